This is an optimization exercise on Yosys and OpenROAD, whose aim is small area, not a production implementation. Where RTL was checked, it was by simulation tests only, not by an equivalence proof against the original. Runs are listed by start time; runs that overlapped did not see each other's results, and the first one shown may already differ from the original design. Some runs may be left out. An edit can pass the tests and still lose a function that they never use. For run 1, only the layout was checked, not whether the RTL still works. Power figures rest on the tool's default switching activity, not on a simulated workload.

### design/flow/config.mk
export PLATFORM = sky130hd
export DESIGN_NAME = reservation_station
export DESIGN_NICKNAME = reservation_station
export VERILOG_FILES = /design/flow/design.v
export SDC_FILE = /design/flow/constraint.sdc
export NUM_CORES = 4
export LEC_CHECK = 0
export CAP_MARGIN = 20
export CORE_MARGIN = 4
export CORE_UTILIZATION = 35
export PLACE_DENSITY = 0.55
export SLEW_MARGIN = 20
### design/flow/constraint.sdc
create_clock -name core_clock -period 10.0 [get_ports {clk_i}]
set_input_delay 2.0000 -clock core_clock [delete_from_list [all_inputs] [get_ports {clk_i}]]
set_output_delay 2.0000 -clock core_clock [all_outputs]
set_load 0.01 [all_outputs]
### design/flow/design.v
`timescale 1ns / 1ns
    localparam int PREGS   = 128;
    localparam int PREG_W  = $clog2(PREGS);    
    localparam int ROB_DEPTH = 16;
    localparam int ROB_PTR_W = $clog2(ROB_DEPTH);
    typedef enum logic [3:0] {
        NA,
        ADD,
        SUB,
        ANDD,
        ORR,
        RSHIFT,
        SLTIU,
        LUI
    } ALUCTRL;
    typedef enum logic [3:0] {
        NOFUNC,
        ALU,
        MEM,
        BRANCH
    } FUNCU;
    typedef enum logic {
        BHW,
        WORD
    } MEMDATATYPE;
    typedef enum logic {
        STORE,
        LOAD
    } LOADSTORE;
    typedef struct packed {
        logic [31:0] instr;
        logic [31:0] pc;
    } fetch_t;
    typedef struct packed {
        logic [31:0] instr;
        logic [31:0] pc;         
        logic [6:0]  opcode;
        logic [4:0]  rs1;        
        logic        rs1Used;
        logic [4:0]  rs2;
        logic        rs2Used;
        logic [4:0]  rd;
        logic        rdUsed;
        logic [31:0] imm;
        logic        immUsed;
        logic        spec;
        logic        lsType;     
        logic        loadStore;  
        logic        branch;
        logic        jump;
        logic        speculative;
        logic [3:0]  aluop;
        logic [3:0]  funcU;
    } decode_t;
    typedef struct packed {
        logic [PREG_W-1:0] rs1;
        logic [PREG_W-1:0] rs2;
        logic [PREG_W-1:0] rd;
        logic [PREG_W-1:0] old_rd;
        logic [4:0] arch_rd;
        logic [31:0] pc;
        logic [6:0]  opcode;
        logic [31:0] imm;
        logic        imm_used;
        logic        rd_used;
        logic [3:0]  aluop;
        logic [3:0]  funcU;
        logic [1:0]  load_store_type;    
        logic        speculative;
        logic        jump;
        logic        branch;
    } rename_t;
    typedef struct packed {
        logic        valid;
        logic        ready;
        logic [PREG_W-1:0] rs1;
        logic [PREG_W-1:0] rs2;
        logic [PREG_W-1:0] rd;
        logic [PREG_W-1:0] old_rd;
        logic [ROB_PTR_W-1:0] ROB_tag;
        logic [ROB_PTR_W-1:0] ROB_tag_clone;  
        logic [31:0] pc;
        logic [6:0]  opcode;
        logic [31:0] imm;
        logic        imm_used;
        logic        rd_used;
        logic [3:0]  aluop;
        logic [3:0]  funcU;
        logic [1:0]  load_store_type;
        logic        speculative;
        logic        jump;
        logic        branch;
        logic [31:0] rs1_val;
        logic [31:0] rs2_val;
        logic        rs1_rdy;
        logic        rs2_rdy;
        logic [6:0]  rs1_tag;    
        logic [6:0]  rs2_tag;
    } rs_entry_t;
    typedef rs_entry_t dispatch_t;
    typedef struct packed {
        logic        valid;
        logic        completed;
        logic        has_dest;
        logic [4:0]        arch_rd;
        logic [PREG_W-1:0] dest_preg;
        logic [PREG_W-1:0] old_preg;
        logic        is_branch;
        logic [31:0] pc;
    } rob_entry_t;
    typedef struct packed {
        logic [PREG_W-1:0] rd_addr;
        logic [31:0] rs1_val;
        logic rs1_used;
        logic [31:0] rs2_val;
        logic rs2_used;
        logic [31:0] imm_val;
        logic imm_used;
        logic [3:0] aluop;
        logic [ROB_PTR_W-1:0] ROB_tag;
    } alu_entry_t;
    typedef struct packed {
        logic [PREG_W-1:0] rd_addr;
        logic [31:0] rd_val;
        logic completed;
        logic [ROB_PTR_W-1:0] ROB_tag;
    } alu_out_t;
    typedef struct packed {
        logic [PREG_W-1:0] rd_addr;
        logic [31:0] rs1_val;
        logic rs1_used;
        logic [31:0] rs2_val;
        logic rs2_used;
        logic [31:0] imm_val;
        logic imm_used;
        logic jump;
        logic branch;
        logic [31:0] pc;
        logic took_branch;
        logic [ROB_PTR_W-1:0] ROB_tag;
    } branch_entry_t;
    typedef struct packed {
        logic [PREG_W-1:0] rd_addr;
        logic [31:0] rd_val;
        logic [31:0] dest_addr;
        logic branch_taken;  
        logic completed;
        logic mispredict;
        logic [ROB_PTR_W-1:0] ROB_tag;
    } branch_out_t;
    typedef struct packed {
        logic [PREG_W-1:0] rd_addr;
        logic [31:0] rs1_val;
        logic rs1_used;
        logic [31:0] rs2_val;
        logic rs2_used;
        logic [31:0] imm_val;
        logic imm_used;
        logic lsType;  
        logic loadStore;  
        logic [31:0] pc;
        logic [ROB_PTR_W-1:0] ROB_tag;
    } lsu_entry_t;
    typedef struct packed {
        logic [PREG_W-1:0] rd_addr; 
        logic [31:0] rd_val;
        logic completed;
        logic [ROB_PTR_W-1:0] ROB_tag;
    } lsu_out_t;
    typedef struct packed {
        logic [PREG_W-1:0] rd_addr;      
        logic [31:0]       rd_val;       
        logic              completed;    
        logic              mispredict;   
        logic [ROB_PTR_W-1:0] ROB_tag;  
        logic              branch_taken;  
        logic [31:0]       dest_addr;     
        logic [1:0]        src_fu;        
    } wb_packet_t;
    localparam int RS_ENTRY_W     = 204;    
    localparam int FETCH_T_W      = 64;
    localparam int DECODE_T_W     = 136;
    localparam int RENAME_T_W     = 119;
    localparam int ALU_OUT_T_W    = 44;
    localparam int BRANCH_OUT_T_W = 78;
    localparam int LSU_OUT_T_W    = 44;
`timescale 1ns / 1ns
module prioritydecoder 
#(
    parameter WIDTH = 4
)(
    input logic [WIDTH-1:0] in,
    output logic [$clog2(WIDTH)-1:0] out,
    output logic valid
);
    always_comb begin
        valid = 1'b0;
        out   = '0;
        for (int i = WIDTH-1; i >= 0; i--) begin
            if (in[i] && !valid) begin
                valid = 1'b1;
                out   = i[$clog2(WIDTH)-1:0];  
            end
        end
    end
endmodule
`timescale 1ns / 1ns
 `timescale 1ns / 1ns
module reservation_station #(
    parameter int  RS_DEPTH   = 8
)(
    input  logic      clk_i,
    input  logic      rst_i,
    input  logic      recover_i,
    input  logic      disp_valid_i,
    output logic      disp_ready_o,
    input  logic [RS_ENTRY_W-1:0] disp_entry_i,    
    output logic      issue_valid_o,
    input  logic      issue_ready_i,
    output logic [RS_ENTRY_W-1:0] issue_entry_o,   
    input  logic       cdb_valid_i,
    input  logic [6:0] cdb_tag_i
);
    logic [RS_ENTRY_W-1:0] entries [RS_DEPTH];      
    rs_entry_t rd_tmp;                  
    rs_entry_t nx_tmp;                  
    logic [RS_ENTRY_W-1:0] entries_n [RS_DEPTH];
    logic [RS_DEPTH-1:0] valid_vec;
    logic [RS_DEPTH-1:0] ready_vec;
    always_comb begin
        for (int i = 0; i < RS_DEPTH; i++) begin
            rd_tmp       = entries[i];
            valid_vec[i] = rd_tmp.valid;
            ready_vec[i] = rd_tmp.rs1_rdy & rd_tmp.rs2_rdy;  
        end
    end
    logic [RS_DEPTH-1:0] free_mask; 
    assign free_mask = ~valid_vec;
    logic [$clog2(RS_DEPTH)-1:0] free_idx;
    logic have_free;
    prioritydecoder #(.WIDTH(RS_DEPTH)) u_dec_free (
        .in   (free_mask),
        .out  (free_idx),
        .valid(have_free)
    );
    assign disp_ready_o = have_free && !recover_i;
    wire do_insert = disp_valid_i && disp_ready_o;
    logic [RS_DEPTH-1:0] issue_mask;
    assign issue_mask = valid_vec & ready_vec;
    logic [$clog2(RS_DEPTH)-1:0] issue_idx;
    logic have_issue;
    prioritydecoder #(.WIDTH(RS_DEPTH)) u_dec_issue (
        .in   (issue_mask),
        .out  (issue_idx),
        .valid(have_issue)
    );
    logic                          hold_valid;      
    rs_entry_t                      hold_entry;      
    logic [$clog2(RS_DEPTH)-1:0]    hold_idx;        
    wire cand_valid = have_issue && !recover_i;      
    wire do_issue   = issue_valid_o && issue_ready_i;  
    always_ff @(posedge clk_i or posedge rst_i) begin
        if (rst_i) begin
            hold_valid <= 1'b0;                     
            hold_entry <= '0;                       
            hold_idx   <= '0;                       
        end else if (recover_i) begin
            hold_valid <= 1'b0;
            hold_entry <= '0;
            hold_idx   <= '0;
        end else begin
            if (!hold_valid && cand_valid) begin    
                hold_valid <= 1'b1;                 
                hold_entry <= entries[issue_idx];   
                hold_idx   <= issue_idx;            
            end
            if (hold_valid && issue_ready_i) begin  
                hold_valid <= 1'b0;                 
            end
        end
    end
    assign issue_valid_o = hold_valid && !recover_i;       
    assign issue_entry_o = hold_valid ? hold_entry : '0;   
    always_comb begin
        for (int i = 0; i < RS_DEPTH; i++) begin
            nx_tmp = entries[i];
            if (cdb_valid_i && nx_tmp.valid) begin
                if (!nx_tmp.rs1_rdy && (nx_tmp.rs1_tag == cdb_tag_i))
                    nx_tmp.rs1_rdy = 1'b1;
                if (!nx_tmp.rs2_rdy && (nx_tmp.rs2_tag == cdb_tag_i))
                    nx_tmp.rs2_rdy = 1'b1;
            end
            if (do_insert && (free_idx == i)) begin
                nx_tmp       = disp_entry_i;
                nx_tmp.valid = 1'b1;
            end
            if (do_issue && !(do_insert && (hold_idx == free_idx)) && (hold_idx == i)) begin
                nx_tmp.valid   = 1'b0;
                nx_tmp.rs1_rdy = 1'b0;
                nx_tmp.rs2_rdy = 1'b0;
            end
            entries_n[i] = nx_tmp;
        end
    end
    always_ff @(posedge clk_i or posedge rst_i) begin
        if (rst_i) begin
            for (int i = 0; i < RS_DEPTH; i++) begin
                entries[i] <= '0;
            end
        end else if (recover_i) begin
            for (int i = 0; i < RS_DEPTH; i++) begin
                entries[i] <= '0;
            end
        end else begin
            for (int i = 0; i < RS_DEPTH; i++) begin
                entries[i] <= entries_n[i];
            end
        end
    end
endmodule
### design/flow/run.sh
#!/bin/bash
# synth_recipe.tcl (not shown) runs the flow's synth.tcl, then flattens the netlist and writes it again
# the make line also repeats each setting of config.mk as NAME=value (left out here)
make -C /OpenROAD-flow-scripts/flow DESIGN_CONFIG=/design/flow/config.mk WORK_HOME=/design/flow/orfs CLKGATE_MAP_FILE= SYNTH_SCRIPT=/design/flow/synth_recipe.tcl finish
==> flow_summary.yaml, run 1 <==
status:
  outcome: "complete, no violations"
setup_path:
  r2r_start: "entries[7][203]"
  cp_num_buf_inv: 2
  worst_setup_path_start_kind: "flip-flop"
  critical_path.endpoint: "issue_entry_o[108]"
  worst_setup_path_end_kind: "primary output"
  worst-setup-path-type: "reg -> out"
  worst_ep_required_time_ns: 8.00
  rrSetupSlack_ns: 5.26
  regToRegEndpoint: "hold_entry[141]"
  worst-r2r-cell-count: 7
  critPathMaxStageDelay_ns: 0.98
  crit_path_start: "hold_valid"
  worstPathMaxFanout: 76
  arrival_time_of_the_worst_setup_path_ns: 3.83
  timing.critical_path.max_delay_family: "buffers and inverters"
  crit_chain: "buf_4 -> and2_1 -> clkdlybuf4s50_1"
  critPathSlowestCell: "dfrtp_4"
  crit_path_cell_count: 3
detailed_routing:
  route.detailed.vias_per_inst: 5.82
  drt-wirelength-per-cell_um: 26.1
  post-route-drc-count: 0
  postRouteWirelength_mm: 338
  routed-via-count: 75300
  initialDrtViolationCount: 8023
  antenna_violating_nets_post_route: 0
  dr.pass1.iters: 6
synthesis:
  cell_taking_the_most_area_after_synthesis: "dfrtp_1"
  synth_cells: 9901
  synth_edf_count: 0
  synth_cell_type_count: 46
  yosysTopAreaCellShare_pct: 54.0
  share_of_the_yosys_chip_area_belonging_to_registers_pct: 54.0
  synth_flop_cell: "dfrtp_1"
  synth-async-reset-ratio_pct: 100
  post_synthesis_net_count: 10100
  post_synth.cell_area_avg_um2: 8.62
  synth_cell_area_um2: 85300
  ys_ff_latch: 1840
  yosysWarningCount: 4
  synth_area_leaders: "dfrtp_1 54%, nand2_1 15%, a21oi_1 11%"
final_layout:
  layout_commonest_cell: "nand2_1"
  layout_common_cells: "3432 x nand2_1, 1839 x dfrtp_1, 1810 x a21oi_1"
  num-nets-final: 9771
  layout-area-overhead-vs-synth_pct: 14.6
  drive_above_1_share_pct: 5.13
sta:
  setup_viol_count_final: 0
  period_needed_ns: 5.83
  timing.setup.tns_ns: 0
  clock-skew-final_ns: 0.0636
  timing_worst_slew_pin_value_ns: 1.20
  hold_viol: 0
  unrepaired_setup_endpoints_after_global_routing: "false"
  finalMaxSlewViolations: 0
  achievable-frequency_mhz: 171
  slew_headroom_pct: 20.1
  post-route-period-util_pct: 58.3
power_and_ir_drop:
  max-vdd-ir-drop_uv: 127
  leakagePower_nw: 41.2
  totalPowerFinal_w: 0.0162
  power_density_nw_per_um2: 166
clock_tree:
  cts_resized: 0
  clkSinkCount: 1840
  cts_tree: "done"
  insertion_delay_ns: 0.88
  cts_htree_levels: 4
  cts_root_buf: "clkbuf_16"
  postCtsHoldBufs: 0
  clkSlewWorstSetupHoldPaths_ns: 0.06
  ctsLongestPathBuffers: 3
  cts_setup_buffers: 0
  cts_made_buffers: 204
job:
  drv.max_cap_violation_count: 0
placement:
  gpl.final_weighted_congestion: 0.791
  place_hpwl_mm: 167
  port_buffers: 421
floorplanning:
  die_extent_in_x_um: 502
  initial_core_util_pct: 35.3
  design.die.area_um2: 252000
  coreArea_um2: 242000
  fp-row-count: 180
  dieHeight_um: 502
  pin_count: 423
grt:
  gr-total-overflow: 0
  grt_pass1_wl_mm: 501
  grt_max_degree: 215
  grt_pass1_vias: 75000
  grtUsageTotal_pct: 26.1
  initial_antenna_violation_count: 61
worst_hold_path:
  holdCritPathClass: "reg -> reg"
[synth_stat cells (all sizes together) (2+ instances only)]
cell type     n
a211oi       11
a21o        201
a21oi      1811
a221o       201
a31oi       211
a41o          2
and2        207
and3          7
buf         314
clkbuf      788
dfrtp      1840
mux2i         2
nand2      3434
nand2b        8
nand3        19
nand3b        4
nand4         8
nor2         34
nor3         19
nor3b         3
nor4         34
o21ai       206
o221ai      402
o22ai         4
or2           2
or3b          2
xnor2        34
xor2         80
[cells by family after synthesis]
kind of cell           Yosys count  synth area share [%]
AO/OA/AOI/OAI                 3052                  21.8
XOR/XNOR                       114                  1.17
multiplexers                     2                0.0235
AND/OR/NAND/NOR               3789                  17.6
flip-flops                    1840                  54.0
buffers and inverters         1104                  5.41
[stage by stage]
stage                     setup WS (ns)  area, um^2  hold WS [ns]  instances  util [%]
after detailed placement           3.88       90500         0.486      12500      37.5
after floorplan                  -17.53       85300         0.458       9901         -
after global placement             3.94       90500         0.477      12500      37.4
after CTS                          3.96       97700         0.500      12900      40.4
after global routing               3.91       97700         0.530      12900      40.4
final                              4.17       97800         0.494      12900      40.5
[final cells by class]
class,instances,area (um^2)
inverter,2,18.8
fill,23800,144000
clock buffer,315,6200
timing repair buffer,549,5640
multi-input combinational,6957,34900
clock inverter,65,937
sequential,1840,46000
tap,3185,3990
antenna,33,82.6
[metal layers]
layer | GRT usage (%) | up-vias | wire length (um)
met5 | 0 | - | 229
met4 | 9.54 | 40 | 11600
met1 | 34.4 | 37900 | 136000
li1 | - | 33000 | -
met2 | 42.4 | 3634 | 160000
met3 | 5.62 | 713 | 30100
[flip-flops by register name, summed over array words and instances (netlist names)]
name	flops
hold_valid	1
hold_entry	204
entries	1632
hold_idx	3
[power breakdown]
part | internal [W] | switching, W | total [W]
registers | 0.00751 | 0.0000385 | 0.00755
logic | 0.000179 | 0.000584 | 0.000763
clock network | 0.00462 | 0.00330 | 0.00792
[how the worst min path moves through the flow]
stage	start	end	slack (ns)	cells after the start
final	hold_entry[14]	hold_entry[14]	0.49	2
after global placement	hold_entry[14]	hold_entry[14]	0.48	2
after floorplan	hold_entry[14]	hold_entry[14]	0.46	2
after CTS	hold_entry[15]	hold_entry[15]	0.50	2
after global routing	entries[7][170]	entries[7][170]	0.53	2
after detailed placement	hold_entry[15]	hold_entry[15]	0.49	2
[worst reg2reg max path, cell delays in order, from the launching register on]
cell and delay, ns:
dfrtp_1 0.70, nand3_4 0.74, nand4_1 0.52, buf_12 0.74
buf_4 0.83, buf_4 0.75, a21o_1 0.20, a31oi_1 0.09
==> inputs of run 2 (changes only) <==
--- a/design/flow/design.v
+++ b/design/flow/design.v
@@ -222,99 +222,78 @@
     input  logic [6:0] cdb_tag_i
 );
-    logic [RS_ENTRY_W-1:0] entries [RS_DEPTH];      
-    rs_entry_t rd_tmp;                  
-    rs_entry_t nx_tmp;                  
-    logic [RS_ENTRY_W-1:0] entries_n [RS_DEPTH];
-    logic [RS_DEPTH-1:0] valid_vec;
-    logic [RS_DEPTH-1:0] ready_vec;
+    localparam int PW = RS_ENTRY_W - 3;             
+    localparam int IW = $clog2(RS_DEPTH);
+    logic [PW-1:0]       pay [RS_DEPTH];            
+    logic [RS_DEPTH-1:0] val, rdy1, rdy2;
+    logic                hold_valid;
+    logic [IW-1:0]       hold_idx;
+    wire [PW-1:0] din = {disp_entry_i[RS_ENTRY_W-2:16], disp_entry_i[13:0]};
+    logic [RS_DEPTH-1:0] free_oh;
+    logic                have_free;
     always_comb begin
-        for (int i = 0; i < RS_DEPTH; i++) begin
-            rd_tmp       = entries[i];
-            valid_vec[i] = rd_tmp.valid;
-            ready_vec[i] = rd_tmp.rs1_rdy & rd_tmp.rs2_rdy;  
+        have_free = 1'b0;
+        free_oh   = '0;
+        for (int i = RS_DEPTH-1; i >= 0; i--) begin
+            if (!val[i] && !have_free) begin
+                have_free  = 1'b1;
+                free_oh[i] = 1'b1;
+            end
         end
     end
-    logic [RS_DEPTH-1:0] free_mask; 
-    assign free_mask = ~valid_vec;
-    logic [$clog2(RS_DEPTH)-1:0] free_idx;
-    logic have_free;
-    prioritydecoder #(.WIDTH(RS_DEPTH)) u_dec_free (
-        .in   (free_mask),
-        .out  (free_idx),
-        .valid(have_free)
-    );
     assign disp_ready_o = have_free && !recover_i;
     wire do_insert = disp_valid_i && disp_ready_o;
-    logic [RS_DEPTH-1:0] issue_mask;
-    assign issue_mask = valid_vec & ready_vec;
-    logic [$clog2(RS_DEPTH)-1:0] issue_idx;
-    logic have_issue;
+    wire [RS_DEPTH-1:0] ins = do_insert ? free_oh : '0;
+    wire [RS_DEPTH-1:0] ready_vec = val & rdy1 & rdy2;
+    logic [IW-1:0] issue_idx;
+    logic          have_issue;
     prioritydecoder #(.WIDTH(RS_DEPTH)) u_dec_issue (
-        .in   (issue_mask),
+        .in   (ready_vec),
         .out  (issue_idx),
         .valid(have_issue)
     );
-    logic                          hold_valid;      
-    rs_entry_t                      hold_entry;      
-    logic [$clog2(RS_DEPTH)-1:0]    hold_idx;        
-    wire cand_valid = have_issue && !recover_i;      
-    wire do_issue   = issue_valid_o && issue_ready_i;  
+    assign issue_valid_o = hold_valid && !recover_i;
+    wire do_issue = issue_valid_o && issue_ready_i;
+    logic [RS_DEPTH-1:0] hold_sel;
+    always_comb begin
+        for (int i = 0; i < RS_DEPTH; i++)
+            hold_sel[i] = hold_valid && (hold_idx == IW'(i));
+    end
+    logic [PW-1:0] out_pay;
+    always_comb begin
+        out_pay = '0;
+        for (int i = 0; i < RS_DEPTH; i++)
+            out_pay = out_pay | (pay[i] & {PW{hold_sel[i]}});
+    end
+    assign issue_entry_o = {hold_valid, out_pay[PW-1:14], hold_valid, hold_valid, out_pay[13:0]};
     always_ff @(posedge clk_i or posedge rst_i) begin
         if (rst_i) begin
-            hold_valid <= 1'b0;                     
-            hold_entry <= '0;                       
-            hold_idx   <= '0;                       
+            val        <= '0;
+            hold_valid <= 1'b0;
         end else if (recover_i) begin
+            val        <= '0;
             hold_valid <= 1'b0;
-            hold_entry <= '0;
-            hold_idx   <= '0;
         end else begin
-            if (!hold_valid && cand_valid) begin    
-                hold_valid <= 1'b1;                 
-                hold_entry <= entries[issue_idx];   
-                hold_idx   <= issue_idx;            
-            end
-            if (hold_valid && issue_ready_i) begin  
-                hold_valid <= 1'b0;                 
-            end
+            val <= (val & ~(do_issue ? hold_sel : '0)) | ins;
+            if (hold_valid) hold_valid <= !issue_ready_i;
+            else            hold_valid <= have_issue;
         end
     end
-    assign issue_valid_o = hold_valid && !recover_i;       
-    assign issue_entry_o = hold_valid ? hold_entry : '0;   
-    always_comb begin
+    always_ff @(posedge clk_i) begin
+        if (!hold_valid) hold_idx <= issue_idx;
+    end
+    always_ff @(posedge clk_i) begin
         for (int i = 0; i < RS_DEPTH; i++) begin
-            nx_tmp = entries[i];
-            if (cdb_valid_i && nx_tmp.valid) begin
-                if (!nx_tmp.rs1_rdy && (nx_tmp.rs1_tag == cdb_tag_i))
-                    nx_tmp.rs1_rdy = 1'b1;
-                if (!nx_tmp.rs2_rdy && (nx_tmp.rs2_tag == cdb_tag_i))
-                    nx_tmp.rs2_rdy = 1'b1;
-            end
-            if (do_insert && (free_idx == i)) begin
-                nx_tmp       = disp_entry_i;
-                nx_tmp.valid = 1'b1;
-            end
-            if (do_issue && !(do_insert && (hold_idx == free_idx)) && (hold_idx == i)) begin
-                nx_tmp.valid   = 1'b0;
-                nx_tmp.rs1_rdy = 1'b0;
-                nx_tmp.rs2_rdy = 1'b0;
+            if (ins[i]) begin
+                rdy1[i] <= disp_entry_i[15];
+                rdy2[i] <= disp_entry_i[14];
+            end else if (cdb_valid_i) begin
+                if (pay[i][13:7] == cdb_tag_i) rdy1[i] <= 1'b1;
+                if (pay[i][6:0]  == cdb_tag_i) rdy2[i] <= 1'b1;
             end
-            entries_n[i] = nx_tmp;
         end
     end
-    always_ff @(posedge clk_i or posedge rst_i) begin
-        if (rst_i) begin
-            for (int i = 0; i < RS_DEPTH; i++) begin
-                entries[i] <= '0;
-            end
-        end else if (recover_i) begin
-            for (int i = 0; i < RS_DEPTH; i++) begin
-                entries[i] <= '0;
-            end
-        end else begin
-            for (int i = 0; i < RS_DEPTH; i++) begin
-                entries[i] <= entries_n[i];
-            end
-        end
+    always_ff @(posedge clk_i) begin
+        for (int i = 0; i < RS_DEPTH; i++)
+            if (ins[i]) pay[i] <= din;
     end
 endmodule
==> flow_summary.yaml, run 2 <==
synthesis:
  post_synth.cell_area_avg_um2: 18.7
  synth_cell_area_um2: 60700
  netlist_top_cells_count: "1627 x edfxtp_1, 326 x a22o_1, 242 x a22oi_1"
  yosysWarningCount: 3
  synth-async-reset-ratio_pct: 0.550
  cell_taking_the_most_area_after_synthesis: "edfxtp_1"
  synth_area_leaders: "edfxtp_1 81%, a22o_1 4.7%, a222oi_1 3.1%"
  ys_ff_latch: 1636
  share_of_the_yosys_chip_area_belonging_to_registers_pct: 80.9
  synth_flop_cell: "edfxtp_1"
  yosysTopAreaCellShare_pct: 80.6
  synth_cell_type_count: 50
  synth_most_common_cell: "edfxtp_1"
  synth_edf_count: 1627
  synth_cells: 3244
  post_synthesis_net_count: 3461
sta:
  period_needed_ns: 6.78
  finalMaxSlewViolations: 0
  timing_worst_slew_pin_value_ns: 1.23
  setup_viol_count_final: 0
  hold_viol: 0
  achievable-frequency_mhz: 148
  slew_headroom_pct: 18.3
  post-route-period-util_pct: 67.8
  unrepaired_setup_endpoints_after_global_routing: "false"
  whs_ns: 0.573
  clock-skew-final_ns: 0.0352
  timing.setup.tns_ns: 0
setup_path:
  worst_setup_path_start_kind: "flip-flop"
  worst_setup_path_end_kind: "primary output"
  rrSetupSlack_ns: 6.49
  worst_ep_required_time_ns: 8.00
  worstPathMaxFanout: 54
  worst-setup-path-type: "reg -> out"
  arrival_time_of_the_worst_setup_path_ns: 4.78
clock_tree:
  ctsLongestPathBuffers: 3
  cts_root_buf: "clkbuf_16"
  cts_made_buffers: 171
  clkSinkCount: 1636
  clkSlewWorstSetupHoldPaths_ns: 0.06
  cts_resized: 0
  cts_setup_buffers: 0
  cts_tree: "done"
  postCtsHoldBufs: 0
  cts_htree_levels: 4
  insertion_delay_ns: 0.79
detailed_routing:
  route.detailed.vias_per_inst: 5.44
  dr.pass1.iters: 7
  post-route-drc-count: 0
  routed-via-count: 33300
  postRouteWirelength_mm: 173
  antenna_violating_nets_post_route: 0
  initialDrtViolationCount: 3680
  drt-wirelength-per-cell_um: 28.3
floorplanning:
  fp-row-count: 152
  design.die.area_um2: 180000
  dieHeight_um: 424
  initial_core_util_pct: 35.3
  die_extent_in_x_um: 424
  coreArea_um2: 172000
  pin_count: 423
final_layout:
  layout-area-overhead-vs-synth_pct: 20.0
  largest_reg_flops: 1608
  layout_commonest_cell: "edfxtp_1"
  top_register: "pay"
  layout_common_cells: "1627 x edfxtp_1, 420 x clkdlybuf4s50_1, 326 x a22o_1"
  drive_above_1_share_pct: 9.43
  final_core_util_pct: 42.3
  layout.cell_area.non_filler_um2: 72800
  num-nets-final: 3881
placement:
  placed_area_um2: 67300
  gpl.final_weighted_congestion: 0.752
  port_buffers: 421
  place_hpwl_mm: 87.4
power_and_ir_drop:
  internal-power_w: 0.0114
  power_density_nw_per_um2: 198
  leakagePower_nw: 22.8
  sw_frac_of_total_pct: 21.1
  comb_power_share_pct: 4.6
  max-vdd-ir-drop_uv: 178
  share_clk_of_total_power_pct: 42.5
  power_share_of_the_sequential_group_pct: 52.9
  switchingPower_w: 0.00303
grt:
  grtUsageTotal_pct: 18.7
  grt_max_degree: 143
  gr-total-overflow: 0
  grt_pass1_vias: 33900
  grt_pass1_wl_mm: 245
  initial_antenna_violation_count: 40
worst_hold_path:
  holdCritPathClass: "reg -> reg"
job:
  drv.max_cap_violation_count: 0
status:
  outcome: "complete, no violations"
==> run 2: layout make-up <==
cell class	count	area [um^2]
fill	15400	99200
sequential	1636	49100
multi-input combinational	1372	10600
timing repair buffer	472	4680
clock buffer	209	4500
tap	2310	2890
clock inverter	96	886
inverter	11	103
antenna	17	42.5
==> run 2: metal layers <==
layer	up-vias	GRT usage [%]	share of wire [%]
li1	14500	-	-
met1	17400	23.6	41
met2	1089	32.2	50
met3	289	4.10	6.4
met4	12	5.88	2.9
met5	-	0	0.054
==> run 2: logic make-up after synthesis <==
| kind of cell | synth area share (%) |
|---|---|
| compound gates | 12.1 |
| xor+xnor | 1.62 |
| buf+inv | 1.80 |
| flops | 80.9 |
| mux | 0.937 |
| simple gates | 2.67 |
==> run 2: final timing paths <==
kind / startpoint / depth (start not counted) / endpoint
worst max-delay path: hold_idx[2] / 6 / issue_entry_o[2]
worst min-delay path: val[0] / 2 / val[0]
worst max register to register: val[7] / 5 / pay[2][124]
worst min register to register: val[0] / 2 / val[0]
max in group asynchronous: rst_i / 2 / val[4]
min in group asynchronous: rst_i / 2 / val[0]
==> run 2: power by group through the flow <==
stage / Clock, W / Sequential, W / Combinational (W)
6_report: 0.00613 / 0.00763 / 0.000656
5_1_grt: 0.00659 / 0.00763 / 0.000704
4_1_cts: 0.00630 / 0.00763 / 0.000668
3_5_place_dp: 0 / 0.00777 / 0.000665
3_3_place_gp: 0 / 0.00777 / 0.000659
2_1_floorplan: 0 / 0.00778 / 0.000278
==> run 2: metrics by stage <==
step | power [W] | setup slack, ns | instances
after floorplan | 0.00806 | 2.60 | 3244
after global placement | 0.00843 | 3.97 | 5801
after detailed placement | 0.00844 | 3.95 | 5801
after CTS | 0.0146 | 3.04 | 6106
after global routing | 0.0149 | 2.99 | 6114
final | 0.0144 | 3.22 | 6123
==> run 2: worst max-delay path, stage by stage (launching register included) <==
cell	delay, ns
edfxtp_1	0.64
buf_4	0.33
and4b_4	0.93
buf_4	0.84
a222oi_1	0.26
nand3_1	0.15
clkdlybuf4s50_1	0.74
==> inputs of run 3 (changes only) <==
==> design/flow/flow/run.sh (new file) <==
#!/bin/bash
# Standard layout, with two changes:
#  - port buffers are sky130_fd_sc_hd__buf_1 instead of the default choice;
#  - CTS uses small clock buffers, small sink clusters and no dummy loads.
# The make output goes to standard_flow.log; ORFS's per-step logs stay under orfs/logs.
set -euo pipefail
export BUFFER_PORTS_ARGS="-buffer_cell sky130_fd_sc_hd__buf_1"
export CTS_ARGS="-sink_clustering_enable -repair_clock_nets -dont_use_dummy_load -buf_list sky130_fd_sc_hd__clkbuf_4 -sink_clustering_size 8 -sink_clustering_max_diameter 50"
bash standard.sh > standard_flow.log 2>&1
==> design/flow/standard.sh (new file) <==
#!/bin/bash
# synth_recipe.tcl (not shown) runs the flow's synth.tcl, then flattens the netlist and writes it again
# the make line also repeats each setting of config.mk as NAME=value (left out here)
make -C /OpenROAD-flow-scripts/flow DESIGN_CONFIG=/design/flow/config.mk WORK_HOME=/design/flow/orfs CLKGATE_MAP_FILE= SYNTH_SCRIPT=/design/flow/synth_recipe.tcl "${@:-finish}"
removed: design/flow/run.sh
==> flow_summary.yaml, run 3 <==
placement:
  port_buffers: 421
  post-place-cells: 5808
  gpl.final_weighted_congestion: 0.750
  place_hpwl_mm: 86.3
setup_path:
  worst_ep_required_time_ns: 8.00
  arrival_time_of_the_worst_setup_path_ns: 5.00
  worst-setup-path-type: "reg -> out"
  worstPathMaxFanout: 48
  worst-r2r-cell-count: 5
  worst_setup_path_start_kind: "flip-flop"
  worst_setup_path_end_kind: "primary output"
worst_hold_path:
  holdCritPathClass: "reg -> reg"
  count_of_cells_along_the_worst_hold_path: 2
synthesis:
  synth_edf_count: 1627
  share_of_the_yosys_chip_area_belonging_to_registers_pct: 80.9
  synth_cell_type_count: 50
  post_synth.cell_area_avg_um2: 18.7
  synth_flop_cell: "edfxtp_1"
  synth_most_common_cell: "edfxtp_1"
  yosysWarningCount: 3
  cell_taking_the_most_area_after_synthesis: "edfxtp_1"
  netlist_top_cells_count: "1627 x edfxtp_1, 326 x a22o_1, 242 x a22oi_1"
  synth_cell_area_um2: 60700
  synth_area_leaders: "edfxtp_1 81%, a22o_1 4.7%, a222oi_1 3.1%"
  synth-async-reset-ratio_pct: 0.550
  synth_cells: 3244
  ys_ff_latch: 1636
  yosysTopAreaCellShare_pct: 80.6
  post_synthesis_net_count: 3461
final_layout:
  top_register: "pay"
  final.fill_count: 15900
  layout-area-overhead-vs-synth_pct: 9.73
  layout_commonest_cell: "edfxtp_1"
  finalNonFillerCells: 6066
  largest_reg_flops: 1608
  layout_common_cells: "1627 x edfxtp_1, 421 x buf_1, 326 x a22o_1"
  seqCellArea_um2: 49100
  multi_input_comb_area_um2: 10600
  drive_above_1_share_pct: 9.81
  num-nets-final: 3950
clock_tree:
  postCtsHoldBufs: 0
  insertion_delay_ns: 1.22
  ctsLongestPathBuffers: 3
  clkSlewWorstSetupHoldPaths_ns: 0.08
  cts_tree: "done"
  clkSinkCount: 1636
  cts_setup_buffers: 0
  cts_made_buffers: 233
  cts_resized: 0
  cts_root_buf: "clkbuf_4"
  cts_htree_levels: 4
detailed_routing:
  dr.pass1.iters: 7
  routed-via-count: 33300
  post-route-drc-count: 0
  route.detailed.vias_per_inst: 5.49
  drt-wirelength-per-cell_um: 28.3
  antenna_violating_nets_post_route: 0
  postRouteWirelength_mm: 171
  initialDrtViolationCount: 3669
sta:
  unrepaired_setup_endpoints_after_global_routing: "false"
  post-route-period-util_pct: 70.0
  hold_viol: 0
  timing.setup.tns_ns: 0
  setup_viol_count_final: 0
  finalMaxSlewViolations: 0
  period_needed_ns: 7.00
  slew_headroom_pct: 25.2
  timing_worst_slew_pin_value_ns: 1.12
  achievable-frequency_mhz: 143
  clock-skew-final_ns: 0.103
floorplanning:
  dieHeight_um: 424
  pin_count: 423
  initial_core_util_pct: 35.3
  die_extent_in_x_um: 424
  fp-row-count: 152
  design.die.area_um2: 180000
  coreArea_um2: 172000
grt:
  initial_antenna_violation_count: 47
  grt_pass1_vias: 34200
  grt_max_degree: 145
  gr-total-overflow: 0
  grt_pass1_wl_mm: 243
  grtUsageTotal_pct: 18.6
power_and_ir_drop:
  leakagePower_nw: 20.2
  max-vdd-ir-drop_uv: 128
  power_density_nw_per_um2: 170
status:
  outcome: "complete, no violations"
job:
  drv.max_cap_violation_count: 0
run 3: kinds of logic (layout without fill, tap and decap cells):
kind of cell              count (synthesis)  after routing  share of synthesized area (%)
xor gates and xnor gates                112            112                           1.62
muxes                                    52             52                          0.937
other                                     0             25                              0
DFF                                    1636           1636                           80.9
buffers and inverters                   236            723                           1.80
AOI/OAI and AO/OA                       889            889                           12.1
and+or+nand+nor                         319            319                           2.67
run 3: worst paths after layout:
check | from | endpoint | slack [ns]
max | hold_idx[2] | issue_entry_o[6] | 3.00
min | val[0] | val[0] | 0.58
max reg2reg | val[7] | pay[1][25] | 6.28
min reg2reg | val[0] | val[0] | 0.58
max in group asynchronous | rst_i | val[0] | 8.98
min in group asynchronous | rst_i | val[2] | 0.72
run 3: critical path, cell delays in order (launching register included):
cell and delay, ns:
edfxtp_1 0.34, buf_4 0.58, and2b_4 0.33, and2_4 0.53
buf_4 0.71, a222oi_1 0.24, o21ai_0 0.75, buf_1 0.22
run 3: through the flow:
| stage | hold slack, ns | worst slack, ns | instance area [um^2] | util [%] | power, W |
|---|---|---|---|---|---|
| 6_report | 0.585 | 3.00 | 66600 | 38.7 | 0.0113 |
| 5_1_grt | 0.625 | 2.68 | 66500 | 38.7 | 0.0118 |
| 4_1_cts | 0.544 | 2.68 | 66500 | 38.7 | 0.0115 |
| 3_5_place_dp | 0.571 | 4.06 | 64700 | 37.7 | 0.00834 |
| 3_3_place_gp | 0.565 | 4.07 | 64700 | 37.7 | 0.00833 |
| 2_1_floorplan | 0.530 | 2.60 | 60700 | - | 0.00806 |
run 3: cell type report:
cell class / instances / area share [%]
clock buffers: 233 / 2.63
multi-input cells: 1372 / 15.9
repair buffers: 479 / 3.14
diodes: 25 / 0.0940
flip-flops and latches: 1636 / 73.7
well taps: 2310 / 4.34
inverters: 11 / 0.154
run 3: per-layer routing:
metal  routed length (um)  track usage (%)  up-vias  share of wire [%]
met2                85200             31.6     1158                 50
met1                68900             23.3    17200                 40
met3                11700             4.36      337                6.8
li1                     -                -    14600                  -
met5                  181                0        -               0.11
met4                 5430             6.67       24                3.2
run 3: where the power goes:
part / switching [W] / internal [W]
clock: 0.00211 / 0.00106
combinational: 0.000402 / 0.000158
sequential: 0.0000159 / 0.00760
==> inputs of run 4 (changes only) <==
==> design/flow/flow/run.sh (replaced) <==
#!/bin/bash
# Standard layout (standard.sh, all steps), with three changes:
#  - synthesis is the standard one (same passes, same flip-flop mapping, same
#    flatten and renaming) except that abc maps the logic with an area-oriented
#    script (flow/area.abc) instead of the speed script; see flow/synth_area.tcl;
#  - port buffers are sky130_fd_sc_hd__buf_1 instead of the default choice;
#  - CTS uses small clock buffers, small sink clusters and no dummy loads.
# The make output goes to flow.log; ORFS's per-step logs stay under orfs/logs.
set -euo pipefail
W=$PWD
export AREA_ABC_SCRIPT=$W/flow/area.abc
export BUFFER_PORTS_ARGS="-buffer_cell sky130_fd_sc_hd__buf_1"
export CTS_ARGS="-sink_clustering_enable -repair_clock_nets -dont_use_dummy_load -buf_list sky130_fd_sc_hd__clkbuf_4 -sink_clustering_size 8 -sink_clustering_max_diameter 50"
sed "s#SYNTH_SCRIPT=[^ ]*#SYNTH_SCRIPT=$W/flow/synth_area.tcl#" standard.sh > own_standard.sh
grep -q "SYNTH_SCRIPT=$W/flow/synth_area.tcl" own_standard.sh
bash own_standard.sh > flow.log 2>&1
==> design/flow/flow/area.abc (new file) <==
strash
&get -n
&fraig -x
&put
scorr
dc2
strash
&get -n
&dch -f
&nf -R 1000
&put
topo
stime -c
==> design/flow/flow/synth_area.tcl (new file) <==
proc synth {args} { yosys synth -nofsm -noshare {*}$args }
# Same as the standard synthesis, but abc maps with an area-oriented script.
proc abc {args} {
  set i [lsearch -exact $args -script]
  if {$i >= 0} { set args [lreplace $args [expr {$i+1}] [expr {$i+1}] $::env(AREA_ABC_SCRIPT)] }
  yosys abc {*}$args
}
source $::env(SCRIPTS_DIR)/synth.tcl
# left out here: clear keep_hierarchy, flatten, clean up, hide names made inside functions, write 1_2_yosys.v
==> flow_summary.yaml, run 4 <==
final_layout:
  top_register: "pay"
  layout_common_cells: "1627 x edfxtp_1, 421 x buf_1, 315 x a222oi_1"
  drive_above_1_share_pct: 8.35
  num-nets-final: 3740
  layout_commonest_cell: "edfxtp_1"
  largest_reg_flops: 1608
  layout-area-overhead-vs-synth_pct: 11.7
synthesis:
  synth_cell_area_um2: 57700
  synth_edf_count: 1627
  share_of_the_yosys_chip_area_belonging_to_registers_pct: 85.0
  synth_area_leaders: "edfxtp_1 85%, a222oi_1 5.5%, a22oi_1 2.7%"
  netlist_top_cells_count: "1627 x edfxtp_1, 315 x a222oi_1, 206 x a22oi_1"
  cell_taking_the_most_area_after_synthesis: "edfxtp_1"
  synth_flop_cell: "edfxtp_1"
  synth-async-reset-ratio_pct: 0.550
  yosysTopAreaCellShare_pct: 84.6
  yosysWarningCount: 3
  synth_cells: 2825
  synth_most_common_cell: "edfxtp_1"
  post_synth.cell_area_avg_um2: 20.4
  post_synthesis_net_count: 3042
  ys_ff_latch: 1636
  synth_cell_type_count: 39
worst_hold_path:
  min_to: "hold_valid"
  count_of_cells_along_the_worst_hold_path: 1
  holdCritStartpoint: "hold_valid"
  holdCritPathClass: "reg -> reg"
setup_path:
  regToRegEndpoint: "pay[6][80]"
  r2r_start: "val[6]"
  crit_chain: "nand2b_1 -> nor3_4 -> buf_4 -> buf_4 -> a222oi_1 -> nand3_1 -> buf_1"
  worst_setup_path_start_kind: "flip-flop"
  worst_ep_required_time_ns: 8.00
  worst-r2r-cell-count: 8
  critPathSlowestCell: "buf_4"
  worst_setup_path_end_kind: "primary output"
  arrival_time_of_the_worst_setup_path_ns: 4.57
  rrSetupSlack_ns: 5.87
  worst_path_most_repeated_cell: "buf_4"
  worst-setup-path-type: "reg -> out"
  critPathMaxStageDelay_ns: 0.88
  worstPathMaxFanout: 61
detailed_routing:
  wl_met2_mm: 77.5
  top_signal_layer_used: "met5"
  dr.pass1.iters: 8
  antenna_violating_nets_post_route: 0
  wl_met3_mm: 11.6
  postRouteWirelength_mm: 161
  drt-wirelength-per-cell_um: 28.1
  post-route-drc-count: 0
  routed-via-count: 32500
  initialDrtViolationCount: 3739
  route.detailed.vias_per_inst: 5.68
  wire_length_the_detailed_router_placed_on_met1_mm: 66.9
clock_tree:
  insertion_delay_ns: 1.31
  cts_htree_levels: 4
  cts_root_buf: "clkbuf_4"
  cts_setup_buffers: 0
  clkSlewWorstSetupHoldPaths_ns: 0.08
  cts_made_buffers: 231
  postCtsHoldBufs: 0
  clkSinkCount: 1636
  cts_tree: "done"
  cts_resized: 0
  ctsLongestPathBuffers: 3
grt:
  grt_pass1_vias: 32400
  grt_pass1_wl_mm: 231
  grt_max_degree: 112
  gr-total-overflow: 0
  grtUsageTotal_pct: 18.2
  initial_antenna_violation_count: 30
placement:
  place_hpwl_mm: 79.8
  port_buffers: 421
  gpl.final_weighted_congestion: 0.797
sta:
  setup_viol_count_final: 0
  period_needed_ns: 6.57
  hold_viol: 0
  unrepaired_setup_endpoints_after_global_routing: "false"
  post-route-period-util_pct: 65.7
  slew_headroom_pct: 27.9
  finalMaxSlewViolations: 0
  timing_worst_slew_pin_value_ns: 1.08
  timing.setup.tns_ns: 0
  clock-skew-final_ns: 0.131
  achievable-frequency_mhz: 152
floorplanning:
  dieHeight_um: 414
  initial_core_util_pct: 35.3
  pin_count: 423
  fp-row-count: 148
  design.die.area_um2: 171000
  coreArea_um2: 163000
  die_extent_in_x_um: 414
power_and_ir_drop:
  power_density_nw_per_um2: 172
  max-vdd-ir-drop_uv: 114
  leakagePower_nw: 19.3
  totalPowerFinal_w: 0.0111
status:
  outcome: "complete, no violations"
job:
  drv.max_cap_violation_count: 0
run 4: cell count changes in the layout (fill, tap and decap cells not counted), sizes merged, moves of 60 or more:
| cell | delta |
|---|---|
| a221oi | +60 |
| a222oi | +128 |
| a22o | -277 |
| nand2 | +86 |
| nor2 | -73 |
| o21ai | -78 |
| xnor2 | -102 |
run 4: through the flow:
step	setup slack, ns	area, um^2	cells	hold slack (ns)	utilization [%]
2_1_floorplan	0.143	57700	2825	0.504	-
3_3_place_gp	4.57	62700	5465	0.557	38.4
3_5_place_dp	4.61	62700	5465	0.568	38.4
4_1_cts	3.15	64400	5696	0.507	39.4
5_1_grt	3.00	64400	5713	0.551	39.5
6_report	3.43	64400	5717	0.575	39.5
run 4: layout make-up:
cell class                      instances  area, um^2
Fill cell                           14900       98900
Sequential cell                      1636       49100
Multi-Input combinational cell       1146        8540
Tap cell                             2175        2720
Timing Repair Buffer                  468        2110
Clock buffer                          231        1730
Inverter                               40         203
Antenna cell                           21        52.6
run 4: cell families after synthesis:
logic type             synth area share (%)
AND/OR/NAND/NOR                        3.38
AO/OA/AOI/OAI                          10.9
buffers and inverters                 0.299
flip-flops                             85.0
XOR/XNOR                              0.395
run 4: per-layer routing:
| metal | global-route usage [%] | up-vias |
|---|---|---|
| li1 | - | 14100 |
| met1 | 24.3 | 16800 |
| met2 | 29.4 | 1335 |
| met3 | 3.96 | 280 |
| met4 | 6.44 | 10 |
| met5 | 0 | - |
run 4: critical path, delay by kind of cell, from the launching register on:
kind,cells,cell delay [ns]
buffers and inverters,3,1.69
AO/OA/AOI/OAI,1,0.30
AND/OR/NAND/NOR,3,0.85
flip-flops,1,0.39
run 4: worst max path at each step:
stage / slack [ns] / startpoint / to / depth (start not counted)
after detailed placement: 4.61 / hold_valid / issue_entry_o[148] / 7
after global routing: 3.00 / hold_valid / issue_entry_o[149] / 7
after floorplan: 0.14 / hold_idx[0] / issue_entry_o[0] / 4
after global placement: 4.57 / hold_idx[2] / issue_entry_o[148] / 7
after CTS: 3.15 / hold_idx[2] / issue_entry_o[148] / 7
final: 3.43 / hold_idx[2] / issue_entry_o[149] / 7
run 4: power by group:
part | switching [W] | total, W | internal [W] | leakage [nW]
clock | 0.00206 | 0.00311 | 0.00105 | 1.06
sequential | 0.0000176 | 0.00761 | 0.00759 | 14.8
combinational | 0.000263 | 0.000346 | 0.0000838 | 3.35
total | 0.00234 | 0.0111 | 0.00872 | 19.3
==> inputs of run 5 (changes only) <==
--- a/design/flow/design.v
+++ b/design/flow/design.v
@@ -205,4 +205,16 @@
     end
 endmodule
+module rs_slot_next
+#(
+    parameter W = 1
+)(
+    input  logic [W-1:0] wdata,
+    input  logic         we,
+    input  logic         we_n,
+    input  logic [W-1:0] q,
+    output logic [W-1:0] d
+);
+    assign d = (wdata & {W{we}}) | (q & {W{we_n}});
+endmodule
 `timescale 1ns / 1ns
  `timescale 1ns / 1ns
@@ -293,7 +305,17 @@
         end
     end
+    logic [PW-1:0] pay_d [RS_DEPTH];
+    for (genvar g = 0; g < RS_DEPTH; g++) begin : g_slot
+        rs_slot_next #(.W(PW)) u_next (
+            .wdata(din),
+            .we   (ins[g]),
+            .we_n (~ins[g]),
+            .q    (pay[g]),
+            .d    (pay_d[g])
+        );
+    end
     always_ff @(posedge clk_i) begin
         for (int i = 0; i < RS_DEPTH; i++)
-            if (ins[i]) pay[i] <= din;
+            pay[i] <= pay_d[i];
     end
 endmodule
--- a/design/flow/config.mk
+++ b/design/flow/config.mk
@@ -11,2 +11,3 @@
 export PLACE_DENSITY = 0.55
 export SLEW_MARGIN = 20
+export SYNTH_HIERARCHICAL = 1
==> flow_summary.yaml, run 5 <==
status:
  outcome: "complete, no violations"
clock_tree:
  postCtsHoldBufs: 0
  cts_resized: 0
  cts_htree_levels: 4
  cts_tree: "done"
  insertion_delay_ns: 1.34
  clkSinkCount: 1636
  ctsLongestPathBuffers: 3
  clkSlewWorstSetupHoldPaths_ns: 0.09
  cts_made_buffers: 230
  cts_setup_buffers: 0
  cts_root_buf: "clkbuf_4"
setup_path:
  critPathMaxStageDelay_ns: 0.81
  timing.critical_path.max_delay_family: "buffers and inverters"
  worstPathMaxFanout: 49
  rrSetupSlack_ns: 5.34
  worst-r2r-cell-count: 8
  arrival_time_of_the_worst_setup_path_ns: 4.88
  crit_chain: "nand2b_1 -> nor2_4 -> buf_4 -> buf_4 -> a22oi_1 -> nand4_1 -> buf_1"
  regToRegEndpoint: "pay[0][176]"
  worst_ep_required_time_ns: 8.00
  worst_path_most_repeated_cell: "buf_4"
  r2r_start: "val[5]"
  worst_setup_path_start_kind: "flip-flop"
  critPathSlowestCell: "buf_4"
  worst_setup_path_end_kind: "primary output"
  cp_num_buf_inv: 3
  worst-setup-path-type: "reg -> out"
detailed_routing:
  routed-via-count: 48300
  dr.pass1.iters: 10
  postRouteWirelength_mm: 224
  post-route-drc-count: 0
  drt-wirelength-per-cell_um: 30.7
  initialDrtViolationCount: 6866
  route.detailed.vias_per_inst: 6.62
  antenna_violating_nets_post_route: 0
floorplanning:
  die_extent_in_x_um: 407
  fp-row-count: 146
  initial_core_util_pct: 35.2
  pin_count: 423
  dieHeight_um: 407
  coreArea_um2: 158000
  design.die.area_um2: 166000
final_layout:
  multi_input_comb_area_um2: 22700
  largest_reg_flops: 1608
  seqCellArea_um2: 33000
  num-nets-final: 5403
  layout-area-overhead-vs-synth_pct: 12.2
  drive_above_1_share_pct: 6.10
  final.fill_count: 15300
  layout_commonest_cell: "a22o_1"
  top_register: "pay"
  layout_common_cells: "1617 x a22o_1, 1608 x dfxtp_1, 421 x buf_1"
sta:
  unrepaired_setup_endpoints_after_global_routing: "false"
  timing.setup.tns_ns: 0
  slew_headroom_pct: 20.1
  achievable-frequency_mhz: 145
  setup_viol_count_final: 0
  period_needed_ns: 6.88
  post-route-period-util_pct: 68.8
  hold_viol: 0
  clock-skew-final_ns: 0.233
  finalMaxSlewViolations: 0
  timing_worst_slew_pin_value_ns: 1.20
grt:
  grt_pass1_wl_mm: 328
  gr-total-overflow: 0
  grt_max_degree: 141
  initial_antenna_violation_count: 49
  grtUsageTotal_pct: 25.6
  grt_pass1_vias: 47300
synthesis:
  netlist_top_cells_count: "1617 x a22o_1, 1608 x dfxtp_1, 315 x a22oi_1"
  synth_flop_cell: "dfxtp_1"
  share_of_the_yosys_chip_area_belonging_to_registers_pct: 59.1
  synth-async-reset-ratio_pct: 0.550
  synth_most_common_cell: "a22o_1"
  post_synthesis_net_count: 4690
  ys_ff_latch: 1636
  synth_area_leaders: "dfxtp_1 58%, a22o_1 25%, a222oi_1 5.1%"
  yosysWarningCount: 11
  cell_taking_the_most_area_after_synthesis: "dfxtp_1"
  synth_cell_area_um2: 55800
  synth_edf_count: 19
  synth_cell_type_count: 40
  yosysTopAreaCellShare_pct: 57.7
  post_synth.cell_area_avg_um2: 12.5
  synth_cells: 4473
worst_hold_path:
  holdCritPathClass: "reg -> reg"
  holdCritStartpoint: "pay[4][139]"
  count_of_cells_along_the_worst_hold_path: 1
  min_to: "pay[4][139]"
placement:
  port_buffers: 421
  place_hpwl_mm: 106
  gpl.final_weighted_congestion: 0.818
power_and_ir_drop:
  leakagePower_nw: 24.2
  max-vdd-ir-drop_uv: 108
  totalPowerFinal_w: 0.0114
  power_density_nw_per_um2: 182
job:
  drv.max_cap_violation_count: 0
run 5: worst max path at each step:
stage,from,to,slack [ns],cells past startpoint
after floorplan,disp_valid_i,pay[6][0],-1.67,3
final,hold_valid,issue_entry_o[0],3.12,7
after global routing,hold_valid,issue_entry_o[59],2.94,7
after global placement,recover_i,pay[0][87],4.10,7
after detailed placement,recover_i,pay[0][176],4.05,7
after CTS,hold_valid,issue_entry_o[118],3.05,7
run 5: metal layers:
layer / vias to the layer above / global-route usage, % / share of wire, %
met5: - / 0 / 0.072
met4: 24 / 9.07 / 2.8
li1: 20700 / - / -
met3: 400 / 6.20 / 9.7
met1: 24500 / 35.3 / 43
met2: 2647 / 38.9 / 44
run 5: worst register-to-register path, cell delays in order (launching register included):
cell and delay [ns]:
dfrtp_1 0.47, and3_1 0.25, and3_1 0.20, a41oi_1 0.35, nand2_1 0.28, or4b_4 0.94, inv_8 0.84, buf_4 1.01
a22o_1 0.32
run 5: logic make-up (layout without fill, tap and decap cells):
kind of cell	Yosys count	count (layout)	synth area share [%]
DFF	1636	1636	59.1
and+or+nand+nor	424	424	3.85
xor gates and xnor gates	31	31	0.487
other	0	38	0
buffers and inverters	49	760	0.350
AOI/OAI and AO/OA	2333	2333	36.2
run 5: stage by stage:
step | setup WS [ns] | instance area [um^2] | hold slack, ns | utilization (%) | instances
after floorplan | -1.67 | 55800 | 0.438 | - | 4473
after global placement | 4.10 | 60800 | 0.451 | 38.4 | 7026
after detailed placement | 4.05 | 60800 | 0.451 | 38.4 | 7026
after CTS | 3.05 | 62500 | 0.474 | 39.5 | 7256
after global routing | 2.94 | 62600 | 0.481 | 39.5 | 7282
final | 3.12 | 62600 | 0.472 | 39.5 | 7294
run 5: power breakdown:
group	internal, W	switching (W)
logic	0.000388	0.000372
clock network	0.00105	0.00225
registers	0.00705	0.000311
run 5: cell type report:
cell class / instances / share of cell area, %
Tap cell: 2072 / 4.14
Multi-Input combinational cell: 2788 / 36.3
Sequential cell: 1636 / 52.7
Timing Repair Buffer: 484 / 3.60
Antenna cell: 38 / 0.152
Clock buffer: 230 / 2.76
Inverter: 46 / 0.372
==> inputs of run 6 (changes only) <==
--- a/design/flow/flow/run.sh
+++ b/design/flow/flow/run.sh
@@ -11,5 +11,5 @@
 export AREA_ABC_SCRIPT=$W/flow/area.abc
 export BUFFER_PORTS_ARGS="-buffer_cell sky130_fd_sc_hd__buf_1"
-export CTS_ARGS="-sink_clustering_enable -repair_clock_nets -dont_use_dummy_load -buf_list sky130_fd_sc_hd__clkbuf_4 -sink_clustering_size 8 -sink_clustering_max_diameter 50"
+export CTS_ARGS="-sink_clustering_enable -repair_clock_nets -dont_use_dummy_load -buf_list sky130_fd_sc_hd__clkbuf_4 -sink_clustering_size 9 -sink_clustering_max_diameter 50"
 sed "s#SYNTH_SCRIPT=[^ ]*#SYNTH_SCRIPT=$W/flow/synth_area.tcl#" standard.sh > own_standard.sh
 grep -q "SYNTH_SCRIPT=$W/flow/synth_area.tcl" own_standard.sh
--- a/design/flow/config.mk
+++ b/design/flow/config.mk
@@ -8,6 +8,6 @@
 export CAP_MARGIN = 20
 export CORE_MARGIN = 4
-export CORE_UTILIZATION = 35
-export PLACE_DENSITY = 0.55
+export CORE_UTILIZATION = 70
+export PLACE_DENSITY = 0.85
 export SLEW_MARGIN = 20
 export SYNTH_HIERARCHICAL = 1
==> flow_summary.yaml, run 6 <==
status:
  outcome: "complete, no violations"
detailed_routing:
  post-route-drc-count: 0
  initialDrtViolationCount: 9632
  antenna_violating_nets_post_route: 0
  route.detailed.vias_per_inst: 8.00
  routed-via-count: 49900
  postRouteWirelength_mm: 191
  drt-wirelength-per-cell_um: 30.7
  dr.pass1.iters: 10
final_layout:
  layout_common_cells: "1617 x a22o_1, 1608 x dfxtp_1, 421 x buf_1"
  largest_reg_flops: 1608
  multi_input_comb_area_um2: 22700
  layout.cell_area.non_filler_um2: 61000
  layout_commonest_cell: "a22o_1"
  finalNonFillerCells: 6237
  layout-area-overhead-vs-synth_pct: 9.28
  num-nets-final: 5360
  seqCellArea_um2: 33000
  final.fill_count: 5246
  final_core_util_pct: 77.2
  drive_above_1_share_pct: 5.31
  top_register: "pay"
sta:
  post-route-period-util_pct: 70.2
  slew_headroom_pct: 17.7
  achievable-frequency_mhz: 142
  setup_viol_count_final: 0
  finalMaxSlewViolations: 0
  whs_ns: 0.478
  clock-skew-final_ns: 0.114
  timing_worst_slew_pin_value_ns: 1.24
  hold_viol: 0
  period_needed_ns: 7.02
  unrepaired_setup_endpoints_after_global_routing: "false"
synthesis:
  synth_area_leaders: "dfxtp_1 58%, a22o_1 25%, a222oi_1 5.1%"
  synthSimpleGateAreaFrac_pct: 3.85
  yosys.area_share.xor_xnor_pct: 0.487
  cell_taking_the_most_area_after_synthesis: "dfxtp_1"
  netlist_top_cells_count: "1617 x a22o_1, 1608 x dfxtp_1, 315 x a22oi_1"
  synth.mux.area_fraction_pct: 0
  synth_most_common_cell: "a22o_1"
  synth_cell_type_count: 40
  yosysWarningCount: 11
  synth_cells: 4473
  synth_edf_count: 19
  synth_top_family_by_area: "compound AO/OA/AOI/OAI gates"
  ys_ff_latch: 1636
  synth_cell_area_um2: 55800
  synth_compound_area_share_pct: 36.2
  synth_flop_cell: "dfxtp_1"
  synth-adder-area-share_pct: 0
  post_synthesis_net_count: 4690
  post_synth.cell_area_avg_um2: 12.5
  share_of_the_yosys_chip_area_belonging_to_registers_pct: 59.1
  yosysTopAreaCellShare_pct: 57.7
  synth-async-reset-ratio_pct: 0.550
clock_tree:
  clkSlewWorstSetupHoldPaths_ns: 0.10
  insertion_delay_ns: 1.14
  cts_htree_levels: 4
  clkSinkCount: 1636
  postCtsHoldBufs: 0
  cts_setup_buffers: 0
  ctsLongestPathBuffers: 3
  cts_root_buf: "clkbuf_4"
  cts_resized: 0
  cts_tree: "done"
  cts_made_buffers: 201
setup_path:
  worst-setup-path-type: "reg -> out"
  critPathMaxStageDelay_ns: 0.90
  rrSetupSlack_ns: 5.06
  worst_setup_path_end_kind: "primary output"
  r2r_start: "val[7]"
  timing.critical_path.max_delay_family: "buffers and inverters"
  worst_path_most_repeated_cell: "buf_4"
  arrival_time_of_the_worst_setup_path_ns: 5.02
  worst-r2r-cell-count: 9
  cp_num_buf_inv: 3
  worst_ep_required_time_ns: 8.00
  worstPathMaxFanout: 61
  regToRegEndpoint: "pay[2][55]"
  critPathSlowestCell: "buf_4"
  crit_chain: "nand2_1 -> nor3_4 -> buf_4 -> buf_4 -> a222oi_1 -> nand4_1 -> buf_1"
  worst_setup_path_start_kind: "flip-flop"
placement:
  post-place-cells: 5989
  gpl.final_weighted_congestion: 0.913
  placed_area_um2: 59300
  place_hpwl_mm: 91.3
  port_buffers: 421
grt:
  grt_pass1_vias: 48100
  gr-total-overflow: 0
  initial_antenna_violation_count: 57
  grt_pass1_wl_mm: 289
  grt_max_degree: 170
  grtUsageTotal_pct: 42.7
power_and_ir_drop:
  max-vdd-ir-drop_uv: 118
  sw_frac_of_total_pct: 24.8
  comb_power_share_pct: 6.8
  power_density_nw_per_um2: 182
  leakagePower_nw: 24.0
  totalPowerFinal_w: 0.0111
  internal-power_w: 0.00836
  share_clk_of_total_power_pct: 26.8
  power_share_of_the_sequential_group_pct: 66.3
  switchingPower_w: 0.00276
worst_hold_path:
  holdCritStartpoint: "pay[6][191]"
  min_to: "pay[6][191]"
  count_of_cells_along_the_worst_hold_path: 1
  holdCritPathClass: "reg -> reg"
floorplanning:
  coreArea_um2: 79000
  design.die.area_um2: 84300
  pin_count: 423
  fp-row-count: 103
  dieHeight_um: 290
  initial_core_util_pct: 70.6
  die_extent_in_x_um: 290
job:
  drv.max_cap_violation_count: 0
==> run 6: cell counts after synthesis <==
Identical to the previous run, type by type.
==> run 6: logic make-up (layout without fill, tap and decap cells) <==
kind of cell | Yosys count | count (layout)
AOI/OAI and AO/OA | 2333 | 2333
and+or+nand+nor | 424 | 424
xor gates and xnor gates | 31 | 31
buffers and inverters | 49 | 717
other | 0 | 46
DFF | 1636 | 1636
==> run 6: final cells by class <==
| type | instances | area share [%] |
|---|---|---|
| Antenna cell | 46 | 0.189 |
| Inverter | 46 | 0.390 |
| Timing Repair Buffer | 470 | 3.44 |
| Tap cell | 1050 | 2.16 |
| Clock buffer | 201 | 2.48 |
| Sequential cell | 1636 | 54.1 |
| Multi-Input combinational cell | 2788 | 37.2 |
==> run 6: worst max-delay path by stage <==
| stage | from | to | cells past startpoint |
|---|---|---|---|
| after floorplan | disp_valid_i | pay[6][0] | 3 |
| after global placement | recover_i | pay[2][115] | 8 |
| after detailed placement | recover_i | pay[2][153] | 8 |
| after CTS | hold_valid | issue_entry_o[2] | 7 |
| after global routing | hold_valid | issue_entry_o[2] | 7 |
| final | hold_valid | issue_entry_o[2] | 7 |
==> run 6: through the flow <==
stage               setup TNS (ns)  setup slack (ns)
floorplan                  -335.45             -1.67
global placement                 0              3.85
detailed placement               0              3.81
CTS                              0              3.15
global route                     0              2.91
finish                           0              2.98
==> run 6: metal layers <==
layer  share of wire [%]  vias to the layer above  track usage, %
li1                    -                    20500               -
met1                  37                    24400            56.5
met2                  44                     4291            63.5
met3                  14                      651            13.0
met4                 4.5                       40            22.0
met5                0.15                        -               0
==> run 6: power by group through the flow <==
stage | clock (W) | sequential (W) | combinational, W
after detailed placement | 0 | 0.00749 | 0.000735
after global placement | 0 | 0.00748 | 0.000694
after CTS | 0.00297 | 0.00735 | 0.000732
after floorplan | 0 | 0.00741 | 0.000499
after global routing | 0.00322 | 0.00742 | 0.000812
final | 0.00298 | 0.00737 | 0.000759
==> inputs of run 7 (changes only) <==
--- a/design/flow/design.v
+++ b/design/flow/design.v
@@ -217,4 +217,22 @@
     assign d = (wdata & {W{we}}) | (q & {W{we_n}});
 endmodule
+module rs_issue_mux
+#(
+    parameter W = 1
+)(
+    input  logic [8*W-1:0] d,        
+    input  logic [7:0]     sel,      
+    output logic [W-1:0]   q
+);
+    logic [W-1:0] t [8];
+    always_comb begin
+        for (int i = 0; i < 8; i++)
+            t[i] = d[i*W +: W] & {W{sel[i]}};
+    end
+    wire [W-1:0] g0 = t[0] | t[1] | t[2];
+    wire [W-1:0] g1 = t[3] | t[4] | t[5];
+    wire [W-1:0] g2 = t[6] | t[7];
+    assign q = g0 | g1 | g2;
+endmodule
 `timescale 1ns / 1ns
  `timescale 1ns / 1ns
@@ -272,9 +290,9 @@
     end
     logic [PW-1:0] out_pay;
-    always_comb begin
-        out_pay = '0;
-        for (int i = 0; i < RS_DEPTH; i++)
-            out_pay = out_pay | (pay[i] & {PW{hold_sel[i]}});
-    end
+    rs_issue_mux #(.W(PW)) u_issue_mux (
+        .d  ({pay[7], pay[6], pay[5], pay[4], pay[3], pay[2], pay[1], pay[0]}),
+        .sel(hold_sel),
+        .q  (out_pay)
+    );
     assign issue_entry_o = {hold_valid, out_pay[PW-1:14], hold_valid, hold_valid, out_pay[13:0]};
     always_ff @(posedge clk_i or posedge rst_i) begin
--- a/design/flow/flow/run.sh
+++ b/design/flow/flow/run.sh
@@ -2,6 +2,8 @@
 # Standard layout (standard.sh, all steps), with three changes:
 #  - synthesis is the standard one (same passes, same flip-flop mapping, same
-#    flatten and renaming) except that abc maps the logic with an area-oriented
-#    script (flow/area.abc) instead of the speed script; see flow/synth_area.tcl;
+#    flatten and renaming) except for the abc step: the issue mux module is
+#    mapped with flow/mux.abc (keeps its grouped AND-OR structure), all other
+#    logic with the area-oriented flow/area.abc, instead of the speed script;
+#    see flow/synth_area.tcl;
 #  - port buffers are sky130_fd_sc_hd__buf_1 instead of the default choice;
 #  - CTS uses small clock buffers, small sink clusters and no dummy loads.
@@ -10,4 +12,5 @@
 W=$PWD
 export AREA_ABC_SCRIPT=$W/flow/area.abc
+export MUX_ABC_SCRIPT=$W/flow/mux.abc
 export BUFFER_PORTS_ARGS="-buffer_cell sky130_fd_sc_hd__buf_1"
 export CTS_ARGS="-sink_clustering_enable -repair_clock_nets -dont_use_dummy_load -buf_list sky130_fd_sc_hd__clkbuf_4 -sink_clustering_size 9 -sink_clustering_max_diameter 50"
==> design/flow/flow/mux.abc (new file) <==
strash
&get -n
&nf -R 1000
&put
topo
stime -c
==> design/flow/flow/synth_area.tcl (replaced) <==
proc synth {args} { yosys synth -nofsm -noshare {*}$args }
# Same as the standard synthesis, except the abc step: the issue mux module
# (rs_issue_mux) is mapped with a script that keeps its grouped structure
# (MUX_ABC_SCRIPT), every other module with an area-oriented script
# (AREA_ABC_SCRIPT).
proc abc {args} {
  set i [lsearch -exact $args -script]
  set mux_args [lreplace $args [expr {$i+1}] [expr {$i+1}] $::env(MUX_ABC_SCRIPT)]
  set area_args [lreplace $args [expr {$i+1}] [expr {$i+1}] $::env(AREA_ABC_SCRIPT)]
  yosys abc {*}$mux_args {*rs_issue_mux*}
  yosys abc {*}$area_args {*rs_issue_mux*} %n
}
source $::env(SCRIPTS_DIR)/synth.tcl
# left out here: clear keep_hierarchy, flatten, clean up, hide names made inside functions, write 1_2_yosys.v
==> flow_summary.yaml, run 7 <==
setup_path:
  arrival_time_of_the_worst_setup_path_ns: 4.71
  rrSetupSlack_ns: 5.32
  worst_setup_path_end_kind: "primary output"
  regToRegEndpoint: "pay[0][198]"
  worst_ep_required_time_ns: 8.00
  r2r_start: "val[7]"
  worst-setup-path-type: "reg -> out"
  worst_setup_path_start_kind: "flip-flop"
  worst-r2r-cell-count: 8
  critical_path.endpoint: "issue_entry_o[81]"
  worstPathMaxFanout: 126
  crit_path_start: "hold_valid"
grt:
  grt_max_degree: 175
  gr-total-overflow: 0
  initial_antenna_violation_count: 53
  grt_pass1_vias: 46800
  grt_pass1_wl_mm: 282
  grtUsageTotal_pct: 42.8
sta:
  timing_worst_slew_pin_value_ns: 1.39
  clock-skew-final_ns: 0.0764
  timing.setup.tns_ns: 0
  setup_viol_count_final: 0
  finalMaxSlewViolations: 0
  period_needed_ns: 6.71
  unrepaired_setup_endpoints_after_global_routing: "false"
  hold_viol: 0
  post-route-period-util_pct: 67.1
  achievable-frequency_mhz: 149
  slew_headroom_pct: 7.16
power_and_ir_drop:
  power_density_nw_per_um2: 183
  leakagePower_nw: 24.0
  totalPowerFinal_w: 0.0111
  max-vdd-ir-drop_uv: 140
clock_tree:
  cts_tree: "done"
  cts_root_buf: "clkbuf_4"
  cts_htree_levels: 4
  insertion_delay_ns: 1.11
  clkSlewWorstSetupHoldPaths_ns: 0.10
  clkSinkCount: 1636
  cts_resized: 0
  cts_setup_buffers: 0
  postCtsHoldBufs: 0
  cts_made_buffers: 199
  ctsLongestPathBuffers: 3
final_layout:
  largest_reg_flops: 1608
  layout_commonest_cell: "a22o_1"
  drive_above_1_share_pct: 5.52
  layout-area-overhead-vs-synth_pct: 9.25
  num-nets-final: 5215
  final.fill_count: 5158
  top_register: "pay"
  layout_common_cells: "1611 x a22o_1, 1608 x dfxtp_1, 421 x buf_1"
floorplanning:
  coreArea_um2: 78000
  pin_count: 423
  fp-row-count: 102
  design.die.area_um2: 83700
  initial_core_util_pct: 71.0
  dieHeight_um: 289
  die_extent_in_x_um: 289
detailed_routing:
  postRouteWirelength_mm: 190
  post-route-drc-count: 0
  antenna_violating_nets_post_route: 0
  route.detailed.vias_per_inst: 8.11
  dr.pass1.iters: 13
  routed-via-count: 49200
  drt-wirelength-per-cell_um: 31.2
  initialDrtViolationCount: 9948
synthesis:
  synth_most_common_cell: "a22o_1"
  yosysTopAreaCellShare_pct: 58.1
  synth_edf_count: 19
  cell_taking_the_most_area_after_synthesis: "dfxtp_1"
  yosysWarningCount: 13
  synth_cell_type_count: 33
  netlist_top_cells_count: "1611 x a22o_1, 1608 x dfxtp_1, 413 x a222oi_1"
  share_of_the_yosys_chip_area_belonging_to_registers_pct: 59.6
  synth_area_leaders: "dfxtp_1 58%, a22o_1 25%, a222oi_1 7.5%"
  synth_flop_cell: "dfxtp_1"
  synth-async-reset-ratio_pct: 0.550
  synth_cells: 4325
  post_synth.cell_area_avg_um2: 12.8
  ys_ff_latch: 1636
  synth_cell_area_um2: 55400
  post_synthesis_net_count: 4542
worst_hold_path:
  holdCritStartpoint: "pay[5][60]"
  holdCritPathClass: "reg -> reg"
status:
  outcome: "complete, no violations"
placement:
  gpl.final_weighted_congestion: 0.922
  place_hpwl_mm: 92.6
  port_buffers: 421
job:
  drv.max_cap_violation_count: 0
## run 7: how the worst min path moves through the flow
stage,cells after the start,slack (ns),to
floorplan,1,0.44,pay[1][100]
global placement,1,0.45,pay[1][25]
detailed placement,1,0.45,pay[1][174]
CTS,1,0.48,pay[4][85]
global route,1,0.49,pay[1][190]
finish,1,0.48,pay[5][60]
## run 7: per-stage QoR
stage | hold WS, ns | setup slack, ns | instances | util (%) | area (um^2)
after global placement | 0.451 | 4.08 | 5835 | 75.5 | 58900
after floorplan | 0.439 | -1.66 | 4325 | - | 55400
final | 0.477 | 3.29 | 6074 | 77.6 | 60500
after detailed placement | 0.452 | 4.02 | 5836 | 75.5 | 58900
after global routing | 0.487 | 3.26 | 6060 | 77.6 | 60500
after CTS | 0.480 | 3.45 | 6035 | 77.5 | 60400
## run 7: area by class of cell
type,instances,area [um^2],share of cell area (%)
Timing Repair Buffer,475,2100,3.47
Clock buffer,199,1490,2.47
Inverter,40,210,0.347
Sequential cell,1636,33000,54.5
Antenna cell,38,95.1,0.157
Tap cell,1040,1300,2.15
Multi-Input combinational cell,2646,22300,36.9
## run 7: cell families (layout without fill, tap and decap cells)
kind of cell              after synthesis  in the layout  synth area share, %
other                                   0             38                    0
AOI/OAI and AO/OA                    2328           2328                 37.0
and+or+nand+nor                       281            281                 2.58
xor gates and xnor gates               37             37                0.585
DFF                                  1636           1636                 59.6
buffers and inverters                  43            714                0.312
## run 7: critical path, cell delays in order, from the launching register on
cell	delay, ns
dfrtp_1	0.45
nand2_1	0.36
nor3_4	0.27
buf_12	0.66
buf_4	1.06
a222oi_1	0.24
nand3_1	0.17
buf_1	0.37
## run 7: power breakdown
| part | total [W] | internal [W] | switching [W] |
|---|---|---|---|
| clock network | 0.00296 | 0.000911 | 0.00205 |
| registers | 0.00738 | 0.00705 | 0.000325 |
| logic | 0.000755 | 0.000384 | 0.000372 |
## run 7: layer usage
metal  part of all wire, %  global-route usage (%)  vias up
li1                      -                       -    20300
met1                    37                    57.1    24200
met2                    44                    62.9     4176
met3                    15                    14.0      570
met4                   4.2                    20.8       34
met5                  0.11                       0        -

## afterwards: timing with drivers on the ports
How much do the figures lean on ideal ports? The routed layouts below were timed once more, with nothing changed but the port constraints. Step 1 sets driving cells, clkbuf_16 on the clock port and buf_2 on the other inputs (assumed; they add their load-dependent delay and slew). Step 2 adds t to the input delays and takes it off the output delays; t is the mean of the earliest and latest rising clock arrival at the registers after step 1. Input paths then give back, and output paths get back, about the clock's delay inside the block. Three values: ideal, step 1, step 2; two values: the first two.
run | t, ns | setup WS [ns] | worst hold slack (ns) | latest minus earliest clock arrival (ns) | cell pins on the clock port's net
run 1 | 0.941 | 4.167 / 4.076 / 3.675 | 0.494 / 0.494 / 0.494 | 0.070 / 0.069 | 1
run 2 | 0.853 | 3.221 / 3.147 / 3.982 | 0.573 / 0.573 / 0.573 | 0.038 / 0.039 | 1
run 3 | 1.269 | 3.003 / 2.933 / 4.202 | 0.585 / 0.585 / 0.585 | 0.173 / 0.172 | 1
run 4 | 1.276 | 3.428 / 3.361 / 4.638 | 0.575 / 0.575 / 0.575 | 0.193 / 0.193 | 1
run 5 | 1.298 | 3.119 / 3.046 / 3.841 | 0.472 / 0.472 / 0.472 | 0.233 / 0.232 | 1
run 6 | 1.139 | 2.979 / 2.916 / 3.528 | 0.478 / 0.478 / 0.478 | 0.133 / 0.133 | 1
run 7 | 1.122 | 3.289 / 3.224 / 3.953 | 0.477 / 0.477 / 0.477 | 0.114 / 0.115 | 1
After both steps setup and hold are still met in every run listed. The setup slack of run 1, which loses most, moves by -0.091 ns with the drivers and by -0.492 ns with both steps.
